What follows belongs to an exercise in optimizing a design on an open flow for small area; a production flow would make more cautious choices. In this exercise RTL edits were held to simulation tests only and were not proved equivalent to the original. The runs stand in the order in which they began. Some may have run side by side, so a run need not build on the results above it, and the first need not be the original design. Not every run is shown, and edits may drop behaviour that the tests do not exercise. No activity file was given, so power comes from the tool's default toggle rates.

==> flow/design.v <==
`timescale 1ns/100ps
module reg32bit #(parameter [31:0] RESET_VALUE = 32'h00000000) (
  input        clk,
  input        rst_n,
  input        wr_en_i,
  input  wire [31:0] reg_i,
  output reg  [31:0] reg_o
);
  always @(posedge clk or negedge rst_n) begin
    if (!rst_n)
      reg_o <= RESET_VALUE;
    else if (wr_en_i)
      reg_o <= reg_i;
    else
      reg_o <= reg_o;
  end
endmodule
`timescale 1ns/100ps
module ifu (
  input   clk,
  input   rst_n,
  output  [31:0] pc_o
);
  wire [31:0] next_pc;
  reg32bit #(.RESET_VALUE(32'h00000000))  
           reg32bit_pc_inst(.clk  (clk),
                            .rst_n(rst_n),
                            .wr_en_i(1'b1),  
                            .reg_i(next_pc),
                            .reg_o(pc_o));
  assign next_pc = pc_o + 32'd4;  
endmodule
`timescale 1ns/100ps
module regfile #(parameter NUM_REGS=32)
(
  input          clk,      
  input          rst_n,    
  input          wr_en,    
  input   [ 4:0] rs1_i,    
  input   [ 4:0] rs2_i,    
  input   [ 4:0] rd_i,    
  input   [31:0] wdata_i,  
  output  wire [31:0] rs1_o,    
  output  wire [31:0] rs2_o     
);
  reg [31:0] x [0:NUM_REGS-1];
  always @(posedge clk or negedge rst_n) begin
    if (!rst_n)
    begin
      x[ 0] <= 32'd0;
      x[ 1] <= 32'd0;
      x[ 2] <= 32'd0;
      x[ 3] <= 32'd0;
      x[ 4] <= 32'd0;
      x[ 5] <= 32'd0;
      x[ 6] <= 32'd0;
      x[ 7] <= 32'd0;
      x[ 8] <= 32'd0;
      x[ 9] <= 32'd0;
      x[10] <= 32'd0;
      x[11] <= 32'd0;
      x[12] <= 32'd0;
      x[13] <= 32'd0;
      x[14] <= 32'd0;
      x[15] <= 32'd0;
      x[16] <= 32'd0;
      x[17] <= 32'd0;
      x[18] <= 32'd0;
      x[19] <= 32'd0;
      x[20] <= 32'd0;
      x[21] <= 32'd0;
      x[22] <= 32'd0;
      x[23] <= 32'd0;
      x[24] <= 32'd0;
      x[25] <= 32'd0;
      x[26] <= 32'd0;
      x[27] <= 32'd0;
      x[28] <= 32'd0;
      x[29] <= 32'd0;
      x[30] <= 32'd0;
      x[31] <= 32'd0;
    end
    else if (wr_en && (rd_i != 5'd0)) begin
      x[rd_i] <= wdata_i;
    end
  end
  assign rs1_o = x[rs1_i];
  assign rs2_o = x[rs2_i];
endmodule
`timescale 1ns/100ps
module decode 
  (
    input              clk_i,
    input              rst_n_i,
    input              wr_en_i,
    input       [31:0] instruction_i,
    input       [31:0] alu_result_i,
    input       [31:0] load_data_i,
    output      [ 2:0] funct3_o,
    output             op_type_o,
    output      [11:0] imm_o,
    output reg  [ 4:0] shamt_o,
    output reg         load_en_o,
    output      [31:0] rs1_data_o,
    output reg  [31:0] operand2_o
  );
  wire [ 6:0] opcode_s;
  wire [31:0] rs2_data_s;
  reg [31:0] rf_wdata_q;
  always @*
  begin
      rf_wdata_q = 32'd0;
      rf_wdata_q = load_en_o ? load_data_i : alu_result_i;
  end
  regfile regfile_inst(.clk    (clk_i),
                       .rst_n  (rst_n_i),
                       .wr_en  (wr_en_i),
                       .rs1_i  (instruction_i[19:15]),
                       .rs2_i  (instruction_i[24:20]),
                       .rd_i   (instruction_i[11: 7]),
                       .wdata_i(rf_wdata_q),
                       .rs1_o  (rs1_data_o),
                       .rs2_o  (rs2_data_s)
                       );
  assign op_type_o = instruction_i[30] &
                     ((opcode_s == 7'b0110011) ||
                      ((opcode_s == 7'b0010011) && (funct3_o == 3'b101)));
  assign imm_o     = instruction_i[31:20];
  assign opcode_s  = instruction_i[ 6: 0];
  assign funct3_o  = instruction_i[14:12];
  always @(*)
  begin
    operand2_o   = 32'd0;
    shamt_o      = 5'd0;
    load_en_o    = 1'b0;
    case(opcode_s)
      7'b0110011:
      begin
        operand2_o   = rs2_data_s;
        shamt_o      = rs2_data_s[4:0];
      end
      7'b0010011: 
      begin
        operand2_o   = {{20{imm_o[11]}}, imm_o};
        shamt_o      = instruction_i[24:20];
      end
      7'b0000011: 
      begin
        load_en_o   = 1'b1;
      end
      default: begin end
    endcase
  end
endmodule
`timescale 1ns/100ps
module alu (
  input              op_type_i,
  input  wire [31:0] rs1_data_i,
  input       [31:0] operand2_i,
  input  wire [ 2:0] funct3_i,
  input  wire [ 4:0] shamt_i,
  output reg  [31:0] alu_result_o
);
  wire signed [31:0] rs1_signed_s = rs1_data_i;
  wire        [31:0] sra_result_s = rs1_signed_s >>> shamt_i;
  always @(*) 
  begin
    case (funct3_i)
      3'b000: alu_result_o = (op_type_i) ? (rs1_data_i - operand2_i) : (rs1_data_i + operand2_i); 
      3'b010: alu_result_o = { 31'd0, ($signed(rs1_data_i) < $signed(operand2_i)) }; 
      3'b011: alu_result_o = { 31'd0, (rs1_data_i < operand2_i) }; 
      3'b100: alu_result_o = rs1_data_i ^  operand2_i;
      3'b110: alu_result_o = rs1_data_i |  operand2_i;
      3'b111: alu_result_o = rs1_data_i &  operand2_i;  
      3'b001: alu_result_o = (rs1_data_i << shamt_i);
      3'b101: alu_result_o = (op_type_i) ? sra_result_s : (rs1_data_i >> shamt_i);
      default:
        alu_result_o = 32'hDEADC0DE; 
    endcase
  end
endmodule
`timescale 1ns/100ps
module ld_st_unit (
  input             clk_i,
  input             rst_n_i,
  input             load_en_i,
  input      [11:0] offset_i,
  input      [ 2:0] funct3_i,
  input      [31:0] rs1_data_i,
  output reg [31:0] ld_address_o
  );
  always @(*)
  begin
    ld_address_o = 32'd0;
    if (load_en_i)
    begin
      case (funct3_i)
        3'b010: ld_address_o = rs1_data_i + {{20{offset_i[11]}}, offset_i}; 
        default: begin end
      endcase
    end
  end
endmodule
`timescale 1ns/100ps
module cpu_top(
  input         clk_i,
  input         rst_n_i,
  input         wr_en_i,
  input  [31:0] instr_i,
  input  [31:0] mem_rdata_i,
  output [31:0] pc_o,
  output [31:0] mem_addr_o,
  output        mem_rd_o,
  output [31:0] alu_result_o,
  output        z_flag_o
);
  wire sysclk, op_type_s, data_read_en_s, load_en_s;
  wire [31:0] rs1_data_s, operand2_s, instruction_s, alu_result_s, ld_address_s;
  wire [ 4:0] shamt_s;
  wire [11:0] imm_s;
  wire [ 2:0] funct3_s;
  wire [31:0] pc_s, data_address_s, load_data_s;
  assign alu_result_o = alu_result_s;
  assign z_flag_o     = ~(|alu_result_s);
  assign sysclk = clk_i;
  ifu i_ifu(
    .clk  (sysclk),
    .rst_n(rst_n_i),
    .pc_o (pc_s)
  );
  assign data_address_s = ld_address_s;
  assign data_read_en_s = load_en_s;
  assign pc_o           = pc_s;
  assign mem_addr_o     = data_address_s;
  assign mem_rd_o       = data_read_en_s;
  assign instruction_s  = instr_i;
  assign load_data_s    = mem_rdata_i;
  decode i_decode(
    .clk_i         (sysclk),
    .rst_n_i       (rst_n_i),
    .wr_en_i       (wr_en_i),
    .instruction_i (instruction_s),
    .alu_result_i  (alu_result_s),
    .load_data_i   (load_data_s),
    .funct3_o      (funct3_s),
    .op_type_o     (op_type_s),
    .imm_o         (imm_s),
    .shamt_o       (shamt_s),
    .load_en_o     (load_en_s),
    .rs1_data_o    (rs1_data_s),
    .operand2_o    (operand2_s)
  );
  alu i_alu(
    .op_type_i    (op_type_s),
    .rs1_data_i   (rs1_data_s),
    .operand2_i   (operand2_s),
    .funct3_i     (funct3_s),
    .shamt_i      (shamt_s),
    .alu_result_o (alu_result_s)
  );
  ld_st_unit i_ld_st_unit(
    .clk_i        (sysclk),
    .rst_n_i      (rst_n_i),
    .load_en_i    (load_en_s),
    .funct3_i     (funct3_s),
    .offset_i     (imm_s),
    .rs1_data_i   (rs1_data_s),
    .ld_address_o (ld_address_s)
  );
endmodule
==> flow/run.sh <==
#!/bin/bash
# synth_recipe.tcl (not shown) runs the flow's synth.tcl, then flattens the netlist and writes it again
# the make line also repeats each setting of config.mk as NAME=value (left out here)
make -C /OpenROAD-flow-scripts/flow DESIGN_CONFIG=/design/flow/config.mk WORK_HOME=/design/flow/orfs CLKGATE_MAP_FILE= SYNTH_SCRIPT=/design/flow/synth_recipe.tcl finish
==> flow/config.mk <==
export PLATFORM = sky130hd
export DESIGN_NAME = cpu_top
export DESIGN_NICKNAME = cpu_top
export VERILOG_FILES = /design/flow/design.v
export SDC_FILE = /design/flow/constraint.sdc
export NUM_CORES = 4
export LEC_CHECK = 0
export CAP_MARGIN = 20
export CORE_MARGIN = 2
export CORE_UTILIZATION = 45
export PLACE_DENSITY = 0.6
export SETUP_SLACK_MARGIN = 0.5
export SLEW_MARGIN = 20
==> flow/constraint.sdc <==
create_clock -name core_clock -period 14.0 [get_ports {clk_i}]
set_input_delay 2.8000 -clock core_clock [delete_from_list [all_inputs] [get_ports {clk_i}]]
set_output_delay 2.8000 -clock core_clock [all_outputs]
set_load 0.01 [all_outputs]
==> impl_metrics.py, run 1 <==
metrics = {
    "pwr": {
        "vdd.ir_drop.worst_mv": 0.107,
        "internal-power_w": 0.00521,
        "p_switching_w": 0.00220,
        "power.share.clock_pct": 43.6,
        "powerDensity_mw_per_mm2": 103,
        "power.share.sequential_pct": 44.2,
        "pwr-share-comb_pct": 12.2,
        "p_sw_share_pct": 29.7,
        "power_leakage_nw": 32.8,
    },
    "cts": {
        "worstSkewPairLatency_ns": 0.83,
        "tritoncts": "built",
        "clockBufferDepth": 3,
        "cts_sinks": 1054,
        "cts_root_buffer": "clkbuf_16",
        "clk_pin_slew_worst_paths_ns": 0.06,
        "htreeDepth": 3,
        "cts_hold_buf": 0,
        "numCtsBuffers": 114,
    },
    "grt": {
        "grtUsageTotal_pct": 51.1,
        "grt_pass1_wl_mm": 508,
        "grt_use_met3_pct": 20.5,
        "gr-usage-met2_pct": 71.4,
        "grt_max_degree": 169,
        "antenna_found_initial": 33,
        "grt_pass1_vias": 62800,
        "grt_overflow_total": 0,
        "top_usage_layer": "met2",
        "use_met1_pct": 63.6,
    },
    "placed_design": {
        "post-dp-hpwl_mm": 250,
        "io_buffers": 162,
        "placedCellCount": 9176,
        "gp_congestion": 1.07,
    },
    "worst_setup_path": {
        "slowest_stage": "clkdlybuf4s50_1",
        "path_common_cell": "buf_4",
        "crit_required_ns": 11.20,
        "crit_family": "compound AO/OA/AOI/OAI gates",
        "end_kind": "output pin",
        "path_buf_inv": 7,
        "crit_fanout": 19,
        "cpPeakStageDelay_ns": 0.56,
        "worstSetupStartpointType": "primary input",
        "critical_path_class": "in2out",
        "worstPathArrival_ns": 10.47,
    },
    "timing": {
        "slew_viol_final": 0,
        "hold_slack_ns": 0.399,
        "hold_viol": 0,
        "fmax_mhz": 75.4,
        "finalSetupViolCount": 0,
        "fin_crit_sh_pct": 94.8,
        "period_needed_ns": 13.27,
        "finClkSkew_ns": 0.128,
        "setup_tns_ns": 0,
        "rsz0062_at_grt": "no",
        "tightest_slew_ns": 1.28,
        "relSlewSlack_pct": 14.3,
    },
    "drt": {
        "drt-pass1-iter-count": 8,
        "vias": 67900,
        "routed_wl_mm": 369,
        "viasPerCell": 7.19,
        "final_antenna_net_count": 0,
        "drt_iter0_drc": 11500,
        "drcViolationCount": 0,
        "wl_per_cell_um": 39.0,
    },
    "logic_synthesis": {
        "yosys-top-cells-area": "dfrtp_1 42%, o21ai_0 9.2%, nand2_1 8.6%",
        "yosysUniqueCellTypes": 96,
        "synth_commonest_cells": "1431 x nand2_1, 1143 x o21ai_0, 1054 x dfrtp_1",
        "synthFlopType": "dfrtp_1",
        "ys.warnings.count": 6,
        "async_reset_ff_share_pct": 100,
        "avgSynthCellArea_sq_um": 8.27,
        "synth_top_area_share_pct": 42.3,
        "synth_top_area_cell": "dfrtp_1",
        "synth_seq_cells": 1054,
        "seq_area_frac_synth_pct": 42.3,
        "synth_enable_flop_cells": 0,
        "synthMostInstantiatedCell": "nand2_1",
        "netlist_area_sq_mm": 0.0623,
        "syn_inst": 7531,
    },
    "die": {
        "die_x_um": 376,
        "initial_core_util_pct": 45.3,
        "rows": 136,
        "die_h_um": 376,
        "pin_count": 165,
        "dieArea_sq_mm": 0.141,
        "coreArea_sq_mm": 0.137,
    },
    "hold_path": {
        "min_path_type": "reg2reg",
    },
    "final_layout": {
        "syn_to_final_growth_pct": 15.2,
        "fin_cells": 9447,
        "drive_gt1_share_pct": 11.6,
        "nFillCells": 13100,
        "finish.utilization_pct": 52.2,
        "nNetsFinal": 7726,
    },
    "run": {
        "drv_cap": 0,
    },
    "status": {
        "status": "complete, no violations",
    },
}
[worst paths after layout]
check / startpoint / end / depth (start not counted) / slack [ns]
hold / removal: i_decode.regfile_inst.x[0][29] / i_decode.regfile_inst.x[0][29] / 0 / 0.40
setup reg to reg: i_decode.regfile_inst.x[24][3] / i_decode.regfile_inst.x[5][25] / 24 / 6.93
setup / recovery: instr_i[17] / z_flag_o / 28 / 0.73
max in group asynchronous: rst_n_i / i_decode.regfile_inst.x[21][20] / 3 / 9.44
hold reg to reg: i_decode.regfile_inst.x[0][29] / i_decode.regfile_inst.x[0][29] / 0 / 0.40
min in group asynchronous: rst_n_i / i_decode.regfile_inst.x[15][18] / 1 / 2.02
[cell type report]
| cell class | instances | area [sq um] | share of cell area [%] |
|---|---|---|---|
| Multi-Input combinational cell | 5644 | 33500 | 46.7 |
| Clock inverter | 58 | 756 | 1.05 |
| Antenna cell | 28 | 70.1 | 0.0976 |
| Clock buffer | 156 | 3210 | 4.47 |
| Timing Repair Buffer | 598 | 5140 | 7.17 |
| Tap cell | 1794 | 2240 | 3.13 |
| Sequential cell | 1054 | 26400 | 36.8 |
| Inverter | 115 | 432 | 0.602 |
[metrics by stage]
stage	setup WS [ns]	cell area [sq um]	total power, W
global route	0.518	71700	0.00754
global placement	0.393	67400	0.00416
CTS	0.544	71300	0.00733
finish	0.731	71800	0.00741
floorplan	2.46	62300	0.00366
detailed placement	0.506	67400	0.00417
[registers in the layout (all words and copies together) (netlist names)]
register,flops
i_decode.regfile_inst.x,1024
i_ifu.reg32bit_pc_inst.reg_o,30
[layer usage]
| layer | part of all wire (%) | wire length (um) |
|---|---|---|
| met5 | 0.069 | 253 |
| met4 | 9.4 | 34700 |
| met1 | 36 | 131000 |
| met3 | 15 | 55600 |
| met2 | 40 | 147000 |
[layout by cell type, fill, tap and decap left out, types with 23 or more instances in the layout]
master / Yosys / routed
a22o_1: 28 / 28
nor4_1: 71 / 70
xor2_1: 28 / 28
a21oi_1: 165 / 163
inv_1: 111 / 111
nand4_1: 101 / 101
a2111oi_0: 106 / 103
clkbuf_16: 0 / 114
and3_1: 373 / 372
nor2_1: 303 / 244
ha_1: 129 / 129
buf_4: 8 / 414
o211ai_1: 43 / 43
o21ai_0: 1143 / 1136
nor3_1: 59 / 58
nand2b_1: 32 / 31
and4_1: 29 / 29
a22oi_1: 532 / 532
clkdlybuf4s50_1: 0 / 152
xnor2_1: 53 / 53
clkinv_2: 0 / 24
nand2_1: 1431 / 1407
a221oi_1: 43 / 43
nand3b_1: 35 / 35
nor2b_1: 26 / 24
diode_2: 0 / 28
nor2_4: 0 / 39
a32oi_1: 23 / 23
mux2i_1: 80 / 57
a21o_1: 25 / 24
or3_1: 40 / 38
mux2_2: 55 / 55
o22ai_1: 33 / 33
a31oi_1: 54 / 53
dfrtp_1: 1054 / 1054
nand3_1: 292 / 284
[power groups by stage]
stage | sequential [W] | combinational [W] | clock (W)
floorplan | 0.00327 | 0.000396 | 0
global placement | 0.00332 | 0.000841 | 0
detailed placement | 0.00332 | 0.000846 | 0
CTS | 0.00327 | 0.000847 | 0.00321
global route | 0.00328 | 0.000928 | 0.00333
finish | 0.00328 | 0.000900 | 0.00323
[cell families after synthesis]
group / share of synthesized area (%)
xor+xnor: 1.14
compound gates: 24.3
fa+ha+maj: 2.69
simple gates: 21.9
mux: 2.37
flops: 42.3
buf+inv: 5.32
other cells: 0.00602
[timing repair]
| action | 4_1_cts | 5_1_grt |
|---|---|---|
| pin swaps | 1 | 9 |
| resized for setup | 1 | 26 |
| setup buffers | 0 | 26 |
| endpoints found under the setup margin | 1 | 3 |
| endpoints found under the hold margin | 0 | 0 |
| gates cloned | 0 | 1 |
==> inputs of run 2 (changes only) <==
==> flow/design.v (replaced) <==
`timescale 1ns/100ps
module aoi222 (input a0, b0, a1, b1, a2, b2, output y);
  assign y = ~((a0 & b0) | (a1 & b1) | (a2 & b2));
endmodule
module nand2 (input a, b, output y);
  assign y = ~(a & b);
endmodule
module nand3 (input a, b, c, output y);
  assign y = ~(a & b & c);
endmodule
module nand4 (input a, b, c, d, output y);
  assign y = ~(a & b & c & d);
endmodule
module or3 (input a, b, c, output y);
  assign y = a | b | c;
endmodule
`timescale 1ns/100ps
module ifu (
  input  [29:0] pc_i,
  output [29:0] next_pc_o
);
  assign next_pc_o = pc_i + 30'd1;
endmodule
`timescale 1ns/100ps
module rf_read (
  input  [991:0] data_i,    
  input  [ 31:1] valid_i,
  input  [  4:0] addr_i,
  output [ 31:0] data_o
);
  wire [31:1] sel_s;
  genvar i, j;
  generate
    for (i = 1; i < 32; i = i + 1) begin : g_sel
      assign sel_s[i] = valid_i[i] & (addr_i == i);
    end
    for (j = 0; j < 32; j = j + 1) begin : g_bit
      wire [31:1] col_s;
      for (i = 1; i < 32; i = i + 1) begin : g_col
        assign col_s[i] = data_i[32*(i-1)+j];
      end
      rdmux31 u_mux(.sel_i(sel_s), .d_i(col_s), .q_o(data_o[j]));
    end
  endgenerate
endmodule
module rdmux31 (
  input  [31:1] sel_i,
  input  [31:1] d_i,
  output        q_o
);
  wire [10:0] n_s;
  wire [ 2:0] m_s;
  genvar k;
  generate
    for (k = 0; k < 10; k = k + 1) begin : g_aoi
      aoi222 u_aoi(.a0(sel_i[3*k+1]), .b0(d_i[3*k+1]),
                   .a1(sel_i[3*k+2]), .b1(d_i[3*k+2]),
                   .a2(sel_i[3*k+3]), .b2(d_i[3*k+3]), .y(n_s[k]));
    end
  endgenerate
  nand2 u_last(.a(sel_i[31]), .b(d_i[31]), .y(n_s[10]));
  nand4 u_m0(.a(n_s[0]), .b(n_s[1]), .c(n_s[2]), .d(n_s[3]), .y(m_s[0]));
  nand4 u_m1(.a(n_s[4]), .b(n_s[5]), .c(n_s[6]), .d(n_s[7]), .y(m_s[1]));
  nand3 u_m2(.a(n_s[8]), .b(n_s[9]), .c(n_s[10]), .y(m_s[2]));
  or3   u_o (.a(m_s[0]), .b(m_s[1]), .c(m_s[2]), .y(q_o));
endmodule
`timescale 1ns/100ps
module decode (
  input  [31:0] instruction_i,
  input  [31:0] rs2_data_i,
  output        load_en_o,    
  output        ld_addr_o,    
  output        sub_o,        
  output        sra_o,        
  output        f_add_o,      
  output        f_sll_o,      
  output        f_sr_o,       
  output        f_p_o,        
  output        f_g_o,        
  output        f_slt_o,      
  output        f_sltu_o,     
  output [31:0] operand2_o
);
  wire [6:0] opcode_s = instruction_i[6:0];
  wire [2:0] f3_s     = instruction_i[14:12];
  wire       is_op_s  = (opcode_s == 7'b0110011);
  wire       is_imm_s = (opcode_s == 7'b0010011);
  wire       alt_s    = instruction_i[30] &
                        (is_op_s | (is_imm_s & (f3_s == 3'b101)));
  assign load_en_o = (opcode_s == 7'b0000011);
  assign ld_addr_o = load_en_o & (f3_s == 3'b010);
  assign sub_o     = ((f3_s == 3'b000) & alt_s) | (f3_s == 3'b011) |
                     ((f3_s == 3'b010) & ~load_en_o);
  assign sra_o     = alt_s & (f3_s == 3'b101);
  assign f_add_o  = (f3_s == 3'b000);
  assign f_sll_o  = (f3_s == 3'b001);
  assign f_slt_o  = (f3_s == 3'b010);
  assign f_sltu_o = (f3_s == 3'b011);
  assign f_sr_o   = (f3_s == 3'b101);
  assign f_p_o    = (f3_s == 3'b100) | (f3_s == 3'b110);
  assign f_g_o    = (f3_s == 3'b110) | (f3_s == 3'b111);
  assign operand2_o = (is_imm_s | ld_addr_o) ? {{20{instruction_i[31]}}, instruction_i[31:20]} :
                      is_op_s                ? rs2_data_i : 32'd0;
endmodule
`timescale 1ns/100ps
module alu (
  input         sub_i,
  input         ld_addr_i,
  input         sra_i,
  input         f_add_i,
  input         f_sll_i,
  input         f_sr_i,
  input         f_p_i,
  input         f_g_i,
  input         f_slt_i,
  input         f_sltu_i,
  input  [31:0] rs1_data_i,
  input  [31:0] operand2_i,
  output [31:0] sum_o,
  output [31:0] alu_result_o
);
  wire [31:0] a  = rs1_data_i;
  wire [31:0] b  = operand2_i ^ {32{sub_i}};
  wire [31:0] p  = a ^ b;
  wire [31:0] g  = a & b;
  wire [32:0] c;
  assign c[0] = sub_i;
  genvar k;
  generate
    for (k = 0; k < 8; k = k + 1) begin : g_blk
      wire [3:0] bp = p[4*k+3:4*k];
      wire [3:0] bg = g[4*k+3:4*k];
      wire       blk_p = &bp;
      wire       blk_g = bg[3] | (bp[3] & bg[2]) | (bp[3] & bp[2] & bg[1]) |
                         (bp[3] & bp[2] & bp[1] & bg[0]);
      assign c[4*k+1] = bg[0] | (bp[0] & c[4*k]);
      assign c[4*k+2] = bg[1] | (bp[1] & c[4*k+1]);
      assign c[4*k+3] = bg[2] | (bp[2] & c[4*k+2]);
      assign c[4*k+4] = blk_g | (blk_p & c[4*k]);
    end
  endgenerate
  assign sum_o = p ^ c[31:0];
  wire lt_s  = ld_addr_i ? a[31] :
               ((a[31] ^ operand2_i[31]) ? a[31] : sum_o[31]);
  wire ltu_s = ~c[32];
  function automatic [31:0] rev32(input [31:0] v);
    integer n;
    for (n = 0; n < 32; n = n + 1) rev32[n] = v[31-n];
  endfunction
  wire        fill_s = sra_i & a[31];
  wire [31:0] shin_s = f_sll_i ? rev32(a) : a;
  wire [63:0] shx_s  = {{32{fill_s}}, shin_s} >> operand2_i[4:0];
  wire [31:0] sr_s   = shx_s[31:0];
  wire [31:0] sl_s   = rev32(sr_s);
  assign alu_result_o = ({32{f_add_i}} & sum_o) |
                        ({32{f_p_i}}   & p) |
                        ({32{f_g_i}}   & g) |
                        ({32{f_sll_i}} & sl_s) |
                        ({32{f_sr_i}}  & sr_s) |
                        {31'd0, (f_slt_i & lt_s) | (f_sltu_i & ltu_s)};
endmodule
`timescale 1ns/100ps
module ld_st_unit (
  input         ld_addr_i,
  input  [31:0] sum_i,
  output [31:0] ld_address_o
);
  assign ld_address_o = {32{ld_addr_i}} & sum_i;
endmodule
`timescale 1ns/100ps
module cpu_top(
  input         clk_i,
  input         rst_n_i,
  input         wr_en_i,
  input  [31:0] instr_i,
  input  [31:0] mem_rdata_i,
  output [31:0] pc_o,
  output [31:0] mem_addr_o,
  output        mem_rd_o,
  output [31:0] alu_result_o,
  output        z_flag_o
);
  reg  [29:0] pc_q;
  wire [29:0] next_pc_s;
  always @(posedge clk_i or negedge rst_n_i)
    if (!rst_n_i)
      pc_q <= 30'd0;
    else
      pc_q <= next_pc_s;
  ifu i_ifu(.pc_i(pc_q), .next_pc_o(next_pc_s));
  assign pc_o = {pc_q, 2'b00};
  wire [ 4:0] rd_s = instr_i[11:7];
  wire [31:0] wdata_s;
  wire [991:0] rf_data_s;
  reg  [ 31:1] valid_q;
  genvar i;
  generate
    for (i = 1; i < 32; i = i + 1) begin : g_reg
      reg  [31:0] x_q;
      wire        we_s = wr_en_i & (rd_s == i);
      always @(posedge clk_i)
        if (we_s)
          x_q <= wdata_s;
      always @(posedge clk_i or negedge rst_n_i)
        if (!rst_n_i)
          valid_q[i] <= 1'b0;
        else if (we_s)
          valid_q[i] <= 1'b1;
      assign rf_data_s[32*(i-1) +: 32] = x_q;
    end
  endgenerate
  wire [31:0] rs1_data_s, rs2_data_s;
  rf_read i_rd1(.data_i(rf_data_s), .valid_i(valid_q), .addr_i(instr_i[19:15]), .data_o(rs1_data_s));
  rf_read i_rd2(.data_i(rf_data_s), .valid_i(valid_q), .addr_i(instr_i[24:20]), .data_o(rs2_data_s));
  wire        load_en_s, ld_addr_s, sub_s, sra_s;
  wire        f_add_s, f_sll_s, f_sr_s, f_p_s, f_g_s, f_slt_s, f_sltu_s;
  wire [31:0] operand2_s, sum_s, alu_result_s;
  decode i_decode(
    .instruction_i (instr_i),
    .rs2_data_i    (rs2_data_s),
    .load_en_o     (load_en_s),
    .ld_addr_o     (ld_addr_s),
    .sub_o         (sub_s),
    .sra_o         (sra_s),
    .f_add_o       (f_add_s),
    .f_sll_o       (f_sll_s),
    .f_sr_o        (f_sr_s),
    .f_p_o         (f_p_s),
    .f_g_o         (f_g_s),
    .f_slt_o       (f_slt_s),
    .f_sltu_o      (f_sltu_s),
    .operand2_o    (operand2_s)
  );
  alu i_alu(
    .sub_i        (sub_s),
    .ld_addr_i    (ld_addr_s),
    .sra_i        (sra_s),
    .f_add_i      (f_add_s),
    .f_sll_i      (f_sll_s),
    .f_sr_i       (f_sr_s),
    .f_p_i        (f_p_s),
    .f_g_i        (f_g_s),
    .f_slt_i      (f_slt_s),
    .f_sltu_i     (f_sltu_s),
    .rs1_data_i   (rs1_data_s),
    .operand2_i   (operand2_s),
    .sum_o        (sum_s),
    .alu_result_o (alu_result_s)
  );
  ld_st_unit i_ld_st_unit(
    .ld_addr_i    (ld_addr_s),
    .sum_i        (sum_s),
    .ld_address_o (mem_addr_o)
  );
  assign wdata_s      = load_en_s ? mem_rdata_i : alu_result_s;
  assign alu_result_o = alu_result_s;
  assign z_flag_o     = ~(|alu_result_s);
  assign mem_rd_o     = load_en_s;
endmodule
--- a/flow/config.mk
+++ b/flow/config.mk
@@ -11,3 +11,4 @@
 export PLACE_DENSITY = 0.6
 export SETUP_SLACK_MARGIN = 0.5
 export SLEW_MARGIN = 20
+export SYNTH_HIERARCHICAL = 1
==> run 2 against run 1 <==
  * Sequential power grew 12%
  * Sequential share of layout area grew 19 points
  * Clock skew is 0.089 ns lower
  * Cell count is 48% lower
  * Hold slack better by 0.088 ns
  * Still clean on timing, DRC and antenna
  * First-iteration DRC count fell by 22%
  * Highest routed layer unchanged
  * Combinational power increased by 18%
==> impl_metrics.py, run 2 <==
metrics = {
    "timing": {
        "finalSetupViolCount": 0,
        "period_needed_ns": 13.23,
        "hold_slack_ns": 0.487,
        "hold_viol": 0,
        "fmax_mhz": 75.6,
        "rsz0062_at_grt": "yes",
        "tightest_slew_ns": 1.18,
        "setup_tns_ns": 0,
        "finClkSkew_ns": 0.0388,
        "relSlewSlack_pct": 21.2,
        "fin_crit_sh_pct": 94.5,
        "slew_viol_final": 0,
    },
    "logic_synthesis": {
        "synth_top_area_share_pct": 63.0,
        "synth-compound-area-share_pct": 16.4,
        "synth_top_family_by_area": "compound AO/OA/AOI/OAI gates",
        "synthFlopType": "edfxtp_1",
        "synth_top_area_cell": "edfxtp_1",
        "synth_enable_flop_cells": 992,
        "synth_mux_area_share_pct": 4.73,
        "avgSynthCellArea_sq_um": 15.9,
        "synth_xor_area_share_pct": 1.30,
        "yosys-top-cells-area": "edfxtp_1 63%, a222oi_1 14%, dfrtp_1 3.2%",
        "syn_inst": 2970,
        "ys.warnings.count": 8,
        "netlist_area_sq_mm": 0.0473,
        "synthAdderAreaFrac_pct": 1.85,
        "yosysUniqueCellTypes": 74,
        "seq_area_frac_synth_pct": 66.2,
        "synthMostInstantiatedCell": "edfxtp_1",
        "synth_seq_cells": 1053,
        "async_reset_ff_share_pct": 5.79,
        "synth_simple_gate_area_share_pct": 8.46,
        "synth_commonest_cells": "992 x edfxtp_1, 669 x a222oi_1, 142 x nand2_1, 142 x nand4_1, 82 x nand3_1",
    },
    "cts": {
        "worstSkewPairLatency_ns": 0.70,
        "numCtsBuffers": 107,
        "tritoncts": "built",
        "cts_root_buffer": "clkbuf_16",
        "clockBufferDepth": 3,
        "cts_sinks": 1053,
        "clk_pin_slew_worst_paths_ns": 0.06,
        "post_cts_buffers": 0,
        "htreeDepth": 3,
    },
    "worst_setup_path": {
        "reg2reg_from": "valid_q[19]",
        "reg2reg_slack_ns": 6.36,
        "worstSetupStartpointType": "primary input",
        "end_kind": "output pin",
        "crit_required_ns": 11.20,
        "worstPathArrival_ns": 10.43,
        "r2r_cells": 27,
        "crit_fanout": 15,
        "critical_path_class": "in2out",
        "r2r-end": "g_reg[23].x_q[0]",
    },
    "die": {
        "initial_core_util_pct": 45.5,
        "pin_count": 165,
        "dieArea_sq_mm": 0.108,
        "rows": 118,
        "die_x_um": 328,
        "die_h_um": 328,
        "coreArea_sq_mm": 0.104,
    },
    "drt": {
        "final_antenna_net_count": 0,
        "routed_wl_mm": 191,
        "wl_per_cell_um": 38.7,
        "drt-pass1-iter-count": 14,
        "vias": 37100,
        "drcViolationCount": 0,
        "drt_iter0_drc": 8962,
        "viasPerCell": 7.51,
    },
    "grt": {
        "grt_pass1_vias": 36000,
        "antenna_found_initial": 13,
        "grt_max_degree": 62,
        "grt_pass1_wl_mm": 267,
        "grtUsageTotal_pct": 34.7,
        "grt_overflow_total": 0,
    },
    "final_layout": {
        "top_register": "g.x_q",
        "layout_common_cells": "992 x edfxtp_1, 669 x a222oi_1, 276 x buf_4, 155 x clkdlybuf4s50_1",
        "nNetsFinal": 3582,
        "fin_cells": 4936,
        "drive_gt1_share_pct": 19.4,
        "mostFrequentLayoutCell": "edfxtp_1",
        "syn_to_final_growth_pct": 19.4,
        "largest_register_ffs": 992,
        "top_regs": "g.x_q: 992 flops, valid_q: 31 flops, pc_q: 30 flops",
    },
    "placed_design": {
        "post-dp-hpwl_mm": 130,
        "placedCellCount": 4727,
        "gp_congestion": 1.04,
        "io_buffers": 162,
    },
    "pwr": {
        "vdd.ir_drop.worst_mv": 0.106,
        "power_leakage_nw": 19.2,
        "powerDensity_mw_per_mm2": 134,
        "power_w": 0.00757,
    },
    "hold_path": {
        "holdPathStages": 1,
        "hold_end": "valid_q[12]",
        "min_from": "valid_q[12]",
        "min_path_type": "reg2reg",
    },
    "status": {
        "status": "complete, no violations",
    },
    "run": {
        "drv_cap": 0,
    },
}
-- run 2: cell types whose count changed in the layout (fill, tap and decap cells not counted), sizes merged, moves of 227 or more --
cell / delta
edfxtp: +992
and3: -302
a222oi: +659
nor2: -227
dfrtp: -993
a22oi: -516
o21ai: -1129
nand2: -1289
-- run 2: report_power, final --
part           leakage, nW  internal (W)  total [W]  switching, W
sequential            9.87       0.00363    0.00366     0.0000280
combinational         7.61      0.000326    0.00106      0.000731
clock                 1.70       0.00164    0.00286       0.00122
total                 19.2       0.00559    0.00757       0.00198
-- run 2: cell families after synthesis --
| group | after synthesis |
|---|---|
| DFF | 1053 |
| AOI/OAI and AO/OA | 831 |
| and+or+nand+nor | 708 |
| muxes | 165 |
| buffers and inverters | 86 |
| xor gates and xnor gates | 70 |
| adders and majority gates | 56 |
| other | 1 |
-- run 2: modules after synthesis (local to each module, per instance), excerpt --
module | cells inside | flip-flops and latches
ld_st_unit | 35 | 0
cpu_top | 1183 | 1053
alu | 508 | 0
ifu | 77 | 0
nand4 | 1 | 0
aoi222 | 1 | 0
or3 | 1 | 0
nand2 | 1 | 0
-- run 2: cell type report --
class,instances,area (sq um)
Timing Repair Buffer,453,3960
Antenna cell,8,20.0
Sequential cell,1053,31300
Inverter,12,45.0
Tap cell,1380,1730
Fill cell,8419,47500
Clock buffer,125,2770
Multi-Input combinational cell,1832,15900
Clock inverter,73,729
-- run 2: routing by layer --
layer | share of wire (%) | wire [um] | track usage (%) | up-vias
met5 | 0.056 | 107 | 0 | -
met2 | 45 | 85600 | 53.6 | 3328
li1 | - | - | - | 14700
met4 | 6.3 | 12100 | 18.3 | 16
met3 | 14 | 26800 | 9.17 | 557
met1 | 35 | 66400 | 45.1 | 18400
-- run 2: worst max-delay path by stage --
stage / from / to / slack [ns]
finish: instr_i[17] / alu_result_o[0] / 0.77
global route: instr_i[20] / alu_result_o[0] / 0.45
CTS: instr_i[17] / z_flag_o / 0.62
detailed placement: instr_i[23] / z_flag_o / -0.15
global placement: instr_i[23] / z_flag_o / -0.24
floorplan: instr_i[21] / z_flag_o / 1.75
-- run 2: repair_timing --
item                                    4_1_cts  5_1_grt
resized for setup                            19       24
endpoints found under the setup margin        2        2
pin swaps                                     4        9
hold endpoints to repair                      0        0
gates cloned                                  0        0
hold buffers                                  0        0
-- run 2: critical path, cell delays in order --
cell,delay [ns]
clkdlybuf4s50_1,0.57
and3b_2,0.36
and3_1,0.51
buf_4,0.38
a222oi_1,0.57
nand4_1,0.45
or3_1,0.65
ha_1,0.40
a21o_1,0.17
a21oi_1,0.21
nand2_1,0.08
nor2_1,0.11
a21oi_1,0.13
fa_1,0.40
fa_1,0.40
fa_1,0.38
xor2_1,0.24
a21oi_1,0.10
o21ai_0,0.16
a22oi_1,0.09
nand2_1,0.16
a211oi_2,0.06
a21oi_4,0.26
buf_6,0.21
clkdlybuf4s50_1,0.56
-- run 2: metrics by stage --
step / setup WS [ns] / area, sq um / utilization, %
2_1_floorplan: 1.75 / 47300 / -
3_3_place_gp: -0.245 / 52800 / 50.8
3_5_place_dp: -0.148 / 52800 / 50.8
4_1_cts: 0.617 / 56300 / 54.2
5_1_grt: 0.450 / 56400 / 54.3
6_report: 0.772 / 56400 / 54.3
==> inputs of run 3 (changes only) <==
--- a/flow/design.v
+++ b/flow/design.v
@@ -14,12 +14,56 @@
 module or3 (input a, b, c, output y);
   assign y = a | b | c;
 endmodule
+module aoi22 (input a0, b0, a1, b1, output y);
+  assign y = ~((a0 & b0) | (a1 & b1));
+endmodule
+module ao21 (input a0, b0, c, output y);
+  assign y = (a0 & b0) | c;
+endmodule
+module and2 (input a, b, output y);
+  assign y = a & b;
+endmodule
+module and4 (input a, b, c, d, output y);
+  assign y = a & b & c & d;
+endmodule
+module xor2 (input a, b, output y);
+  assign y = a ^ b;
+endmodule
+module mux2 (input a0, a1, s, output y);
+  assign y = s ? a1 : a0;
+endmodule
+module oai22 (input a0, b0, a1, b1, output y);
+  assign y = ~((a0 | b0) & (a1 | b1));
+endmodule
+module nor2 (input a, b, output y);
+  assign y = ~(a | b);
+endmodule
+module or2 (input a, b, output y);
+  assign y = a | b;
+endmodule
+module mux2i (input a0, a1, s, output y);
+  assign y = ~(s ? a1 : a0);
+endmodule
+module ha (input a, b, output s, output co);
+  assign {co, s} = a + b;
+endmodule
+module or4 (input a, b, c, d, output y);
+  assign y = a | b | c | d;
+endmodule
 `timescale 1ns/100ps
 module ifu (
   input  [29:0] pc_i,
   output [29:0] next_pc_o
 );
-  assign next_pc_o = pc_i + 30'd1;
+  wire [29:0] c_s;
+  assign next_pc_o[0] = ~pc_i[0];
+  assign c_s[0]       = pc_i[0];
+  genvar i;
+  generate
+    for (i = 1; i < 30; i = i + 1) begin : g_inc
+      ha u_ha(.a(pc_i[i]), .b(c_s[i-1]), .s(next_pc_o[i]), .co(c_s[i]));
+    end
+  endgenerate
 endmodule
 `timescale 1ns/100ps
 module rf_read (
@@ -64,10 +108,54 @@
   nand3 u_m2(.a(n_s[8]), .b(n_s[9]), .c(n_s[10]), .y(m_s[2]));
   or3   u_o (.a(m_s[0]), .b(m_s[1]), .c(m_s[2]), .y(q_o));
 endmodule
+module rf_read_op2 (
+  input  [991:0] data_i,    
+  input  [ 31:1] valid_i,
+  input  [  4:0] addr_i,
+  input          en_i,
+  input  [ 31:0] ext_i,
+  output [ 31:0] data_o
+);
+  wire [31:1] sel_s;
+  genvar i, j;
+  generate
+    for (i = 1; i < 32; i = i + 1) begin : g_sel
+      assign sel_s[i] = en_i & valid_i[i] & (addr_i == i);
+    end
+    for (j = 0; j < 32; j = j + 1) begin : g_bit
+      wire [31:1] col_s;
+      for (i = 1; i < 32; i = i + 1) begin : g_col
+        assign col_s[i] = data_i[32*(i-1)+j];
+      end
+      rdmux31x u_mux(.sel_i(sel_s), .d_i(col_s), .ext_i(ext_i[j]), .q_o(data_o[j]));
+    end
+  endgenerate
+endmodule
+module rdmux31x (
+  input  [31:1] sel_i,
+  input  [31:1] d_i,
+  input         ext_i,
+  output        q_o
+);
+  wire [10:0] n_s;
+  wire [ 2:0] m_s;
+  genvar k;
+  generate
+    for (k = 0; k < 10; k = k + 1) begin : g_aoi
+      aoi222 u_aoi(.a0(sel_i[3*k+1]), .b0(d_i[3*k+1]),
+                   .a1(sel_i[3*k+2]), .b1(d_i[3*k+2]),
+                   .a2(sel_i[3*k+3]), .b2(d_i[3*k+3]), .y(n_s[k]));
+    end
+  endgenerate
+  nand2 u_last(.a(sel_i[31]), .b(d_i[31]), .y(n_s[10]));
+  nand4 u_m0(.a(n_s[0]), .b(n_s[1]), .c(n_s[2]), .d(n_s[3]), .y(m_s[0]));
+  nand4 u_m1(.a(n_s[4]), .b(n_s[5]), .c(n_s[6]), .d(n_s[7]), .y(m_s[1]));
+  nand3 u_m2(.a(n_s[8]), .b(n_s[9]), .c(n_s[10]), .y(m_s[2]));
+  or4   u_o (.a(m_s[0]), .b(m_s[1]), .c(m_s[2]), .d(ext_i), .y(q_o));
+endmodule
 `timescale 1ns/100ps
 module decode (
   input  [31:0] instruction_i,
-  input  [31:0] rs2_data_i,
   output        load_en_o,    
   output        ld_addr_o,    
   output        sub_o,        
@@ -79,7 +167,8 @@
   output        f_g_o,        
   output        f_slt_o,      
   output        f_sltu_o,     
-  output [31:0] operand2_o
+  output        rs2_en_o,
+  output [31:0] imm_o
 );
   wire [6:0] opcode_s = instruction_i[6:0];
   wire [2:0] f3_s     = instruction_i[14:12];
@@ -99,8 +188,9 @@
   assign f_sr_o   = (f3_s == 3'b101);
   assign f_p_o    = (f3_s == 3'b100) | (f3_s == 3'b110);
   assign f_g_o    = (f3_s == 3'b110) | (f3_s == 3'b111);
-  assign operand2_o = (is_imm_s | ld_addr_o) ? {{20{instruction_i[31]}}, instruction_i[31:20]} :
-                      is_op_s                ? rs2_data_i : 32'd0;
+  wire imm_en_s = is_imm_s | ld_addr_o;
+  assign rs2_en_o = is_op_s;
+  assign imm_o    = {32{imm_en_s}} & {{20{instruction_i[31]}}, instruction_i[31:20]};
 endmodule
 `timescale 1ns/100ps
 module alu (
@@ -119,45 +209,79 @@
   output [31:0] sum_o,
   output [31:0] alu_result_o
 );
-  wire [31:0] a  = rs1_data_i;
-  wire [31:0] b  = operand2_i ^ {32{sub_i}};
-  wire [31:0] p  = a ^ b;
-  wire [31:0] g  = a & b;
+  wire [31:0] a = rs1_data_i;
+  wire [31:0] bx, p, g;
   wire [32:0] c;
   assign c[0] = sub_i;
-  genvar k;
+  genvar i, k;
   generate
+    for (i = 0; i < 32; i = i + 1) begin : g_pg
+      xor2 u_bx(.a(operand2_i[i]), .b(sub_i), .y(bx[i]));
+      xor2 u_p (.a(a[i]), .b(bx[i]), .y(p[i]));
+      and2 u_g (.a(a[i]), .b(bx[i]), .y(g[i]));
+      xor2 u_s (.a(p[i]), .b(c[i]), .y(sum_o[i]));
+    end
     for (k = 0; k < 8; k = k + 1) begin : g_blk
-      wire [3:0] bp = p[4*k+3:4*k];
-      wire [3:0] bg = g[4*k+3:4*k];
-      wire       blk_p = &bp;
-      wire       blk_g = bg[3] | (bp[3] & bg[2]) | (bp[3] & bp[2] & bg[1]) |
-                         (bp[3] & bp[2] & bp[1] & bg[0]);
-      assign c[4*k+1] = bg[0] | (bp[0] & c[4*k]);
-      assign c[4*k+2] = bg[1] | (bp[1] & c[4*k+1]);
-      assign c[4*k+3] = bg[2] | (bp[2] & c[4*k+2]);
-      assign c[4*k+4] = blk_g | (blk_p & c[4*k]);
+      wire g01, g012, g0123, pblk;
+      ao21 u_g1(.a0(p[4*k+1]), .b0(g[4*k]),  .c(g[4*k+1]), .y(g01));
+      ao21 u_g2(.a0(p[4*k+2]), .b0(g01),     .c(g[4*k+2]), .y(g012));
+      ao21 u_g3(.a0(p[4*k+3]), .b0(g012),    .c(g[4*k+3]), .y(g0123));
+      and4 u_p (.a(p[4*k]), .b(p[4*k+1]), .c(p[4*k+2]), .d(p[4*k+3]), .y(pblk));
+      ao21 u_c1(.a0(p[4*k]),   .b0(c[4*k]),   .c(g[4*k]),   .y(c[4*k+1]));
+      ao21 u_c2(.a0(p[4*k+1]), .b0(c[4*k+1]), .c(g[4*k+1]), .y(c[4*k+2]));
+      ao21 u_c3(.a0(p[4*k+2]), .b0(c[4*k+2]), .c(g[4*k+2]), .y(c[4*k+3]));
+      ao21 u_co(.a0(pblk),     .b0(c[4*k]),   .c(g0123),    .y(c[4*k+4]));
     end
   endgenerate
-  assign sum_o = p ^ c[31:0];
   wire lt_s  = ld_addr_i ? a[31] :
                ((a[31] ^ operand2_i[31]) ? a[31] : sum_o[31]);
   wire ltu_s = ~c[32];
-  function automatic [31:0] rev32(input [31:0] v);
-    integer n;
-    for (n = 0; n < 32; n = n + 1) rev32[n] = v[31-n];
-  endfunction
-  wire        fill_s = sra_i & a[31];
-  wire [31:0] shin_s = f_sll_i ? rev32(a) : a;
-  wire [63:0] shx_s  = {{32{fill_s}}, shin_s} >> operand2_i[4:0];
-  wire [31:0] sr_s   = shx_s[31:0];
-  wire [31:0] sl_s   = rev32(sr_s);
-  assign alu_result_o = ({32{f_add_i}} & sum_o) |
-                        ({32{f_p_i}}   & p) |
-                        ({32{f_g_i}}   & g) |
-                        ({32{f_sll_i}} & sl_s) |
-                        ({32{f_sr_i}}  & sr_s) |
-                        {31'd0, (f_slt_i & lt_s) | (f_sltu_i & ltu_s)};
+  wire cmp_s = (f_slt_i & lt_s) | (f_sltu_i & ltu_s);
+  wire        fill_s  = sra_i & a[31];
+  wire        nfill_s = ~fill_s;
+  wire [ 3:0] nd0_s = ~(4'b0001 << operand2_i[1:0]);
+  wire [ 3:0] nd1_s = ~(4'b0001 << operand2_i[3:2]);
+  wire [31:0] nshin_s, ns1_s, s2_s;
+  wire [34:0] nx0_s;
+  wire [43:0] nx1_s;
+  wire [47:0] x2_s;
+  generate
+    for (i = 0; i < 32; i = i + 1) begin : g_sh
+      wire n0, n1, m0, m1;
+      mux2i u_rev(.a0(a[i]), .a1(a[31-i]), .s(f_sll_i), .y(nshin_s[i]));
+      oai22 u_a0(.a0(nd0_s[0]), .b0(nx0_s[i]),   .a1(nd0_s[1]), .b1(nx0_s[i+1]), .y(n0));
+      oai22 u_a1(.a0(nd0_s[2]), .b0(nx0_s[i+2]), .a1(nd0_s[3]), .b1(nx0_s[i+3]), .y(n1));
+      nor2  u_a (.a(n0), .b(n1), .y(ns1_s[i]));
+      oai22 u_b0(.a0(nd1_s[0]), .b0(nx1_s[i]),   .a1(nd1_s[1]), .b1(nx1_s[i+4]),  .y(m0));
+      oai22 u_b1(.a0(nd1_s[2]), .b0(nx1_s[i+8]), .a1(nd1_s[3]), .b1(nx1_s[i+12]), .y(m1));
+      or2   u_b (.a(m0), .b(m1), .y(s2_s[i]));
+    end
+  endgenerate
+  assign nx0_s = {{3{nfill_s}}, nshin_s};
+  assign nx1_s = {{12{nfill_s}}, ns1_s};
+  assign x2_s  = {{16{fill_s}}, s2_s};
+  wire sr_lo = f_sr_i  & ~operand2_i[4];
+  wire sr_hi = f_sr_i  &  operand2_i[4];
+  wire sl_lo = f_sll_i & ~operand2_i[4];
+  wire sl_hi = f_sll_i &  operand2_i[4];
+  generate
+    for (i = 0; i < 32; i = i + 1) begin : g_res
+      wire r0, r1, r2, r3;
+      aoi222 u_r0(.a0(f_add_i), .b0(sum_o[i]), .a1(f_p_i), .b1(p[i]),
+                  .a2(f_g_i), .b2(g[i]), .y(r0));
+      aoi222 u_r1(.a0(sr_lo), .b0(x2_s[i]), .a1(sr_hi), .b1(x2_s[i+16]),
+                  .a2(sl_lo), .b2(x2_s[31-i]), .y(r1));
+      if (i == 0) begin : g_cmp
+        assign r2 = ~cmp_s;
+        nand3 u_r(.a(r0), .b(r1), .c(r2), .y(alu_result_o[i]));
+      end else if (i <= 15) begin : g_lo
+        nand2 u_r(.a(r0), .b(r1), .y(alu_result_o[i]));
+      end else begin : g_hi
+        nand2 u_r2(.a(sl_hi), .b(x2_s[47-i]), .y(r2));
+        nand3 u_r(.a(r0), .b(r1), .c(r2), .y(alu_result_o[i]));
+      end
+    end
+  endgenerate
 endmodule
 `timescale 1ns/100ps
 module ld_st_unit (
@@ -165,7 +289,12 @@
   input  [31:0] sum_i,
   output [31:0] ld_address_o
 );
-  assign ld_address_o = {32{ld_addr_i}} & sum_i;
+  genvar i;
+  generate
+    for (i = 0; i < 32; i = i + 1) begin : g_and
+      and2 u_and(.a(ld_addr_i), .b(sum_i[i]), .y(ld_address_o[i]));
+    end
+  endgenerate
 endmodule
 `timescale 1ns/100ps
 module cpu_top(
@@ -209,15 +338,17 @@
       assign rf_data_s[32*(i-1) +: 32] = x_q;
     end
   endgenerate
-  wire [31:0] rs1_data_s, rs2_data_s;
-  rf_read i_rd1(.data_i(rf_data_s), .valid_i(valid_q), .addr_i(instr_i[19:15]), .data_o(rs1_data_s));
-  rf_read i_rd2(.data_i(rf_data_s), .valid_i(valid_q), .addr_i(instr_i[24:20]), .data_o(rs2_data_s));
+  wire [31:0] rs1_data_s, operand2_s, imm_s;
+  wire        rs2_en_s;
+  rf_read     i_rd1(.data_i(rf_data_s), .valid_i(valid_q), .addr_i(instr_i[19:15]),
+                    .data_o(rs1_data_s));
+  rf_read_op2 i_rd2(.data_i(rf_data_s), .valid_i(valid_q), .addr_i(instr_i[24:20]),
+                    .en_i(rs2_en_s), .ext_i(imm_s), .data_o(operand2_s));
   wire        load_en_s, ld_addr_s, sub_s, sra_s;
   wire        f_add_s, f_sll_s, f_sr_s, f_p_s, f_g_s, f_slt_s, f_sltu_s;
-  wire [31:0] operand2_s, sum_s, alu_result_s;
+  wire [31:0] sum_s, alu_result_s;
   decode i_decode(
     .instruction_i (instr_i),
-    .rs2_data_i    (rs2_data_s),
     .load_en_o     (load_en_s),
     .ld_addr_o     (ld_addr_s),
     .sub_o         (sub_s),
@@ -229,7 +360,8 @@
     .f_g_o         (f_g_s),
     .f_slt_o       (f_slt_s),
     .f_sltu_o      (f_sltu_s),
-    .operand2_o    (operand2_s)
+    .rs2_en_o      (rs2_en_s),
+    .imm_o         (imm_s)
   );
   alu i_alu(
     .sub_i        (sub_s),
==> flow/flow/run.sh (new file) <==
#!/bin/bash
# Own layout flow: the standard ORFS flow (standard.sh, with the standard
# synthesis), changed only through ORFS's own variables:
#  - port buffers use the smallest buffer cell instead of the default,
#  - clock tree synthesis inserts no dummy loads and uses clkbuf_4 with
#    smaller sink clusters,

# Each tool's full output is in ORFS's logs under orfs/logs/; make's own
# output is in flow_make.log in this folder.
set -euo pipefail
cd "$(dirname "$0")/.."

export BUFFER_PORTS_ARGS="-buffer_cell sky130_fd_sc_hd__buf_1"
export CTS_ARGS="-sink_clustering_enable -repair_clock_nets -dont_use_dummy_load -buf_list sky130_fd_sc_hd__clkbuf_4 -sink_clustering_size 9 -sink_clustering_max_diameter 45"

bash standard.sh > flow_make.log 2>&1
==> flow/standard.sh (new file) <==
#!/bin/bash
# synth_recipe.tcl (not shown) runs the flow's synth.tcl, then flattens the netlist and writes it again
# the make line also repeats each setting of config.mk as NAME=value (left out here)
make -C /OpenROAD-flow-scripts/flow DESIGN_CONFIG=/design/flow/config.mk WORK_HOME=/design/flow/orfs CLKGATE_MAP_FILE= SYNTH_SCRIPT=/design/flow/synth_recipe.tcl "${@:-finish}"
--- a/flow/config.mk
+++ b/flow/config.mk
@@ -7,8 +7,8 @@
 export LEC_CHECK = 0
 export CAP_MARGIN = 20
 export CORE_MARGIN = 2
-export CORE_UTILIZATION = 45
-export PLACE_DENSITY = 0.6
-export SETUP_SLACK_MARGIN = 0.5
+export CORE_UTILIZATION = 40
+export PLACE_DENSITY = 0.55
+export SETUP_SLACK_MARGIN = 0.2
 export SLEW_MARGIN = 20
 export SYNTH_HIERARCHICAL = 1
removed: flow/run.sh
==> run 3 against run 2 <==
  * Die area grew 9.4%
  * Cell count shrank 2.0%
  * Final area shrank 10%
  * Largest cell class unchanged
==> impl_metrics.py, run 3 <==
metrics = {
    "logic_synthesis": {
        "avgSynthCellArea_sq_um": 15.8,
        "syn_inst": 2906,
        "synth_commonest_cells": "992 x edfxtp_1, 704 x a222oi_1, 131 x nand4_1",
        "synth_top_area_cell": "edfxtp_1",
        "synthFlopType": "edfxtp_1",
        "yosys-top-cells-area": "edfxtp_1 65%, a222oi_1 15%, dfrtp_1 3.3%",
        "synth_top_area_share_pct": 64.7,
        "netlist_area_sq_mm": 0.0460,
        "async_reset_ff_share_pct": 5.79,
        "yosysUniqueCellTypes": 54,
        "synth_seq_cells": 1053,
        "ys.warnings.count": 7,
        "synth_enable_flop_cells": 992,
        "synthMostInstantiatedCell": "edfxtp_1",
        "seq_area_frac_synth_pct": 68.0,
    },
    "drt": {
        "viasPerCell": 7.65,
        "drt_iter0_drc": 9423,
        "drt-pass1-iter-count": 15,
        "drcViolationCount": 0,
        "final_antenna_net_count": 0,
        "vias": 37000,
        "wl_per_cell_um": 41.0,
        "routed_wl_mm": 198,
    },
    "pwr": {
        "powerDensity_mw_per_mm2": 119,
        "vdd.ir_drop.worst_mv": 0.0902,
        "power_w": 0.00603,
        "power_leakage_nw": 17.1,
    },
    "grt": {
        "grtUsageTotal_pct": 32.8,
        "grt_pass1_vias": 35700,
        "antenna_found_initial": 16,
        "grt_overflow_total": 0,
        "grt_max_degree": 62,
        "grt_pass1_wl_mm": 272,
    },
    "placed_design": {
        "gp_congestion": 1.01,
        "io_buffers": 162,
        "post-dp-hpwl_mm": 127,
        "placed_area_sq_mm": 0.0496,
        "dp_slack_ns": 0.270,
    },
    "cts": {
        "cts_hold_buf": 0,
        "cts_sinks": 1053,
        "clk_pin_slew_worst_paths_ns": 0.07,
        "worstSkewPairLatency_ns": 1.11,
        "post_cts_buffers": 0,
        "tritoncts": "built",
        "clockBufferDepth": 3,
        "numCtsBuffers": 150,
        "cts_root_buffer": "clkbuf_4",
        "htreeDepth": 4,
    },
    "timing": {
        "final.setup.worst_slack_ns": 0.479,
        "fmax_mhz": 74.0,
        "finalSetupViolCount": 0,
        "fin_crit_sh_pct": 96.6,
        "hold_viol": 0,
        "rsz0062_at_grt": "no",
        "relSlewSlack_pct": 21.2,
        "finClkSkew_ns": 0.119,
        "period_needed_ns": 13.52,
        "tightest_slew_ns": 1.18,
        "setup_tns_ns": 0,
        "slew_viol_final": 0,
    },
    "die": {
        "pin_count": 165,
        "die_h_um": 343,
        "die_x_um": 343,
        "initial_core_util_pct": 40.3,
        "rows": 124,
        "dieArea_sq_mm": 0.118,
        "coreArea_sq_mm": 0.114,
    },
    "final_layout": {
        "largest_register_ffs": 992,
        "final_cell_area_sq_mm": 0.0507,
        "top_regs": "g.x_q: 992 flops, valid_q: 31 flops, pc_q: 30 flops",
        "nNetsFinal": 3413,
        "syn_to_final_growth_pct": 10.2,
        "drive_gt1_share_pct": 12.0,
        "mostFrequentLayoutCell": "edfxtp_1",
        "top_register": "g.x_q",
        "finish.utilization_pct": 44.4,
        "layout_common_cells": "992 x edfxtp_1, 704 x a222oi_1, 161 x buf_1, 150 x clkbuf_4, 131 x nand4_1",
        "nFillCells": 10300,
    },
    "hold_path": {
        "min_path_type": "reg2reg",
    },
    "worst_setup_path": {
        "crit_fanout": 25,
        "worstPathArrival_ns": 10.72,
        "worstSetupStartpointType": "primary input",
        "end_kind": "output pin",
        "critical_path_class": "in2out",
        "crit_family": "simple AND/OR/NAND/NOR gates",
        "path_buf_inv": 4,
        "slowest_stage": "or4_4",
        "path_common_cell": "a21o_1",
        "cpPeakStageDelay_ns": 0.73,
        "crit_required_ns": 11.20,
    },
    "run": {
        "drv_cap": 0,
    },
    "status": {
        "status": "complete, no violations",
    },
}
[run 3: cell types whose count changed in the layout (fill, tap and decap cells not counted), moves of 108 or more]
cell             delta
buf_4             -147
clkbuf_4          +150
clkdlybuf4s50_1   -155
o22ai_1           +128
buf_1             +161
clkbuf_16         -108
[run 3: logic make-up after synthesis]
family	Yosys count	synth area share [%]
AOI/OAI and AO/OA	909	18.3
adders and majority gates	29	0.788
other	1	0.00814
xor gates and xnor gates	96	1.83
DFF	1053	68.0
buffers and inverters	39	0.598
and+or+nand+nor	715	8.99
muxes	64	1.48
[run 3: modules after synthesis (local to each module, per instance), a selection]
module,cell area (sq um),times used
cpu_top,32300,1
ao21,7.51,56
or3,6.26,32
nand2,3.75,95
rf_read_op2,364,1
xor2,8.76,96
and4,8.76,8
alu,114,1
mux2i,10.0,32
or4,7.51,32
[run 3: metrics by stage]
step	hold WS [ns]	std cells
6_report	0.472	4838
2_1_floorplan	0.439	2907
4_1_cts	0.477	4827
3_5_place_dp	0.464	4677
3_3_place_gp	0.447	4677
5_1_grt	0.510	4831
[run 3: layer usage]
metal  share of wire [%]  vias to the layer above  global-route usage, %
met5               0.041                        -                      0
met2                  44                     3528                   49.7
met1                  35                    18300                   42.1
met4                 7.3                       14                   19.7
li1                    -                    14500                      -
met3                  15                      686                   9.37
[run 3: path summary, 6_finish.rpt]
kind	endpoint	slack [ns]	start	cells after the start
setup reg to reg	g_reg[7].x_q[0]	6.39	valid_q[22]	24
hold / removal	pc_q[0]	0.47	pc_q[0]	1
max in group asynchronous	pc_q[10]	11.56	rst_n_i	2
setup / recovery	z_flag_o	0.48	instr_i[6]	31
hold reg to reg	pc_q[0]	0.47	pc_q[0]	1
min in group asynchronous	valid_q[16]	1.87	rst_n_i	2
[run 3: timing repair]
action,4_1_cts,5_1_grt
endpoints found under the setup margin,0,1
endpoints found under the hold margin,0,0
resized for setup,0,3
[run 3: report_power, final]
part	internal [W]	leakage [nW]	switching, W	total (W)
Combinational	0.000199	6.58	0.000679	0.000878
Sequential	0.00363	9.86	0.0000333	0.00366
Clock	0.000491	0.690	0.000998	0.00149
[run 3: cell type report]
cell class	count	area, sq um	area share, %
Tap cell	1512	1890	3.73
Inverter	6	22.5	0.0444
Sequential cell	1053	31300	61.7
Antenna cell	11	27.5	0.0542
Multi-Input combinational cell	1815	14800	29.1
Timing Repair Buffer	291	1580	3.11
Clock buffer	150	1130	2.22
==> inputs of run 4 (changes only) <==
--- a/flow/config.mk
+++ b/flow/config.mk
@@ -7,8 +7,8 @@
 export LEC_CHECK = 0
 export CAP_MARGIN = 20
 export CORE_MARGIN = 2
-export CORE_UTILIZATION = 40
-export PLACE_DENSITY = 0.55
+export CORE_UTILIZATION = 45
+export PLACE_DENSITY = 0.6
 export SETUP_SLACK_MARGIN = 0.2
 export SLEW_MARGIN = 20
 export SYNTH_HIERARCHICAL = 1
==> run 4 against run 3 <==
  * Sequential cell count did not move
  * Clock skew is 0.030 ns lower
  * Via count shrank 0.94%
  * Wire length is 4.9% lower
  * Utilization increased by 5.4 points
  * Sequential share of layout area grew 0.13 points
  * Final area fell by 0.21%
  * Still clean on timing, DRC and antenna
==> impl_metrics.py, run 4 <==
metrics = {
    "final_layout": {
        "ff_latch_area_sq_mm": 0.0313,
        "top_register": "g.x_q",
        "nFillCells": 8723,
        "mostFrequentLayoutCell": "edfxtp_1",
        "largest_register_ffs": 992,
        "nNetsFinal": 3423,
        "drive_gt1_share_pct": 11.8,
        "multi_input_area_sq_mm": 0.0148,
        "syn_to_final_growth_pct": 9.96,
        "final_cell_area_sq_mm": 0.0506,
        "layout_common_cells": "992 x edfxtp_1, 704 x a222oi_1, 161 x buf_1, 149 x clkbuf_4, 139 x buf_4",
        "top_regs": "g.x_q: 992 flops, valid_q: 31 flops, pc_q: 30 flops",
    },
    "timing": {
        "period_needed_ns": 13.55,
        "fin_crit_sh_pct": 96.8,
        "finalSetupViolCount": 0,
        "relSlewSlack_pct": 23.7,
        "tightest_slew_ns": 1.14,
        "rsz0062_at_grt": "no",
        "setup_tns_ns": 0,
        "hold_viol": 0,
        "hold_slack_ns": 0.471,
        "final.setup.worst_slack_ns": 0.454,
        "slew_viol_final": 0,
        "finClkSkew_ns": 0.0892,
        "fmax_mhz": 73.8,
    },
    "worst_setup_path": {
        "worstPathArrival_ns": 10.75,
        "crit_fanout": 9,
        "crit_required_ns": 11.20,
        "worstSetupStartpointType": "primary input",
        "critical_path_class": "in2out",
        "end_kind": "output pin",
    },
    "logic_synthesis": {
        "synth_seq_cells": 1053,
        "seq_area_frac_synth_pct": 68.0,
        "synth_enable_flop_cells": 992,
        "yosys-top-cells-area": "edfxtp_1 65%, a222oi_1 15%, dfrtp_1 3.3%",
        "synthAdderAreaFrac_pct": 0.788,
        "synth_top_family_by_area": "compound AO/OA/AOI/OAI gates",
        "synthFlopType": "edfxtp_1",
        "syn_inst": 2906,
        "synth_simple_gate_area_share_pct": 8.99,
        "synth_top_area_cell": "edfxtp_1",
        "synth_commonest_cells": "992 x edfxtp_1, 704 x a222oi_1, 131 x nand4_1",
        "synth_top_area_share_pct": 64.7,
        "synthMostInstantiatedCell": "edfxtp_1",
        "netlist_area_sq_mm": 0.0460,
        "avgSynthCellArea_sq_um": 15.8,
        "synth_xor_area_share_pct": 1.83,
        "ys.warnings.count": 7,
        "async_reset_ff_share_pct": 5.79,
        "synth_mux_area_share_pct": 1.48,
        "yosysUniqueCellTypes": 54,
        "synth-compound-area-share_pct": 18.3,
    },
    "grt": {
        "grt_pass1_wl_mm": 263,
        "grt_max_degree": 62,
        "grt_pass1_vias": 34900,
        "grt_overflow_total": 0,
        "antenna_found_initial": 15,
        "grtUsageTotal_pct": 35.5,
    },
    "pwr": {
        "power_leakage_nw": 17.2,
        "powerDensity_mw_per_mm2": 118,
        "vdd.ir_drop.worst_mv": 0.0823,
    },
    "placed_design": {
        "placed_area_sq_mm": 0.0494,
        "io_buffers": 162,
        "gp_congestion": 1.05,
        "post-dp-hpwl_mm": 125,
        "dp_slack_ns": 0.0791,
    },
    "cts": {
        "cts_root_buffer": "clkbuf_4",
        "worstSkewPairLatency_ns": 1.11,
        "tritoncts": "built",
        "cts_hold_buf": 0,
        "cts_sinks": 1053,
        "clk_pin_slew_worst_paths_ns": 0.09,
        "clockBufferDepth": 3,
        "numCtsBuffers": 149,
        "htreeDepth": 4,
    },
    "drt": {
        "drcViolationCount": 0,
        "drt-pass1-iter-count": 14,
        "routed_wl_mm": 189,
        "vias": 36700,
        "wl_per_cell_um": 40.0,
        "viasPerCell": 7.79,
        "drt_iter0_drc": 10100,
        "final_antenna_net_count": 0,
    },
    "die": {
        "rows": 117,
        "initial_core_util_pct": 45.3,
        "die_h_um": 324,
        "dieArea_sq_mm": 0.105,
        "die_x_um": 324,
        "coreArea_sq_mm": 0.102,
        "pin_count": 165,
    },
    "hold_path": {
        "min_path_type": "reg2reg",
    },
    "status": {
        "status": "complete, no violations",
    },
    "run": {
        "drv_cap": 0,
    },
}
-- run 4: cell counts after synthesis --
No cell type changed its count.
-- run 4: final timing paths --
check	start	endpoint	slack (ns)	cells after the start
worst max-delay path	instr_i[6]	z_flag_o	0.45	28
worst min-delay path	pc_q[0]	pc_q[0]	0.47	1
worst max register to register	valid_q[18]	g_reg[16].x_q[0]	6.81	24
worst min register to register	pc_q[0]	pc_q[0]	0.47	1
max in group asynchronous	rst_n_i	pc_q[23]	11.54	2
min in group asynchronous	rst_n_i	pc_q[1]	1.89	2
-- run 4: cells by family after synthesis --
logic type,Yosys count
other cells,1
flops,1053
fa+ha+maj,29
buf+inv,39
simple gates,715
mux,64
compound gates,909
xor+xnor,96
-- run 4: power by group --
part | switching, W | internal, W
Combinational | 0.000665 | 0.000191
Sequential | 0.0000310 | 0.00363
Clock | 0.000993 | 0.000488
Total | 0.00169 | 0.00431
-- run 4: through the flow --
step	power, W	utilization (%)	instances
after floorplan	0.00414	-	2907
after global placement	0.00453	48.7	4542
after detailed placement	0.00454	48.7	4542
after CTS	0.00597	49.8	4691
after global routing	0.00617	49.8	4698
final	0.00600	49.8	4707
-- run 4: critical path, stage by stage --
cell and delay, ns:
buf_1 0.06, nand3b_1 0.15, buf_12 0.15, nor3_1 0.06, and3_2 0.36, and4b_1 0.30, and3_1 0.35, buf_4 0.27
a222oi_1 0.32, nand4_1 0.53, or4_4 0.68, xor2_1 0.18, xor2_1 0.27, a21o_1 0.22, a21o_1 0.15, a21o_1 0.20
a21o_1 0.21, a21o_1 0.23, a21o_1 0.23, a21o_1 0.22, a21o_1 0.19, xor2_1 0.22, a222oi_1 0.70, nand3_1 0.37
nor4_1 0.44, nand4_1 0.29, nor2_4 0.34, buf_1 0.21
-- run 4: layout make-up --
class | instances | area share [%]
flip-flops and latches | 1053 | 61.8
inverters | 6 | 0.0445
well taps | 1368 | 3.38
repair buffers | 302 | 3.30
diodes | 14 | 0.0692
multi-input cells | 1815 | 29.1
clock buffers | 149 | 2.21
-- run 4: layer usage --
| layer | part of all wire, % | track usage [%] | vias up | wire length [um] |
|---|---|---|---|---|
| li1 | - | - | 14500 | - |
| met3 | 14 | 8.63 | 563 | 26900 |
| met4 | 7.2 | 21.0 | 4 | 13700 |
| met1 | 35 | 47.0 | 18100 | 65700 |
| met2 | 44 | 53.4 | 3512 | 82200 |
| met5 | 0.012 | 0 | - | 22 |
-- run 4: what timing repair did --
action	4_1_cts	5_1_grt
endpoints found under the setup margin	1	1
pin swaps	1	4
gates resized for setup	2	3
buffers inserted	0	2
-- run 4: modules after synthesis (local to each module, per instance), a selection --
module,flops+latches,cell area [sq um]
decode,0,392
rf_read,0,318
or4,0,7.51
or2,0,6.26
nand3,0,5.00
nand2,0,3.75
nor2,0,3.75
==> inputs of run 5 (changes only) <==
==> flow/run.sh (new file) <==
#!/bin/bash
# synth_recipe.tcl (not shown) runs the flow's synth.tcl, then flattens the netlist and writes it again
# the make line also repeats each setting of config.mk as NAME=value (left out here)
make -C /OpenROAD-flow-scripts/flow DESIGN_CONFIG=/design/flow/config.mk WORK_HOME=/design/flow/orfs CLKGATE_MAP_FILE= SYNTH_SCRIPT=/design/flow/synth_recipe.tcl finish
--- a/flow/config.mk
+++ b/flow/config.mk
@@ -8,7 +8,10 @@
 export CAP_MARGIN = 20
 export CORE_MARGIN = 2
 export CORE_UTILIZATION = 45
+export CTS_BUF_LIST = sky130_fd_sc_hd__clkbuf_4
+export CTS_CLUSTER_DIAMETER = 45
+export CTS_CLUSTER_SIZE = 9
 export PLACE_DENSITY = 0.6
-export SETUP_SLACK_MARGIN = 0.2
+export SETUP_SLACK_MARGIN = 0.3
 export SLEW_MARGIN = 20
 export SYNTH_HIERARCHICAL = 1
removed: flow/flow/run.sh
removed: flow/standard.sh
==> run 5 against run 4 <==
  * Still clean on timing, DRC and antenna
  * Hold slack lost 0.0016 ns
  * Final area grew 3.9%
  * Critical path depth grew 7
  * Sequential share of layout area shrank 2.3 points
  * Synthesized cell count is the same
  * Clock-buffer cell count grew 33
  * Sequential power is essentially flat
  * Wire length grew 0.17%
  * First-iteration DRC count shrank 6.0%
  * Via count grew 1.4%
==> impl_metrics.py, run 5 <==
metrics = {
    "hold_path": {
        "min_path_type": "reg2reg",
        "holdPathStages": 1,
    },
    "drt": {
        "routed_wl_mm": 189,
        "final_antenna_net_count": 0,
        "drcViolationCount": 0,
        "viasPerCell": 7.69,
        "drt_iter0_drc": 9464,
        "drt-pass1-iter-count": 15,
        "wl_per_cell_um": 39.1,
        "vias": 37200,
    },
    "pwr": {
        "powerDensity_mw_per_mm2": 121,
        "power_leakage_nw": 18.2,
        "vdd.ir_drop.worst_mv": 0.0770,
    },
    "cts": {
        "clk_pin_slew_worst_paths_ns": 0.08,
        "cts_hold_buf": 0,
        "htreeDepth": 4,
        "numCtsBuffers": 149,
        "worstSkewPairLatency_ns": 1.13,
        "cts_root_buffer": "clkbuf_4",
        "cts_sinks": 1053,
        "clockBufferDepth": 3,
        "tritoncts": "built",
    },
    "worst_setup_path": {
        "cpPeakStageDelay_ns": 0.58,
        "end_kind": "output pin",
        "critical_path_class": "in2out",
        "crit_fanout": 10,
        "slowest_stage": "or4_1",
        "reg2reg_slack_ns": 6.72,
        "path_common_cell": "a21o_1",
        "path_buf_inv": 7,
        "r2r_cells": 25,
        "worstSetupStartpointType": "primary input",
        "crit_required_ns": 11.20,
        "crit_cells": 35,
        "crit_family": "compound AO/OA/AOI/OAI gates",
        "worstPathArrival_ns": 10.57,
    },
    "die": {
        "die_x_um": 324,
        "initial_core_util_pct": 45.3,
        "rows": 117,
        "die_h_um": 324,
        "dieArea_sq_mm": 0.105,
        "pin_count": 165,
        "coreArea_sq_mm": 0.102,
    },
    "logic_synthesis": {
        "seq_area_frac_synth_pct": 68.0,
        "async_reset_ff_share_pct": 5.79,
        "synth_commonest_cells": "992 x edfxtp_1, 704 x a222oi_1, 131 x nand4_1",
        "synth_top_area_cell": "edfxtp_1",
        "yosysUniqueCellTypes": 54,
        "avgSynthCellArea_sq_um": 15.8,
        "synth_top_area_share_pct": 64.7,
        "yosys-top-cells-area": "edfxtp_1 65%, a222oi_1 15%, dfrtp_1 3.3%",
        "synthFlopType": "edfxtp_1",
        "ys.warnings.count": 7,
        "synth_enable_flop_cells": 992,
        "netlist_area_sq_mm": 0.0460,
        "syn_inst": 2906,
        "synth_seq_cells": 1053,
        "synthMostInstantiatedCell": "edfxtp_1",
    },
    "grt": {
        "grtUsageTotal_pct": 35.3,
        "grt_pass1_vias": 35500,
        "grt_pass1_wl_mm": 261,
        "grt_overflow_total": 0,
        "antenna_found_initial": 8,
        "grt_max_degree": 62,
    },
    "timing": {
        "setup_tns_ns": 0,
        "fin_crit_sh_pct": 95.5,
        "finClkSkew_ns": 0.0915,
        "finalSetupViolCount": 0,
        "period_needed_ns": 13.37,
        "tightest_slew_ns": 1.11,
        "hold_viol": 0,
        "rsz0062_at_grt": "no",
        "relSlewSlack_pct": 25.7,
        "fmax_mhz": 74.8,
        "slew_viol_final": 0,
        "hold_slack_ns": 0.469,
        "final.setup.worst_slack_ns": 0.625,
    },
    "final_layout": {
        "top_regs": "g.x_q: 992 flops, valid_q: 31 flops, pc_q: 30 flops",
        "top_register": "g.x_q",
        "largest_register_ffs": 992,
        "nFillCells": 8537,
        "final_cell_area_sq_mm": 0.0526,
        "mostFrequentLayoutCell": "edfxtp_1",
        "syn_to_final_growth_pct": 14.3,
        "layout_common_cells": "992 x edfxtp_1, 704 x a222oi_1, 194 x buf_4, 182 x clkbuf_4, 160 x clkdlybuf4s50_1",
        "nNetsFinal": 3479,
        "finish.utilization_pct": 51.8,
        "drive_gt1_share_pct": 15.0,
    },
    "placed_design": {
        "post-dp-hpwl_mm": 123,
        "placed_area_sq_mm": 0.0509,
        "io_buffers": 162,
        "gp_congestion": 1.04,
        "dp_slack_ns": 0.119,
    },
    "status": {
        "status": "complete, no violations",
    },
    "run": {
        "drv_cap": 0,
    },
}
[run 5: cell counts after synthesis]
No cell type changed its count.
[run 5: cell families (layout without fill, tap and decap cells)]
family	Yosys count	in the layout	share of synthesized area [%]
flops	1053	1053	68.0
compound gates	909	909	18.3
simple gates	715	715	8.99
xor+xnor	96	96	1.83
mux	64	64	1.48
buf+inv	39	592	0.598
fa+ha+maj	29	29	0.788
other cells	1	6	0.00814
[run 5: stage by stage]
stage          instances  total power [W]
2_1_floorplan       2907          0.00414
3_3_place_gp        4599          0.00463
3_5_place_dp        4599          0.00464
4_1_cts             4828          0.00636
5_1_grt             4830          0.00655
6_report            4832          0.00638
[run 5: per-module statistics from Yosys (local to each module, per instance), a selection]
module / copies in the design / cell area (sq um) / cells
ha: 29 / 12.5 / 1
rf_read_op2: 1 / 364 / 49
and4: 8 / 8.76 / 1
nand3: 81 / 5.00 / 1
ifu: 1 / 3.75 / 1
cpu_top: 1 / 32300 / 1183
decode: 1 / 392 / 57
rf_read: 1 / 318 / 47
or4: 32 / 7.51 / 1
and2: 64 / 6.26 / 1
xor2: 96 / 8.76 / 1
or2: 32 / 6.26 / 1
alu: 1 / 114 / 20
[run 5: layout make-up]
class	count	area, sq um	area share, %
sequential	1053	31300	59.5
multi-input combinational	1815	14800	28.1
timing repair buffer	358	3110	5.91
tap	1368	1710	3.25
clock buffer	182	1370	2.60
clock inverter	46	333	0.632
inverter	6	22.5	0.0428
antenna	4	10.0	0.0190
[run 5: where the power goes]
group / internal, W / switching, W / total (W)
logic: 0.000267 / 0.000688 / 0.000955
registers: 0.00363 / 0.0000334 / 0.00366
clock network: 0.000676 / 0.00108 / 0.00176
[run 5: final timing paths]
| kind | startpoint | to |
|---|---|---|
| max in group asynchronous | rst_n_i | pc_q[28] |
| worst min register to register | pc_q[0] | pc_q[0] |
| min in group asynchronous | rst_n_i | valid_q[24] |
| worst max-delay path | instr_i[6] | z_flag_o |
| worst max register to register | valid_q[17] | g_reg[14].x_q[0] |
| worst min-delay path | pc_q[0] | pc_q[0] |
[run 5: timing repair]
action,CTS,global route
resized for setup,3,4
setup endpoints to repair,1,1
setup buffers,1,0
pin swaps,3,8
[run 5: layer usage]
layer  global-route usage, %  up-vias  share of wire, %  routed length (um)
li1                        -    14700                 -                   -
met1                    46.2    18200                35               65600
met2                    52.8     3625                43               81800
met3                    9.07      661                15               27400
met4                    22.0        2               7.4               14100
met5                       0        -            0.0058                  11
==> inputs of run 6 (changes only) <==
==> flow/flow/run.sh (new file) <==
#!/bin/bash
# Own layout flow: the standard ORFS flow (standard.sh, with the standard
# synthesis), changed only through ORFS's own variables:
#  - port buffers use the smallest buffer cell instead of the default,
#  - clock tree synthesis inserts no dummy loads and uses clkbuf_4 with
#    smaller sink clusters,

# Each tool's full output is in ORFS's logs under orfs/logs/; make's own
# output is in flow_make.log in this folder.
set -euo pipefail
cd "$(dirname "$0")/.."

export BUFFER_PORTS_ARGS="-buffer_cell sky130_fd_sc_hd__buf_1"
export CTS_ARGS="-sink_clustering_enable -repair_clock_nets -dont_use_dummy_load -buf_list sky130_fd_sc_hd__clkbuf_4 -sink_clustering_size 9 -sink_clustering_max_diameter 45"

bash standard.sh > flow_make.log 2>&1
==> flow/standard.sh (new file) <==
#!/bin/bash
# synth_recipe.tcl (not shown) runs the flow's synth.tcl, then flattens the netlist and writes it again
# the make line also repeats each setting of config.mk as NAME=value (left out here)
make -C /OpenROAD-flow-scripts/flow DESIGN_CONFIG=/design/flow/config.mk WORK_HOME=/design/flow/orfs CLKGATE_MAP_FILE= SYNTH_SCRIPT=/design/flow/synth_recipe.tcl "${@:-finish}"
==> flow/config.mk (replaced) <==
export PLATFORM = sky130hd
export DESIGN_NAME = cpu_top
export DESIGN_NICKNAME = cpu_top
export VERILOG_FILES = /design/flow/design.v
export SDC_FILE = /design/flow/constraint.sdc
export NUM_CORES = 4
export LEC_CHECK = 0
export CAP_MARGIN = 20
export CORE_MARGIN = 2
export CORE_UTILIZATION = 40
export PLACE_DENSITY = 0.55
export SETUP_SLACK_MARGIN = 0.1
export SLEW_MARGIN = 20
export SYNTH_HIERARCHICAL = 1
removed: flow/run.sh
==> run 6 against run 5 <==
  * Sequential cell count unchanged
  * Via count decreased by 0.45%
  * Hold slack improved by 0.0027 ns
  * Largest cell class unchanged
  * Highest routed layer unchanged
==> impl_metrics.py, run 6 <==
metrics = {
    "status": {
        "status": "complete, no violations",
    },
    "timing": {
        "relSlewSlack_pct": 21.2,
        "setup_tns_ns": 0,
        "period_needed_ns": 13.52,
        "slew_viol_final": 0,
        "finalSetupViolCount": 0,
        "final.setup.worst_slack_ns": 0.479,
        "fmax_mhz": 74.0,
        "hold_viol": 0,
        "tightest_slew_ns": 1.18,
        "fin_crit_sh_pct": 96.6,
        "finClkSkew_ns": 0.119,
        "rsz0062_at_grt": "no",
    },
    "hold_path": {
        "holdPathStages": 1,
        "min_from": "pc_q[0]",
        "min_path_type": "reg2reg",
    },
    "placed_design": {
        "io_buffers": 162,
        "post-dp-hpwl_mm": 127,
        "placed_area_sq_mm": 0.0496,
        "gp_congestion": 1.01,
        "dp_slack_ns": 0.270,
    },
    "cts": {
        "post_cts_buffers": 0,
        "clockBufferDepth": 3,
        "tritoncts": "built",
        "cts_sinks": 1053,
        "clk_pin_slew_worst_paths_ns": 0.07,
        "numCtsBuffers": 150,
        "worstSkewPairLatency_ns": 1.11,
        "cts_root_buffer": "clkbuf_4",
        "htreeDepth": 4,
    },
    "pwr": {
        "power_leakage_nw": 17.1,
        "internal-power_w": 0.00432,
        "vdd.ir_drop.worst_mv": 0.0902,
        "power.share.sequential_pct": 60.7,
        "p_switching_w": 0.00171,
        "p_sw_share_pct": 28.4,
        "powerDensity_mw_per_mm2": 119,
        "pwr-share-comb_pct": 14.6,
        "power.share.clock_pct": 24.7,
        "power_w": 0.00603,
    },
    "final_layout": {
        "top_register": "g.x_q",
        "top_regs": "g.x_q: 992 flops, valid_q: 31 flops, pc_q: 30 flops",
        "final_cell_area_sq_mm": 0.0507,
        "mostFrequentLayoutCell": "edfxtp_1",
        "nNetsFinal": 3413,
        "layout_common_cells": "992 x edfxtp_1, 704 x a222oi_1, 161 x buf_1, 150 x clkbuf_4, 131 x nand4_1",
        "finish.utilization_pct": 44.4,
        "drive_gt1_share_pct": 12.0,
        "largest_register_ffs": 992,
        "syn_to_final_growth_pct": 10.2,
    },
    "die": {
        "rows": 124,
        "initial_core_util_pct": 40.3,
        "coreArea_sq_mm": 0.114,
        "dieArea_sq_mm": 0.118,
        "pin_count": 165,
        "die_x_um": 343,
        "die_h_um": 343,
    },
    "logic_synthesis": {
        "synthFlopType": "edfxtp_1",
        "synth_commonest_cells": "992 x edfxtp_1, 704 x a222oi_1, 131 x nand4_1",
        "synth_top_area_share_pct": 64.7,
        "seq_area_frac_synth_pct": 68.0,
        "netlist_area_sq_mm": 0.0460,
        "avgSynthCellArea_sq_um": 15.8,
        "synth_enable_flop_cells": 992,
        "ys.warnings.count": 7,
        "yosysUniqueCellTypes": 54,
        "async_reset_ff_share_pct": 5.79,
        "synth_top_area_cell": "edfxtp_1",
        "synthMostInstantiatedCell": "edfxtp_1",
        "yosys-top-cells-area": "edfxtp_1 65%, a222oi_1 15%, dfrtp_1 3.3%",
        "synth_seq_cells": 1053,
        "syn_inst": 2906,
    },
    "grt": {
        "use_met1_pct": 42.1,
        "gr-usage-met2_pct": 49.7,
        "grt_max_degree": 62,
        "grt_use_met3_pct": 9.37,
        "grt_overflow_total": 0,
        "grt_pass1_wl_mm": 272,
        "grtUsageTotal_pct": 32.8,
        "top_usage_layer": "met2",
        "antenna_found_initial": 16,
        "grt_pass1_vias": 35700,
    },
    "drt": {
        "routed_wl_mm": 198,
        "vias": 37000,
        "drt-pass1-iter-count": 15,
        "viasPerCell": 7.65,
        "drcViolationCount": 0,
        "final_antenna_net_count": 0,
        "wl_per_cell_um": 41.0,
        "drt_iter0_drc": 9423,
    },
    "run": {
        "drv_cap": 0,
    },
    "worst_setup_path": {
        "crit_family": "simple AND/OR/NAND/NOR gates",
        "crit_required_ns": 11.20,
        "slowest_stage": "or4_4",
        "worstPathArrival_ns": 10.72,
        "r2r_cells": 24,
        "crit_start": "instr_i[6]",
        "path_buf_inv": 4,
        "crit_cells": 31,
        "cpPeakStageDelay_ns": 0.73,
        "path_common_cell": "a21o_1",
        "reg2reg_from": "valid_q[22]",
        "end_kind": "output pin",
        "critical_path_class": "in2out",
        "worstSetupStartpointType": "primary input",
        "crit_fanout": 25,
    },
}
-- run 6: metrics by stage --
step | hold WS (ns) | std cells
2_1_floorplan | 0.439 | 2907
3_3_place_gp | 0.447 | 4677
3_5_place_dp | 0.464 | 4677
5_1_grt | 0.510 | 4831
6_report | 0.472 | 4838
4_1_cts | 0.477 | 4827
-- run 6: what timing repair did --
item                                   in CTS  in global routing
endpoints found under the hold margin       0                  0
hold buffers                                0                  0
setup endpoints to repair                   0                  1
resized for setup                           0                  3
-- run 6: modules after synthesis, one instance, submodules excluded, excerpt --
module | cells | times used | flops+latches
cpu_top | 1183 | 1 | 1053
decode | 57 | 1 | 0
rf_read | 47 | 1 | 0
ha | 1 | 29 | 0
aoi222 | 1 | 704 | 0
and4 | 1 | 8 | 0
ao21 | 1 | 56 | 0
or4 | 1 | 32 | 0
or2 | 1 | 32 | 0
oai22 | 1 | 128 | 0
nand4 | 1 | 128 | 0
and2 | 1 | 64 | 0
nand2 | 1 | 95 | 0
-- run 6: area by class of cell --
cell class	instances	area, sq um
diodes	11	27.5
repair buffers	291	1580
well taps	1512	1890
flip-flops and latches	1053	31300
fillers	10300	63400
clock buffers	150	1130
inverters	6	22.5
multi-input cells	1815	14800
-- run 6: power by group through the flow --
stage / registers, W / clock network, W / logic, W
6_report: 0.00366 / 0.00149 / 0.000878
2_1_floorplan: 0.00371 / 0 / 0.000430
5_1_grt: 0.00367 / 0.00163 / 0.000903
4_1_cts: 0.00366 / 0.00151 / 0.000847
3_3_place_gp: 0.00373 / 0 / 0.000830
3_5_place_dp: 0.00373 / 0 / 0.000844
-- run 6: per-layer routing --
layer	share of wire, %	vias up	wire length [um]
met2	44	3528	86200
met3	15	686	28800
li1	-	14500	-
met1	35	18300	68600
met5	0.041	-	82
met4	7.3	14	14400
-- run 6: final timing paths --
check,end,slack (ns)
worst min-delay path,pc_q[0],0.47
max in group asynchronous,pc_q[10],11.56
worst max register to register,g_reg[7].x_q[0],6.39
worst min register to register,pc_q[0],0.47
worst max-delay path,z_flag_o,0.48
min in group asynchronous,valid_q[16],1.87
-- run 6: logic make-up after synthesis --
family / count (synthesis) / share of synthesized area [%]
muxes: 64 / 1.48
AOI/OAI and AO/OA: 909 / 18.3
other: 1 / 0.00814
buffers and inverters: 39 / 0.598
xor gates and xnor gates: 96 / 1.83
adders and majority gates: 29 / 0.788
and+or+nand+nor: 715 / 8.99
DFF: 1053 / 68.0
==> inputs of run 7 (changes only) <==
--- a/flow/flow/run.sh
+++ b/flow/flow/run.sh
@@ -11,6 +11,6 @@
 cd "$(dirname "$0")/.."
 
 export BUFFER_PORTS_ARGS="-buffer_cell sky130_fd_sc_hd__buf_1"
-export CTS_ARGS="-sink_clustering_enable -repair_clock_nets -dont_use_dummy_load -buf_list sky130_fd_sc_hd__clkbuf_4 -sink_clustering_size 9 -sink_clustering_max_diameter 45"
+export CTS_ARGS="-sink_clustering_enable -repair_clock_nets -dont_use_dummy_load -buf_list sky130_fd_sc_hd__clkbuf_4 -sink_clustering_size 10 -sink_clustering_max_diameter 45"
 
 bash standard.sh > flow_make.log 2>&1
--- a/flow/config.mk
+++ b/flow/config.mk
@@ -9,6 +9,6 @@
 export CORE_MARGIN = 2
 export CORE_UTILIZATION = 40
 export PLACE_DENSITY = 0.55
-export SETUP_SLACK_MARGIN = 0.1
+export SETUP_SLACK_MARGIN = 0.2
 export SLEW_MARGIN = 20
 export SYNTH_HIERARCHICAL = 1
==> run 7 against run 6 <==
  * Combinational power about the same
  * Clock-buffer cell count decreased by 8
  * Highest routed layer unchanged
  * Critical path type unchanged
  * Clock power about the same
==> impl_metrics.py, run 7 <==
metrics = {
    "cts": {
        "cts_root_buffer": "clkbuf_4",
        "numCtsBuffers": 142,
        "clk_pin_slew_worst_paths_ns": 0.07,
        "cts_sinks": 1053,
        "post_cts_buffers": 0,
        "htreeDepth": 4,
        "clockBufferDepth": 3,
        "cts_hold_buf": 0,
        "tritoncts": "built",
        "worstSkewPairLatency_ns": 1.08,
        "cts_resized": 0,
    },
    "die": {
        "pin_count": 165,
        "rows": 124,
        "dieArea_sq_mm": 0.118,
        "die_x_um": 343,
        "die_h_um": 343,
        "coreArea_sq_mm": 0.114,
        "initial_core_util_pct": 40.3,
    },
    "worst_setup_path": {
        "r2r-end": "g_reg[7].x_q[0]",
        "reg2reg_slack_ns": 6.32,
        "cpPeakStageDelay_ns": 0.74,
        "path_common_cell": "a21o_1",
        "critical_path_class": "in2out",
        "reg2reg_from": "valid_q[13]",
        "worstSetupStartpointType": "primary input",
        "crit_required_ns": 11.20,
        "slowest_stage": "or4_4",
        "crit_family": "simple AND/OR/NAND/NOR gates",
        "worstPathArrival_ns": 10.67,
        "path_buf_inv": 4,
        "r2r_cells": 24,
        "crit_fanout": 25,
        "end_kind": "output pin",
    },
    "logic_synthesis": {
        "synth_top_area_cell": "edfxtp_1",
        "syn_inst": 2906,
        "ys.warnings.count": 7,
        "synth_top_area_share_pct": 64.7,
        "yosysUniqueCellTypes": 54,
        "netlist_area_sq_mm": 0.0460,
        "synthMostInstantiatedCell": "edfxtp_1",
        "seq_area_frac_synth_pct": 68.0,
        "yosys-top-cells-area": "edfxtp_1 65%, a222oi_1 15%, dfrtp_1 3.3%",
        "synthFlopType": "edfxtp_1",
        "avgSynthCellArea_sq_um": 15.8,
        "synth_commonest_cells": "992 x edfxtp_1, 704 x a222oi_1, 131 x nand4_1",
        "synth_seq_cells": 1053,
        "synth_enable_flop_cells": 992,
        "async_reset_ff_share_pct": 5.79,
    },
    "grt": {
        "grt_overflow_total": 0,
        "grt_pass1_vias": 35600,
        "grtUsageTotal_pct": 32.8,
        "grt_max_degree": 62,
        "antenna_found_initial": 15,
        "grt_pass1_wl_mm": 272,
    },
    "timing": {
        "finClkSkew_ns": 0.135,
        "period_needed_ns": 13.47,
        "relSlewSlack_pct": 24.1,
        "fin_crit_sh_pct": 96.2,
        "fmax_mhz": 74.3,
        "rsz0062_at_grt": "no",
        "slew_viol_final": 0,
        "finalSetupViolCount": 0,
        "hold_viol": 0,
        "tightest_slew_ns": 1.14,
        "setup_tns_ns": 0,
    },
    "drt": {
        "routed_wl_mm": 198,
        "viasPerCell": 7.64,
        "wl_per_cell_um": 41.2,
        "drcViolationCount": 0,
        "wl_met1_mm": 68.6,
        "met2_length_mm": 86.5,
        "vias": 36900,
        "routed.top_layer": "met5",
        "drt-pass1-iter-count": 14,
        "route.met3.wl_mm": 28.9,
        "drt_iter0_drc": 9612,
        "final_antenna_net_count": 0,
    },
    "pwr": {
        "powerDensity_mw_per_mm2": 118,
        "internal-power_w": 0.00429,
        "pwr-share-comb_pct": 14.7,
        "power.share.sequential_pct": 61.0,
        "vdd.ir_drop.worst_mv": 0.0726,
        "power_leakage_nw": 17.1,
        "p_switching_w": 0.00171,
        "power.share.clock_pct": 24.3,
        "p_sw_share_pct": 28.5,
    },
    "placed_design": {
        "io_buffers": 162,
        "post-dp-hpwl_mm": 127,
        "gp_congestion": 1.01,
    },
    "hold_path": {
        "min_path_type": "reg2reg",
        "hold_end": "pc_q[0]",
        "holdPathStages": 1,
        "min_from": "pc_q[0]",
    },
    "final_layout": {
        "largest_register_ffs": 992,
        "layout_common_cells": "992 x edfxtp_1, 704 x a222oi_1, 161 x buf_1, 142 x clkbuf_4, 131 x nand4_1",
        "top_register": "g.x_q",
        "finish.utilization_pct": 44.4,
        "drive_gt1_share_pct": 11.8,
        "syn_to_final_growth_pct": 10.0,
        "nNetsFinal": 3405,
        "mostFrequentLayoutCell": "edfxtp_1",
        "top_regs": "g.x_q: 992 flops, valid_q: 31 flops, pc_q: 30 flops",
    },
    "status": {
        "status": "complete, no violations",
    },
    "run": {
        "drv_cap": 0,
    },
}
run 7: cell counts after synthesis:
No cell type changed its count.
run 7: cell type report:
cell class | count | area (sq um)
timing repair buffer | 291 | 1580
inverter | 6 | 22.5
fill | 10200 | 63500
clock buffer | 142 | 1070
antenna | 3 | 7.51
multi-input combinational | 1815 | 14800
tap | 1512 | 1890
sequential | 1053 | 31300
run 7: Yosys stat by module (local to each module, per instance), a selection:
module,cells inside,copies in the design,flops+latches,cell area [sq um]
ifu,1,1,0,3.75
nand3,1,81,0,5.00
ao21,1,56,0,7.51
rf_read_op2,49,1,0,364
alu,20,1,0,114
rf_read,47,1,0,318
decode,57,1,0,392
aoi222,1,704,0,10.0
cpu_top,1183,1,1053,32300
oai22,1,128,0,6.26
run 7: metrics by stage:
stage          std cells  total power, W  cell area [sq um]  setup slack, ns  hold WS [ns]
6_report            4822         0.00600              50700            0.535         0.473
2_1_floorplan       2907         0.00414              46100            0.377         0.439
3_3_place_gp        4677         0.00456              49600            0.393         0.447
4_1_cts             4819         0.00599              50600            0.241         0.477
5_1_grt             4820         0.00616              50700            0.281         0.510
3_5_place_dp        4677         0.00457              49600            0.270         0.464
run 7: worst max-delay path by stage:
stage	from	to	slack [ns]	cells after the start
6_report	instr_i[6]	z_flag_o	0.53	31
5_1_grt	instr_i[6]	z_flag_o	0.28	31
4_1_cts	instr_i[6]	z_flag_o	0.24	31
3_5_place_dp	instr_i[6]	z_flag_o	0.27	31
3_3_place_gp	instr_i[6]	z_flag_o	0.39	31
2_1_floorplan	instr_i[12]	z_flag_o	0.38	24
run 7: logic make-up after synthesis:
logic type	after synthesis	synth area share, %
adder cells (fa/ha/maj)	29	0.788
XOR/XNOR	96	1.83
multiplexers	64	1.48
buffers and inverters	39	0.598
AO/OA/AOI/OAI	909	18.3
other	1	0.00814
flip-flops	1053	68.0
AND/OR/NAND/NOR	715	8.99
run 7: layer usage:
layer / GRT usage (%) / up-vias
li1: - / 14400
met1: 42.0 / 18300
met2: 49.7 / 3427
met3: 9.47 / 710
met4: 19.7 / 14
met5: 0 / -
run 7: power groups by stage:
stage / registers [W] / logic [W] / clock network, W
floorplan: 0.00371 / 0.000430 / 0
global placement: 0.00373 / 0.000830 / 0
detailed placement: 0.00373 / 0.000844 / 0
CTS: 0.00366 / 0.000847 / 0.00148
global route: 0.00367 / 0.000906 / 0.00159
finish: 0.00366 / 0.000880 / 0.00146
run 7: worst reg2reg max path: stages, from the launching register on:
cell and delay [ns]:
dfrtp_1 0.43, and3_1 0.29, buf_4 0.34, a222oi_1 0.39, nand4_1 0.47, or4_4 0.74
xor2_1 0.19, xor2_1 0.39, and4_1 0.24, a21o_1 0.27, a21o_1 0.25, a21o_1 0.22
a21o_1 0.27, a21o_1 0.22, a21o_1 0.24, a21o_1 0.22, a21o_1 0.16, a21o_1 0.15
a21o_1 0.13, xor2_1 0.28, a21oi_1 0.11, o311a_1 0.32, nand3_1 0.12, buf_4 0.23
mux2_2 0.62

static timing again, ports no longer ideal:
The flow's constraints put no driver on any port. The routed layouts listed below were extracted and timed again, unchanged, in two steps.
Step 1, drivers: a clkbuf_16 drives clk_i and a buf_2 each remaining input, both assumed.
Step 2 also shifts input and output timing later by t, the mid clock arrival at the registers, as if the neighbouring blocks saw the same clock.
Slacks: no drivers / after step 1 / after step 2; pairs: no drivers / after step 1.
run | t, ns | slack for setup (ns) | worst setup path after step 2 | slew at the worst register clock pin (ns) | pins driven straight from the clock port
run 1 | 0.847 | 0.731 / 0.680 / 0.680 | input to output | 0.07 / 0.07 | 1
run 2 | 0.753 | 0.772 / 0.728 / 0.728 | input to output | 0.06 / 0.06 | 1
run 3 | 1.127 | 0.479 / 0.450 / 0.450 | input to output | 0.11 / 0.11 | 1
run 4 | 1.141 | 0.454 / 0.424 / 0.424 | input to output | 0.11 / 0.11 | 1
run 5 | 1.153 | 0.625 / 0.592 / 0.592 | input to output | 0.11 / 0.11 | 1
run 6 | 1.127 | 0.479 / 0.450 / 0.450 | input to output | 0.11 / 0.11 | 1
run 7 | 1.094 | 0.535 / 0.506 / 0.506 | input to output | 0.12 / 0.12 | 1
After both steps every run listed still meets setup and hold. For run 1, which loses most, drivers alone change the setup slack by -0.051 ns; drivers and shift together by -0.051 ns.
